Background: an optimization exercise with open tools, aiming at small area, a short achievable clock period and few clock cycles. Do not read the settings as production practice. At most, simulation tests tie the RTL to the original design; equivalence was not proved. Runs are listed by start time; runs that overlapped did not see each other's results, and the first one shown may already differ from the original design. Not every run is shown, and edits may drop behaviour that the tests do not exercise. The RTL of runs 2 and 3 was laid out without a check of its function. Power figures rest on the tool's default switching activity, not on a simulated workload.

$ cat design/flow/design.v
module LASER (
input CLK,
input RST,
input [3:0] X,
input [3:0] Y,
output reg [3:0] C1X,
output reg [3:0] C1Y,
output reg [3:0] C2X,
output reg [3:0] C2Y,
output DONE);
parameter GETEDATA = 3'b000;
parameter LOOP = 3'b001;
parameter DECIDE_STEP = 3'b010;
parameter CALCULATE = 3'b011;
parameter CALCULATE2 = 3'b100;
parameter FINISH = 3'b101;
reg [1:0] count;
reg turn, changed, arr;  
reg [2:0] state, nextState;
reg [3:0] TX, TY, NX, NY, TX_t, TY_t; 
reg [5:0] num_count, C1Max, C2Max, AllMax, total_no_shadow, total, step, step_end;
reg array [0:15][0:15];
reg array_ [0:255];         
assign DONE = (state == FINISH);
wire arr_with_mask, inshadow, inshadow1, inshadow2,inshadow3, inshadow4, inshadow5, clear, writeable;
wire TX_B1, TX_B2, TX_B3, TX_B4, TX_S1, TX_S2, TX_S3, TX_S4;
wire [4:0] TX_m_NX, TY_m_NY, TX_NX, TY_NY;
assign TX_B4 = (TX >= 4); 
assign TX_B3 = (TX >= 3); 
assign TX_B2 = (TX >= 2); 
assign TX_B1 = (TX >= 1); 
assign TX_S4 = (TX <= 11); 
assign TX_S3 = (TX <= 12); 
assign TX_S2 = (TX <= 13); 
assign TX_S1 = (TX <= 14); 
assign clear = (state == FINISH);                  
assign writeable = (state == GETEDATA);
wire [3:0] TX_plus_4,TX_plus_3 ,TX_plus_2 ,TX_plus_1 ,TX_minus_1,TX_minus_2,TX_minus_3,TX_minus_4,
TY_plus_4 ,TY_plus_3 ,TY_plus_2 ,TY_plus_1 ,TY_minus_1,TY_minus_2,TY_minus_3,TY_minus_4; 
assign TX_plus_4 = TX + 4;
assign TX_plus_3 = TX + 3;
assign TX_plus_2 = TX + 2;
assign TX_plus_1 = TX + 1;
assign TX_minus_1 = TX - 1;
assign TX_minus_2 = TX - 2;
assign TX_minus_3 = TX - 3;
assign TX_minus_4 = TX - 4;
assign TY_plus_4 = TY + 4;
assign TY_plus_3 = TY + 3;
assign TY_plus_2 = TY + 2;
assign TY_plus_1 = TY + 1;
assign TY_minus_1 = TY - 1;
assign TY_minus_2 = TY - 2;
assign TY_minus_3 = TY - 3;
assign TY_minus_4 = TY - 4;
integer i, j;
assign TX_NX = (TX_t - NX);
assign TY_NY = (TY_t - NY);
assign TX_m_NX = (TX_NX[4] ? (~TX_NX + 1) : (TX_NX));
assign TY_m_NY = (TY_NY[4] ? (~TY_NY + 1) : (TY_NY));
assign inshadow1 = ((TX_m_NX) == 4) & (TY_m_NY == 0);
assign inshadow2 = ((TX_m_NX) == 3) & (TY_m_NY <= 2);
assign inshadow3 = ((TX_m_NX) == 2) & (TY_m_NY <= 3);
assign inshadow4 = ((TX_m_NX) == 1) & (TY_m_NY <= 3);
assign inshadow5 = (TX_m_NX == 0)   & ((TY_m_NY) <= 4);
assign inshadow = !(inshadow1 || inshadow2 || inshadow3 || inshadow4 || inshadow5);
assign arr_with_mask = (arr & inshadow);
always@(*)begin
		case(state)
			GETEDATA:begin
				if(num_count == 40 - 1)
					nextState = LOOP;
				else
					nextState = GETEDATA;
			end
			DECIDE_STEP:
				nextState = CALCULATE;
			CALCULATE:begin
				if(step == step_end)
					nextState = LOOP;
				else
					nextState = CALCULATE;
			end
			LOOP:begin
				if((TX == 15) && (TY == 15) && (changed == 0))
					nextState = FINISH;
				else
					nextState = DECIDE_STEP;
			end
			FINISH:
				nextState = GETEDATA;
			default:
				nextState = 0;
		endcase
end
always@(posedge CLK or posedge RST)begin
	if(RST)
		state <= 0;
	else
		state <= nextState;
end
always@(posedge CLK)begin
	if((RST) || (clear == 1))begin
		for(i = 0;i <= 15;i = i + 1)begin
			for(j = 0;j <= 15; j = j+ 1)begin
				array[i][j] <= 0;
			end
		end
	end
	else if(writeable == 1)begin
		for(i = 0;i <= 15;i = i + 1)begin
			for(j = 0;j <= 15; j = j+ 1)begin
				array[i][j] <= array[i][j];
			end
		end
		array[Y][X] <= 1;
	end
	else begin
		for(i = 0;i <= 15;i = i + 1)begin
			for(j = 0;j <= 15; j = j+ 1)begin
				array[i][j] <= array[i][j];
			end
		end
	end
end
always@(posedge CLK)begin
	step <= step + 1;
	if(RST || clear)begin
		NX <= 0;
		NY <= 0;
	end
	else begin
		NX <= NX;
		NY <= NY;
	end
	if(RST || clear)begin
		num_count <= 0;
		total_no_shadow <= 0;
		total <= 0;
		turn <= 0;
		step <= 6'b000000;
		step_end <= 6'b000000;
		changed <= 0;
		TX <= 0;
		TY <= 0;
		C1X <= 0;
		C1Y <= 0;
		C2X <= 0;
		C2Y <= 0;
		AllMax <= 0;
		C2Max <= 0;
		C1Max <= 0;
	end
	else
		case(state)
			GETEDATA:begin
				num_count <= num_count + 1;
				total_no_shadow <= 0;
				total <= 0;
			end
			LOOP:begin
				num_count <= num_count;
				if(((total + C2Max) > AllMax) && (turn == 0))begin
					changed <= 1;
					C1Max <= total_no_shadow;
					C1X <= TX;
					C1Y <= TY;
					AllMax <= (total + C2Max);
				end
				else if(((total + C1Max) >= AllMax) && (turn == 1))begin
					if(((total + C1Max) == AllMax)  && (C2Max < total_no_shadow))begin
						changed <= 1;
						C2Max <= total_no_shadow;
						C2X <= TX;
						C2Y <= TY;
					end
					else if((total + C1Max) == AllMax)begin
						changed <= changed;
						C2Max <= C2Max;
						C2X <= C2X;
						C2Y <= C2Y;
					end
					else begin
						changed <= 1;
						C2Max <= total_no_shadow;
						C2X <= TX;
						C2Y <= TY;
					end
					AllMax <= (total + C1Max);
				end
				else
					changed <= changed;
				if((TX == 15) && (TY == 15))begin
					changed <= 0;
					TX <= 0;
					TY <= 0;
					turn <= ~turn;
					NX <= turn ? C2X : C1X;
					NY <= turn ? C2Y : C1Y;
				end
				else if(TX == 15)begin
					turn <= turn;
					TX <= 0;
					TY <= TY_plus_1;
				end
				else 
					TX <= TX_plus_1;
				total_no_shadow <= 0;
				total <= 0;
			end
			DECIDE_STEP:begin
				num_count <= num_count;
				case(TY)
					3: begin
						case(TX)
							1:step <= 2;
							0:step <= 3;
							default:step <= 1;
						endcase
					end
					2: begin
						case(TX)
							2:step <= 7;
							1:step <= 8;
							0:step <= 9;
							default: step <= 6;
						endcase
					end
					1: begin
						case(TX)
							2:step <= 14;
							1:step <= 15;
							0:step <= 16;
							default:step <= 13;
						endcase
					end
					0: begin
						case(TX)
							3:step <= 21;
							2: step <= 22;
							1: step <= 23;
							0: step <= 24;
							default: step <= 20;
						endcase
					end
					default:
						step <= 0;
				endcase
				case(TY)
					15: step_end <= 28;
					14: step_end <= 35;
					13: step_end <= 42;
					12: step_end <= 47;
					default:
						step_end <= 48;
				endcase
				total_no_shadow <= 0;
				total <= 0;
			end
			CALCULATE:begin
				num_count <= num_count;
				if(arr == 1)
					total_no_shadow <= total_no_shadow + 1;
				else
					total_no_shadow <= total_no_shadow;
				if(arr_with_mask == 1) 
					total <= 1 + total;
				else
					total <= total;
			end
			FINISH:begin
				num_count <= num_count;
				total_no_shadow <= 0;
				total <= 0;
			end
			default:begin
				NX <= NX;
				NY <= NY;
				total_no_shadow <= 0;
				total <= 0;
				num_count <= 0;
			end
		endcase
end
always@(*)begin
		case(step)
			0:begin
				TY_t = TY_minus_4;
				TX_t = TX;
				arr = array[TY_minus_4][TX];
			end
			1:begin
				TY_t = TY_minus_3;
				if(TX_B2)begin
					arr = array[TY_minus_3][TX_minus_2];
					TX_t = TX_minus_2;
				end
				else begin
					arr = 0;
					TX_t = 0;
				end
			end
			2:begin
				TY_t = TY_minus_3;
				if(TX_B1)begin
					arr = array[TY_minus_3][TX_minus_1];
					TX_t = TX_minus_1;
				end
				else begin
					arr = 0;
					TX_t = 0;
				end
			end
			3:begin
				TY_t = TY_minus_3;
				TX_t = TX;
				arr = array[TY_minus_3][TX];
			end
			4:begin
				TY_t = TY_minus_3;
				if(TX_S1)begin
					arr = array[TY_minus_3][TX_plus_1];
					TX_t = TX_plus_1;
				end
				else begin
					arr = 0;
					TX_t = 0;
				end
			end
			5:begin
				TY_t = TY_minus_3;
				if(TX_S2)begin
					TX_t = TX_plus_2;
					arr = array[TY_minus_3][TX_plus_2];
				end
				else begin
					arr = 0;
					TX_t = 0;
				end
			end	
			6:begin
				TY_t = TY_minus_2;
				if(TX_B3) begin
					arr = array[TY_minus_2][TX_minus_3];
					TX_t = TX_minus_3;
				end
				else begin
					arr = 0;
					TX_t = 0;
				end
			end
			7:begin
				TY_t = TY_minus_2;
				if(TX_B2)begin
					arr = array[TY_minus_2][TX_minus_2];
					TX_t = TX_minus_2;
				end
				else begin
					arr = 0;
					TX_t = 0;
				end
			end
			8:begin
				TY_t = TY_minus_2;
				if(TX_B1)begin
					arr = array[TY_minus_2][TX_minus_1];
					TX_t = TX_minus_1;
				end
				else begin
					arr = 0;
					TX_t = 0;
				end
			end
			9:begin
				TY_t = TY_minus_2;
				TX_t = TX;
				arr = array[TY_minus_2][TX];
			end
			10:begin
				TY_t = TY_minus_2;
				if(TX_S1)begin
					arr = array[TY_minus_2][TX_plus_1];
					TX_t = TX_plus_1;
				end
				else begin
					arr = 0;
					TX_t = 0;
				end
			end
			11:begin
				TY_t = TY_minus_2;
				if(TX_S2)begin
					arr = array[TY_minus_2][TX_plus_2];
					TX_t = TX_plus_2;
				end
				else begin
					arr = 0;
					TX_t = 0;
				end
			end
			12:begin
				TY_t = TY_minus_2;
				if(TX_S3)begin
					arr = array[TY_minus_2][TX_plus_3];
					TX_t = TX_plus_3;
				end
				else begin
					arr = 0;
					TX_t = 0;
				end
			end
			13:begin
				TY_t = TY_minus_1;
				if(TX_B3)begin
					arr = array[TY_minus_1][TX_minus_3];
					TX_t = TX_minus_3;
				end
				else begin
					arr = 0;
					TX_t = 0;
				end
			end
			14:begin
				TY_t = TY_minus_1;
				if(TX_B2)begin
					arr = array[TY_minus_1][TX_minus_2];
					TX_t = TX_minus_2;
				end
				else begin
					arr = 0;
					TX_t = 0;
				end
			end
			15:begin
				TY_t = TY_minus_1;
				if(TX_B1)begin
					arr = array[TY_minus_1][TX_minus_1];
					TX_t = TX_minus_1;
				end
				else begin
					arr = 0;
					TX_t = 0;
				end
			end
			16:begin 
				TY_t = TY_minus_1;
				TX_t = TX;
				arr = array[TY_minus_1][TX];
			end
			17:begin
				TY_t = TY_minus_1;
				if(TX_S1)begin
					arr = array[TY_minus_1][TX_plus_1];
					TX_t = TX_plus_1;
				end
				else begin
					arr = 0;
					TX_t = 0;
				end
			end
			18:begin
				TY_t = TY_minus_1;
				if(TX_S2)begin
					arr = array[TY_minus_1][TX_plus_2];
					TX_t = TX_plus_2;
				end
				else begin
					arr = 0;
					TX_t = 0;
				end
			end
			19:begin
				TY_t = TY_minus_1;
				if(TX_S3)begin
					arr = array[TY_minus_1][TX_plus_3];
					TX_t = TX_plus_3;
				end
				else begin
					arr = 0;
					TX_t = 0;
				end
			end
			20:begin 
				TY_t = TY;
				if(TX_B4)begin
					arr = array[TY][TX_minus_4];
					TX_t = TX_minus_4;
				end
				else begin
					arr = 0;
					TX_t = 0;
				end
			end
			21:begin 
				TY_t = TY;
				if(TX_B3)begin
					arr = array[TY][TX_minus_3];
					TX_t = TX_minus_3;
				end
				else begin
					arr = 0;
					TX_t = 0;
				end
			end
			22:begin 
				TY_t = TY;
				if(TX_B2)begin
					arr = array[TY][TX_minus_2];
					TX_t = TX_minus_2;
				end
				else begin
					arr = 0;
					TX_t = 0;
				end
			end
			23:begin 
				TY_t = TY;
				if(TX_B1)begin
					arr = array[TY][TX_minus_1];
					TX_t = TX_minus_1;
				end
				else begin
					arr = 0;
					TX_t = 0;
				end
			end
			24:begin 
				TY_t = TY;
				TX_t = TX;
				arr = array[TY][TX]; 
			end
			25:begin 
				TY_t = TY;
				if(TX_S1)begin
					arr = array[TY][TX_plus_1];
					TX_t = TX_plus_1;
				end
				else begin
					arr = 0;
					TX_t = 0;
				end
			end
			26:begin 
				TY_t = TY;
				if(TX_S2)begin
					arr = array[TY][TX_plus_2];
					TX_t = TX_plus_2;
				end
				else begin
					arr = 0;
					TX_t = 0;
				end
			end
			27:begin 
				TY_t = TY;
				if(TX_S3)begin
					arr = array[TY][TX_plus_3];
					TX_t = TX_plus_3;
				end
				else begin
					arr = 0;
					TX_t = 0;
				end
			end
			28:begin 
				TY_t = TY;
				if(TX_S4)begin
					arr = array[TY][TX_plus_4];
					TX_t = TX_plus_4;
				end
				else begin
					arr = 0;
					TX_t = 0;
				end
			end
			29:begin 
				TY_t = TY_plus_1;
				if(TX_B3)begin
					arr = array[TY_plus_1][TX_minus_3];
					TX_t = TX_minus_3;
				end
				else begin
					arr = 0;
					TX_t = 0;
				end
			end
			30:begin
				TY_t = TY_plus_1;
				if(TX_B2)begin
					arr = array[TY_plus_1][TX_minus_2];
					TX_t = TX_minus_2;
				end
				else begin
					arr = 0;
					TX_t = 0;
				end
			end
			31:begin 
				TY_t = TY_plus_1;
				if(TX_B1)begin
					arr = array[TY_plus_1][TX_minus_1];
					TX_t = TX_minus_1;
				end
				else begin
					arr = 0;
					TX_t = 0;
				end
			end
			32:begin 
				TY_t = TY_plus_1;
				TX_t = TX;
				arr =	array[TY_plus_1][TX]            ;
			end
			33:begin 
				TY_t = TY_plus_1;
				if(TX_S1)begin
					arr = array[TY_plus_1][TX_plus_1];
					TX_t = TX_plus_1;
				end
				else begin
					arr = 0;
					TX_t = 0;
				end
			end
			34:begin 
				TY_t = TY_plus_1;
				if(TX_S2)begin
					arr = array[TY_plus_1][TX_plus_2];
					TX_t = TX_plus_2;
				end
				else begin
					arr = 0;
					TX_t = 0;
				end
			end
			35:begin 
				TY_t = TY_plus_1;
				if(TX_S3)begin
					arr = array[TY_plus_1][TX_plus_3];
					TX_t = TX_plus_3;
				end
				else begin
					arr = 0;
					TX_t = 0;
				end
			end
			36:begin 
				TY_t = TY_plus_2;
				if(TX_B3)begin
					arr = array[TY_plus_2][TX_minus_3];
					TX_t = TX_minus_3;
				end
				else begin
					arr = 0;
					TX_t = 0;
				end
			end
			37:begin 
				TY_t = TY_plus_2;
				if(TX_B2)begin
					arr = array[TY_plus_2][TX_minus_2];
					TX_t = TX_minus_2;
				end
				else begin
					arr = 0;
					TX_t = 0;
				end
			end
			38:begin 
				TY_t = TY_plus_2;
				if(TX_B1)begin
					arr = array[TY_plus_2][TX_minus_1];
					TX_t = TX_minus_1;
				end
				else begin
					arr = 0;
					TX_t = 0;
				end
			end
			39:begin 
				TY_t = TY_plus_2;
				TX_t = TX;
				arr = array[TY_plus_2][TX]; 
			end
			40:begin 
				TY_t = TY_plus_2;
				if(TX_S1)begin
					arr = array[TY_plus_2][TX_plus_1];
					TX_t = TX_plus_1;
				end
				else begin
					arr = 0;
					TX_t = 0;
				end
			end
			41:begin 
				TY_t = TY_plus_2;
				if(TX_S2)begin
					arr = array[TY_plus_2][TX_plus_2];
					TX_t = TX_plus_2;
				end
				else begin
					arr = 0;
					TX_t = 0;
				end
			end
			42:begin 
				TY_t = TY_plus_2;
				if(TX_S3)begin
					arr = array[TY_plus_2][TX_plus_3];
					TX_t = TX_plus_3;
				end
				else begin
					TX_t = 0;
					arr = 0;
				end
			end
			43:begin 
				TY_t = TY_plus_3;
				if(TX_B2)begin
					arr = array[TY_plus_3][TX_minus_2];
					TX_t = TX_minus_2;
				end
				else begin
					arr = 0;
					TX_t = 0;
				end
			end
			44:begin 
				TY_t = TY_plus_3;
				if(TX_B1)begin
					arr = array[TY_plus_3][TX_minus_1];
					TX_t = TX_minus_1;
				end
				else begin
					arr = 0;
					TX_t = 0;
				end
			end
			45:begin 
				TY_t = TY_plus_3;
				TX_t = TX;
				arr = array[TY_plus_3][TX]            ;
			end
			46:begin 
				TY_t = TY_plus_3;
				if(TX_S1)begin
					arr = array[TY_plus_3][TX_plus_1];
					TX_t = TX_plus_1;
				end
				else begin
					arr = 0;
					TX_t = 0;
				end
			end
			47:begin 
				TY_t = TY_plus_3;
				if(TX_S2)begin
					arr = array[TY_plus_3][TX_plus_2];
					TX_t = TX_plus_2;
				end
				else begin
					arr = 0;
					TX_t = 0;
				end
			end
			48:begin 
				TY_t = TY_plus_4;
				TX_t = TX;
				arr = array[TY_plus_4][TX];
			end
			default:begin
				arr = 0;
				TX_t = 0;
				TY_t = 0;
			end
		endcase
end
endmodule
$ cat design/flow/run.sh
#!/bin/bash
# synth_recipe.tcl (not shown) runs the flow's synth.tcl, then flattens the netlist and writes it again
# the make line also repeats each setting of config.mk as NAME=value (left out here)
make -C /OpenROAD-flow-scripts/flow DESIGN_CONFIG=/design/flow/config.mk WORK_HOME=/design/flow/orfs CLKGATE_MAP_FILE= SYNTH_SCRIPT=/design/flow/synth_recipe.tcl finish
$ cat design/flow/config.mk
export PLATFORM = sky130hd
export DESIGN_NAME = LASER
export DESIGN_NICKNAME = LASER
export VERILOG_FILES = /design/flow/design.v
export SDC_FILE = /design/flow/constraint.sdc
export NUM_CORES = 4
export LEC_CHECK = 0
export CAP_MARGIN = 20
export CORE_MARGIN = 2
export CORE_UTILIZATION = 40
export SLEW_MARGIN = 20
$ cat design/flow/constraint.sdc
create_clock -name core_clock -period 10.0 [get_ports {CLK}]
set_input_delay 2.0000 -clock core_clock [delete_from_list [all_inputs] [get_ports {CLK}]]
set_output_delay 2.0000 -clock core_clock [all_outputs]
set_load 0.01 [all_outputs]
==> impl_metrics.tcl, run 1 <==
set metrics [dict create \
    final_cells 4782 \
    synth_fp_nets 3844 \
    start_kind "register" \
    finalClockSkew_ns 0.0223 \
    layout-drive-gt1-share_pct 19.8 \
    rows 109 \
    ys_seq_area_share_pct 19.5 \
    clkTransAtPathRegs_ns 0.07 \
    cts_made_buffers 38 \
    wl_per_cell_um 34.9 \
    fmax_ghz 0.140 \
    worst_setup_path_end_kind "register" \
    ir_drop_v 0.000130 \
    route.vias.total 35100 \
    grt_pass1_wl_um 239000 \
    cts-resized-gates 0 \
    final-setup-viol-count 0 \
    clk_path_buf_depth 3 \
    ys_warn_count 1 \
    postCtsSetupBuffers 0 \
    insertion_delay_ns 0.60 \
    hold_buffers 0 \
    drc_errors 0 \
    ant_nets 0 \
    die_w_um 302 \
    total_power_mw 4.85 \
    synth_top_area_share_pct 23.6 \
    power_density_mw_per_mm2 127 \
    period_minus_slack_ns 7.17 \
    cts-root-buf "clkbuf_16" \
    min-delay-path-class "reg -> reg" \
    cp_max_fo 51 \
    rsz0062_at_grt "no" \
    drt_iter0_markers 5648 \
    yosysUniqueCellTypes 90 \
    p_leak_nw 12.7 \
    grtUsageTotal_pct 35.8 \
    placedCellCount 4709 \
    routabilityCongestion 1.16 \
    io_buffers 26 \
    multiInputGateArea_sq_mm 0.0271 \
    outcome "timing/DRC/antenna clean" \
    r2r_start "TX[0]" \
    dieArea_sq_mm 0.0913 \
    hold_viol_final 0 \
    design_area_sq_mm 0.0381 \
    antenna_found_initial 11 \
    ys_ff_latch 341 \
    placed_cell_area_sq_mm 0.0369 \
    maxCapViolations 0 \
    ios 27 \
    clock_sinks 341 \
    overflow 0 \
    fp.dieH_um 302 \
    cp.required_ns 10.50 \
    drv_slew 0 \
    seq_area_sq_mm 0.00694 \
    avgSynthCellArea_sq_um 9.45 \
    startpoint "TX[0]" \
    synthCells 3761 \
    synth_area_leaders "mux4_2 (24%), dfxtp_1 (19%), mux2i_1 (9.7%)" \
    yosysTopAreaCell "mux4_2" \
    routed_wl_um 167000 \
    crit_type "reg -> reg" \
    coreArea_sq_mm 0.0882 \
    netlist_area_sq_mm 0.0356 \
    final_nets 3668 \
    area_growth_pct 7.28 \
    grt_pass1_vias 32300 \
    hpwlAfterDp_um 126000 \
    fin_setup_tns_ns 0 \
    fillerInstances 8560 \
    viasPerCell 7.34 \
    drtPass1Iterations 8 \
    tritoncts "built" \
    ys.flop_type "dfxtp_1" \
    synthArstFlopShare_pct 0.880 \
    arrival_ns 7.67 \
    grt_max_degree 187 \
    relSlewSlack_pct 14.1 \
    synth_edf_count 8 \
    period_share_pct 71.7 \
    hp-start "step_end[0]" \
    h-tree-depth 2 \
    worst_pin_slew_ns 1.25 \
    initial_core_util_pct 40.3 \
]
[through the flow]
stage	hold slack, ns	setup slack, ns	util, %
finish	0.470	2.83	43.2
CTS	0.472	3.22	43.2
global route	0.493	2.65	43.2
global placement	0.455	3.28	41.7
detailed placement	0.463	3.21	41.8
floorplan	0.424	3.43	-
[placed cells by master, fill, tap and decap left out, types with 15 or more instances in the layout]
cell type          n
mux4_2           373
nand2_1          367
mux2i_1          345
dfxtp_1          323
nor2_1           275
a22o_1           211
a21oi_1          143
o21ai_0          127
nand3_1          120
buf_4            105
mux2_2            99
nor3_1            81
mux2_1            70
ha_1              66
inv_1             48
a211oi_1          47
a22oi_1           43
o22ai_1           40
clkbuf_16         40
nand4_1           38
o211ai_1          36
nand2b_1          29
xnor2_1           28
and2_1            26
o2111ai_1         26
clkdlybuf4s50_1   26
a31oi_1           23
nor4_1            22
or3_1             19
a21o_1            18
nor2b_1           18
a221oi_1          18
and3_1            17
o221ai_1          16
a2111oi_0         15
o21ai_1           15
[routing by layer]
metal | vias up | track usage, % | wire length [um]
met4 | 16 | 19.2 | 10700
met3 | 588 | 11.6 | 21700
li1 | 14500 | - | -
met2 | 2605 | 52.8 | 71100
met5 | - | 0 | 136
met1 | 17400 | 46.6 | 63400
[worst max-delay path, stage by stage (launching register included)]
cell	delay, ns
dfxtp_4	0.69
inv_2	0.04
buf_4	0.32
ha_4	0.95
buf_4	0.69
mux2i_1	0.32
mux2i_1	0.13
a221oi_1	0.97
nand3_1	0.23
a31oi_1	0.28
a2111oi_0	0.10
or4b_1	0.61
o31ai_1	0.61
and4_1	0.67
o21ai_0	0.19
a21oi_1	0.15
[cell usage after synthesis, types with 15 or more instances]
| library cell | n |
|---|---|
| nand4_1 | 38 |
| a2111oi_0 | 17 |
| a22o_1 | 211 |
| and3_1 | 17 |
| a221oi_1 | 18 |
| clkbuf_1 | 197 |
| a211oi_1 | 48 |
| a31oi_1 | 23 |
| a21oi_1 | 143 |
| buf_2 | 78 |
| o2111ai_1 | 26 |
| o21ai_0 | 127 |
| mux2_1 | 70 |
| nor3_1 | 85 |
| buf_6 | 15 |
| mux4_2 | 373 |
| o221ai_1 | 16 |
| nor2b_1 | 18 |
| ha_1 | 69 |
| a21o_1 | 18 |
| o21ai_1 | 15 |
| nor4_1 | 25 |
| nand2b_1 | 29 |
| dfxtp_1 | 330 |
| buf_4 | 27 |
| o211ai_1 | 36 |
| xnor2_1 | 41 |
| or3_1 | 19 |
| mux2i_1 | 345 |
| nand3_1 | 120 |
| o22ai_1 | 40 |
| a22oi_1 | 43 |
| nand2_1 | 367 |
| nor2_1 | 288 |
| and2_1 | 26 |
| mux2_2 | 99 |
| buf_1 | 34 |
| inv_1 | 49 |
[flip-flops by register name, summed over array words and instances (netlist names)]
| signal | count |
|---|---|
| num_count | 6 |
| state | 3 |
| NY | 4 |
| changed | 1 |
| C2Y | 4 |
| step | 6 |
| TX | 4 |
| AllMax | 6 |
| C1X | 4 |
| step_end | 6 |
| array | 256 |
| C2Max | 6 |
| NX | 4 |
| C1Y | 4 |
| turn | 1 |
| total | 6 |
| C1Max | 6 |
| C2X | 4 |
| total_no_shadow | 6 |
| TY | 4 |
[worst paths after layout]
| path | to | slack, ns | cells past startpoint |
|---|---|---|---|
| setup reg to reg | total_no_shadow[2] | 2.83 | 15 |
| min in group asynchronous | state[2] | 2.18 | 2 |
| hold / removal | step_end[0] | 0.47 | 2 |
| setup / recovery | total_no_shadow[2] | 2.83 | 15 |
| max in group asynchronous | state[0] | 7.59 | 2 |
| hold reg to reg | step_end[0] | 0.47 | 2 |
[cells by family (layout without fill, tap and decap cells)]
group	Yosys count	count (layout)	synth area share [%]
multiplexers	887	887	38.7
adder cells (fa/ha/maj)	73	73	2.65
buffers and inverters	410	260	5.20
XOR/XNOR	60	60	1.58
AO/OA/AOI/OAI	918	918	18.7
flip-flops	341	341	19.5
AND/OR/NAND/NOR	1072	1072	13.7
other	0	6	0
[final cells by class]
cell class / count / share of cell area [%]
clock buffers: 51 / 2.89
flip-flops and latches: 341 / 18.2
repair buffers: 135 / 2.93
clock inverters: 15 / 0.407
diodes: 6 / 0.0394
multi-input cells: 3010 / 71.1
well taps: 1165 / 3.82
inverters: 59 / 0.590
[power by group]
group          total, mW  internal, mW  switching (mW)  leakage, nW
clock               1.45         0.829           0.619        0.610
sequential          1.44          1.38          0.0633         2.80
combinational       1.95         0.713            1.24         9.32
Testbench counts, summed over its fixed seeds: cycles 4,090,998.
==> inputs of run 2 (changes only) <==
==> design/flow/design.v (replaced) <==
module LASER (
input CLK,
input RST,
input [3:0] X,
input [3:0] Y,
output reg [3:0] C1X,
output reg [3:0] C1Y,
output reg [3:0] C2X,
output reg [3:0] C2Y,
output DONE);
localparam NR = 17;      
localparam PC = 10;      
reg        inph;         
reg [5:0]  cnt;          
reg        wv;           
reg [3:0]  Xr, Yr;       
reg [4:0]  wo;           
reg        s1;           
reg [4:0]  y1;           
reg        v2;           
reg [3:0]  y2;           
reg        done_r;
reg        turn, changed, first;
reg [3:0]  NX, NY;
reg [5:0]  C1Max, C2Max, AllMax;
assign DONE = done_r;
wire st = inph & (cnt == 6'd0);      
reg [15:0] ring [0:NR-1];
wire [5:0] wsum = {2'b00, Yr} + {1'b0, wo};
wire [4:0] wrow = (wsum >= 6'd17) ? wsum - 6'd17 : wsum[4:0];
integer p;
always @(posedge CLK) begin
	for (p = 0; p < NR; p = p + 1)
		ring[p] <= (st ? 16'd0 : ring[(p + 1) % NR]) |
		           ((wv && wrow == p) ? (16'd1 << Xr) : 16'd0);
end
reg [15:0] cu0, cu2, cu3, cu4;
integer c;
reg [4:0] du;
always @(*) begin
	for (c = 0; c < 16; c = c + 1) begin
		du = (c >= NX) ? (c - NX) : (NX - c);
		cu0[c] = (du == 0);
		cu2[c] = (du <= 2);
		cu3[c] = (du <= 3);
		cu4[c] = (du <= 4);
	end
end
reg [8:0] rok, rv0, rv2, rv3, rv4;
integer d;
reg signed [6:0] ry, dv;
always @(*) begin
	for (d = 0; d < 9; d = d + 1) begin
		ry = $signed({2'b00, y1}) + d - 4;
		rok[d] = (ry >= 0) && (ry <= 15);
		dv = ry - $signed({3'b000, NY});
		if (dv < 0) dv = -dv;
		rv0[d] = (dv == 0);
		rv2[d] = (dv <= 2);
		rv3[d] = (dv <= 3);
		rv4[d] = (dv <= 4);
	end
end
reg [15:0] a [0:8];
reg [15:0] m [0:8];
integer e;
always @(*) begin
	for (e = 0; e < 9; e = e + 1) begin
		a[e] = ring[PC - 4 + e] & {16{rok[e]}};
		m[e] = a[e] & ~(({16{rv0[e]}} & cu4) | ({16{rv2[e]}} & cu3) |
		                ({16{rv3[e]}} & cu2) | ({16{rv4[e]}} & cu0));
	end
end
function [95:0] discsum;
	input [15:0] r0, r1, r2, r3, r4, r5, r6, r7, r8;
	reg [3:0] v1 [0:23];
	reg [3:0] v5 [0:23];
	reg [3:0] v7 [0:23];
	reg [3:0] v9 [0:23];
	integer k, x;
	begin
		for (k = 0; k < 24; k = k + 1) begin
			v1[k] = 0; v5[k] = 0; v7[k] = 0; v9[k] = 0;
		end
		for (k = 0; k < 16; k = k + 1) begin
			v1[k+4] = r4[k];
			v5[k+4] = r2[k] + r3[k] + r4[k] + r5[k] + r6[k];
			v7[k+4] = v5[k+4] + r1[k] + r7[k];
			v9[k+4] = v7[k+4] + r0[k] + r8[k];
		end
		for (x = 0; x < 16; x = x + 1)
			discsum[6*x +: 6] = v1[x] + v5[x+1] + v7[x+2] + v7[x+3] + v9[x+4] +
			                    v7[x+5] + v7[x+6] + v5[x+7] + v1[x+8];
	end
endfunction
wire [95:0] own1 = discsum(a[0], a[1], a[2], a[3], a[4], a[5], a[6], a[7], a[8]);
wire [95:0] tot1 = discsum(m[0], m[1], m[2], m[3], m[4], m[5], m[6], m[7], m[8]);
wire skip00 = first && (y1 == 5'd0);
reg [95:0] own2, tot2;
always @(posedge CLK) begin
	own2 <= own1;
	tot2 <= {tot1[95:6], skip00 ? 6'd0 : tot1[5:0]};
end
wire [5:0] kadd = turn ? C1Max : C2Max;
reg [11:0] key [0:15];
integer i;
always @(*) begin
	for (i = 0; i < 16; i = i + 1)
		key[i] = {tot2[6*i +: 6] + kadd, turn ? own2[6*i +: 6] : 6'd0};
end
reg [11:0] k1 [0:7];  reg [3:0] i1 [0:7];
reg [11:0] k2 [0:3];  reg [3:0] i2 [0:3];
reg [11:0] k3 [0:1];  reg [3:0] i3 [0:1];
reg [11:0] bk;        reg [3:0] bi;
integer j;
always @(*) begin
	for (j = 0; j < 7; j = j + 1) begin
		if (key[2*j+1] > key[2*j]) begin k1[j] = key[2*j+1]; i1[j] = 2*j+1; end
		else                       begin k1[j] = key[2*j];   i1[j] = 2*j;   end
	end
	k1[7] = key[14]; i1[7] = 14;
	for (j = 0; j < 4; j = j + 1) begin
		if (k1[2*j+1] > k1[2*j]) begin k2[j] = k1[2*j+1]; i2[j] = i1[2*j+1]; end
		else                     begin k2[j] = k1[2*j];   i2[j] = i1[2*j];   end
	end
	for (j = 0; j < 2; j = j + 1) begin
		if (k2[2*j+1] > k2[2*j]) begin k3[j] = k2[2*j+1]; i3[j] = i2[2*j+1]; end
		else                     begin k3[j] = k2[2*j];   i3[j] = i2[2*j];   end
	end
	if (k3[1] > k3[0]) begin bk = k3[1]; bi = i3[1]; end
	else               begin bk = k3[0]; bi = i3[0]; end
end
wire [11:0] skey = {AllMax, turn ? C2Max : 6'd0};
wire        uA   = bk > skey;                  
wire [11:0] kA   = uA ? bk : skey;
wire        uB   = key[15] > kA;               
wire [3:0]  xA   = uA ? bi : (turn ? C2X : C1X);
wire [3:0]  yA   = uA ? y2 : (turn ? C2Y : C1Y);
wire        chA  = changed | uA;
wire [3:0]  wx   = uB ? 4'd15 : bi;
wire [5:0]  wown = own2[6*wx +: 6];
wire [5:0]  ws   = uB ? key[15][11:6] : bk[11:6];
wire        upd  = uA | uB;
always @(posedge CLK) begin
	if (RST || done_r) begin
		inph <= 1'b1;
		cnt <= 6'd0;
		s1 <= 1'b0;
		v2 <= 1'b0;
		done_r <= 1'b0;
		turn <= 1'b0;
		changed <= 1'b0;
		first <= 1'b1;
		NX <= 4'd0; NY <= 4'd0;
		C1X <= 4'd0; C1Y <= 4'd0; C2X <= 4'd0; C2Y <= 4'd0;
		C1Max <= 6'd0; C2Max <= 6'd0; AllMax <= 6'd0;
	end else begin
		if (inph) begin
			cnt <= cnt + 6'd1;
			if (cnt == 6'd39) inph <= 1'b0;
		end
		if (wv && !inph) s1 <= 1'b1;
		v2 <= s1 && (y1 != 5'd16);
		y2 <= y1[3:0];
		if (v2) begin
			if (upd) begin
				changed <= 1'b1;
				AllMax <= ws;
				if (turn) begin
					C2X <= wx; C2Y <= y2; C2Max <= wown;
				end else begin
					C1X <= wx; C1Y <= y2; C1Max <= wown;
				end
			end
			if (y2 == 4'd15) begin
				if (!chA) begin
					done_r <= 1'b1;
					s1 <= 1'b0;
				end
				changed <= 1'b0;
				turn <= ~turn;
				first <= 1'b0;
				NX <= xA;
				NY <= yA;
			end
		end
	end
end
always @(posedge CLK) begin
	wv <= inph & ~RST;
	Xr <= X;
	Yr <= Y;
	wo <= st ? 5'd15 : ((wo == 5'd0) ? 5'd16 : wo - 5'd1);
	y1 <= (wv && !inph) ? 5'd0 : ((y1 == 5'd16) ? 5'd0 : y1 + 5'd1);
end
endmodule
==> impl_metrics.tcl, run 2 <==
set metrics [dict create \
    clk_path_buf_depth 3 \
    wl_per_cell_um 29.0 \
    dieArea_sq_mm 0.147 \
    drtPass1Iterations 6 \
    cpPeakStageDelay_ns 0.39 \
    h-tree-depth 2 \
    grt_max_degree 193 \
    largest_reg_flops 272 \
    rsz0062_at_grt "yes" \
    maxCapViolations 0 \
    worst_setup_path_end_kind "register" \
    synth_common_cells "inv_1 (1137), fa_1 (676), ha_1 (586)" \
    overflow 0 \
    initial_core_util_pct 40.2 \
    worst-r2r-setup-slack_ns -3.36 \
    mostFrequentLayoutCells "inv_1 (1119), buf_4 (1073), fa_1 (655)" \
    cts-root-buf "clkbuf_16" \
    clkTransAtPathRegs_ns 0.06 \
    synth_edf_count 4 \
    synth_top_area_share_pct 23.5 \
    drc_errors 0 \
    ys.flop_type "dfxtp_1" \
    fp.dieH_um 383 \
    largest-register "ring" \
    grt_pass1_vias 53700 \
    grtUsageTotal_pct 37.0 \
    netlist_area_sq_mm 0.0576 \
    insertion_delay_ns 0.74 \
    so_faults "negative setup slack" \
    viasPerCell 5.58 \
    ys_ff_latch 542 \
    routabilityCongestion 1.09 \
    period_minus_slack_ns 13.36 \
    yosysUniqueCellTypes 94 \
    cp_max_fo 8 \
    ant_nets 0 \
    r2r_start "turn" \
    worst_pin_slew_ns 1.12 \
    setup_ws_ns -3.36 \
    drv_slew 0 \
    clock_sinks 542 \
    relSlewSlack_pct 25.0 \
    route.vias.total 53100 \
    grt_pass1_wl_um 387000 \
    yosysTopAreaCell "fa_1" \
    routed_wl_um 276000 \
    die_w_um 383 \
    layout-drive-gt1-share_pct 23.6 \
    arrival_ns 13.95 \
    cp_slowest_cell "a2111o_1" \
    hpwlAfterDp_um 226000 \
    area_growth_pct 28.8 \
    synthArstFlopShare_pct 0 \
    hold_buffers 0 \
    final_nets 8825 \
    synth.most_common_cell "inv_1" \
    io_buffers 26 \
    finalClockSkew_ns 0.0629 \
    hold_depth 1 \
    hold_ws_ns 0.444 \
    r2r-end "C2Max[0]" \
    worstHoldEndpoint "ring[16][14]" \
    synth_area_leaders "fa_1 (24%), dfxtp_1 (19%), ha_1 (13%)" \
    crit_type "reg -> reg" \
    synthCells 6508 \
    start_kind "register" \
    synth_fp_nets 7780 \
    fmax_ghz 0.0749 \
    final-setup-viol-count 45 \
    hold_viol_final 0 \
    cp.required_ns 10.59 \
    avgSynthCellArea_sq_um 8.85 \
    ys_seq_area_share_pct 18.9 \
    coreArea_sq_mm 0.143 \
    tritoncts "built" \
    ios 27 \
    crit_path_frequent_cell "buf_4" \
    rr_worst_depth 88 \
    drt_iter0_markers 4900 \
    final_common_cell "inv_1" \
    antenna_found_initial 18 \
    cts_made_buffers 61 \
    min-delay-path-class "reg -> reg" \
    fillerInstances 13500 \
    period_share_pct 134 \
    ys_warn_count 19 \
    outcome "complete, but fails checks" \
    rows 139 \
    hp-start "ring[0][14]" \
]
## run 2: cell families (layout without fill, tap and decap cells)
kind of cell	count (synthesis)	in the layout	synth area share [%]
buf+inv	1369	2465	8.95
flops	542	542	18.9
compound gates	1561	1561	18.3
xor+xnor	326	326	4.97
fa+ha+maj	1264	1264	36.3
mux	103	103	1.84
simple gates	1343	1344	10.7
other cells	0	5	0
## run 2: per-layer routing
metal	wire length [um]	vias up	part of all wire [%]	global-route usage, %
met3	22000	708	8.0	7.63
li1	-	23800	-	-
met2	119000	2284	43	56.7
met1	113000	26300	41	47.0
met5	80	-	0.029	0
met4	22700	14	8.2	24.6
## run 2: worst max-delay path by stage
stage / to / start / slack [ns]
after floorplan: C1Max[4] / turn / -5.11
after global placement: C2Max[1] / turn / -3.97
after detailed placement: C2Max[1] / turn / -4.36
after CTS: C2Max[1] / turn / -3.22
after global routing: C2Max[0] / turn / -3.89
final: C2Max[0] / turn / -3.36
## run 2: metrics by stage
stage / cell area (sq um) / instances / worst slack, ns / util [%] / TNS [ns]
floorplan: 58000 / 6508 / -5.11 / - / -194.47
global placement: 67400 / 9203 / -3.97 / 47.0 / -148.06
detailed placement: 67400 / 9203 / -4.36 / 47.0 / -162.78
CTS: 72200 / 9443 / -3.22 / 50.4 / -117.29
global route: 74100 / 9508 / -3.89 / 51.7 / -146.79
finish: 74100 / 9513 / -3.36 / 51.7 / -122.50
## run 2: critical path, delay by kind of cell (launching register included)
kind,cells,cell delay [ns]
AOI/OAI and AO/OA,20,3.79
buffers and inverters,45,5.42
muxes,3,0.58
DFF,1,0.38
adders and majority gates,5,1.30
and+or+nand+nor,14,1.49
xor gates and xnor gates,1,0.25
## run 2: layout make-up
type	count	area [sq um]	share of cell area [%]
inverters	1140	4290	5.78
multi-input cells	4598	44200	59.7
clock buffers	80	1740	2.34
clock inverters	35	543	0.732
well taps	1903	2380	3.21
diodes	5	12.5	0.0169
repair buffers	1210	10000	13.5
flip-flops and latches	542	10900	14.7
## run 2: timing repair
item	in CTS	in global routing
endpoints found under the setup margin	55	84
pin swaps	122	165
gates resized for setup	335	303
setup buffers	122	64
gates cloned	7	4
Power of run 2 is not shown: default switching activity piles up to over one toggle a cycle in this logic, so the estimate is an artifact.
==> run 3: too many edits to list; what changed since run 2 <==
design/flow/design.v: 196 -> 1047 lines; modules unchanged: 0
  LASER: edited, 196 -> 1039 lines, shown in part
  LASER_fa: new, 4 lines
  LASER_ha: new, 4 lines
==> module LASER, changes in run 3, first 59 of 1129 lines <==
@@ -8,8 +8,8 @@
 output reg [3:0] C2X,
 output reg [3:0] C2Y,
 output DONE);
-localparam NR = 17;      
-localparam PC = 10;      
+localparam NR = 18;      
+localparam PC = 13;      
 reg        inph;         
 reg [5:0]  cnt;          
 reg        wv;           
@@ -17,8 +17,9 @@
 reg [4:0]  wo;           
 reg        s1;           
 reg [4:0]  y1;           
-reg        v2;           
-reg [3:0]  y2;           
+reg        v2, v3;       
+reg [3:0]  y2, y3;       
+reg        f2;           
 reg        done_r;
 reg        turn, changed, first;
 reg [3:0]  NX, NY;
@@ -27,126 +28,964 @@
 wire st = inph & (cnt == 6'd0);      
 reg [15:0] ring [0:NR-1];
 wire [5:0] wsum = {2'b00, Yr} + {1'b0, wo};
-wire [4:0] wrow = (wsum >= 6'd17) ? wsum - 6'd17 : wsum[4:0];
+wire [4:0] wrow = (wsum >= 6'd18) ? wsum - 6'd18 : wsum[4:0];
+wire [15:0] wcol = 16'd1 << Xr;
 integer p;
 always @(posedge CLK) begin
 	for (p = 0; p < NR; p = p + 1)
 		ring[p] <= (st ? 16'd0 : ring[(p + 1) % NR]) |
-		           ((wv && wrow == p) ? (16'd1 << Xr) : 16'd0);
+		           ((wv && wrow == p) ? wcol : 16'd0);
 end
 reg [15:0] cu0, cu2, cu3, cu4;
-integer c;
+reg [8:0]  rv0, rv2, rv3, rv4;
+reg [3:0]  rokr;             
+wire       pend = v3 && (y3 == 4'd15);       
+wire [3:0] nxn, nyn;                         
+wire [4:0] y1n = (wv && !inph) ? 5'd0 : ((y1 == 5'd17) ? 5'd0 : y1 + 5'd1);
+reg [15:0] cu0n, cu2n, cu3n, cu4n;
+reg [8:0]  rv0n, rv2n, rv3n, rv4n;
+integer c, d;
 reg [4:0] du;
+reg signed [6:0] dv;
 always @(*) begin
 	for (c = 0; c < 16; c = c + 1) begin
-		du = (c >= NX) ? (c - NX) : (NX - c);
-		cu0[c] = (du == 0);
-		cu2[c] = (du <= 2);
-		cu3[c] = (du <= 3);
-		cu4[c] = (du <= 4);
+		du = (c >= nxn) ? (c - nxn) : (nxn - c);
+		cu0n[c] = (du == 0);
+		cu2n[c] = (du <= 2);
==> module LASER_fa as of run 3 <==
module LASER_fa (input a, input b, input c, output s, output co);
assign s = a ^ b ^ c;
assign co = (a & b) | (a & c) | (b & c);
endmodule
==> module LASER_ha as of run 3 <==
module LASER_ha (input a, input b, output s, output co);
assign s = a ^ b;
assign co = a & b;
endmodule
--- a/design/flow/config.mk
+++ b/design/flow/config.mk
@@ -7,5 +7,6 @@
 export LEC_CHECK = 0
 export CAP_MARGIN = 20
 export CORE_MARGIN = 2
-export CORE_UTILIZATION = 40
+export CORE_UTILIZATION = 55
 export SLEW_MARGIN = 20
+export SYNTH_HIERARCHICAL = 1
==> impl_metrics.tcl, run 3 <==
set metrics [dict create \
    route.vias.total 41900 \
    synth.most_common_cell "dfxtp_1" \
    synthCells 5296 \
    min-delay-path-class "reg -> reg" \
    ant_nets 0 \
    drtPass1Iterations 14 \
    power_density_mw_per_mm2 176 \
    setup_ws_ns 3.08 \
    cts-resized-gates 0 \
    io_buffers 26 \
    internal_power_mw 6.30 \
    netSwitchingPower_mw 4.00 \
    h-tree-depth 3 \
    hold_depth 0 \
    ys_warn_count 13 \
    largest_reg_flops 288 \
    ys.flop_type "dfxtp_1" \
    worst-r2r-setup-slack_ns 3.08 \
    routed_wl_um 189000 \
    worstHoldEndpoint "y3[2]" \
    p_leak_nw 27.2 \
    grt_pass1_wl_um 278000 \
    outcome "timing/DRC/antenna clean" \
    hpwlAfterDp_um 150000 \
    synth_fp_nets 6439 \
    synth_common_cells "dfxtp_1 (731), fa_1 (679), nand2_1 (526)" \
    arrival_ns 7.52 \
    pwr-share-seq_pct 34.7 \
    yosysTopAreaCell "dfxtp_1" \
    netlist_area_sq_mm 0.0545 \
    avgSynthCellArea_sq_um 10.3 \
    antenna_found_initial 4 \
    final_common_cell "dfxtp_1" \
    hold_buffers 0 \
    worst_pin_slew_ns 1.30 \
    grtUsageTotal_pct 36.9 \
    fp.dieH_um 319 \
    initial_core_util_pct 55.5 \
    largest-register "ring" \
    relSlewSlack_pct 13.3 \
    switching_share_pct 38.8 \
    area_growth_pct 7.09 \
    cp_max_fo 32 \
    ios 27 \
    mostFrequentLayoutCells "dfxtp_1 (730), fa_1 (679), nand2_1 (525)" \
    synth_top_area_share_pct 26.8 \
    clkTransAtPathRegs_ns 0.07 \
    viasPerCell 6.43 \
    wl_per_cell_um 29.0 \
    period_share_pct 69.2 \
    crit_type "reg -> reg" \
    design_area_sq_mm 0.0584 \
    r2r-end "rv2[3]" \
    ys_ff_latch 731 \
    fin_setup_tns_ns 0 \
    cp.required_ns 10.60 \
    drc_errors 0 \
    r2r_start "turn" \
    ir_drop_v 0.000199 \
    clk_path_buf_depth 3 \
    dieArea_sq_mm 0.102 \
    rr_worst_depth 23 \
    overflow 0 \
    coreArea_sq_mm 0.0983 \
    fillerInstances 8504 \
    clockPowerShare_pct 30.1 \
    fmax_ghz 0.145 \
    final_cells 6511 \
    yosysUniqueCellTypes 99 \
    grt_pass1_vias 41800 \
    drt_iter0_markers 5569 \
    layout-drive-gt1-share_pct 5.99 \
    placedCellCount 6365 \
    tritoncts "built" \
    synth_edf_count 0 \
    finalClockSkew_ns 0.0519 \
    cts_made_buffers 80 \
    cts-root-buf "clkbuf_16" \
    final_nets 6304 \
    ys_seq_area_share_pct 26.8 \
    routabilityCongestion 0.998 \
    start_kind "register" \
    grt_max_degree 232 \
    pre_cts_ws_ns 3.13 \
    worst_setup_path_end_kind "register" \
    period_minus_slack_ns 6.92 \
    hp-start "y2[2]" \
    hold_viol_final 0 \
    clock_sinks 731 \
    synthArstFlopShare_pct 0 \
    drv_slew 0 \
    utilization_pct 59.4 \
    synth_area_leaders "dfxtp_1 (27%), fa_1 (25%), ha_1 (10%)" \
    postCtsSetupBuffers 0 \
    maxCapViolations 0 \
    rsz0062_at_grt "no" \
    final-setup-viol-count 0 \
    insertion_delay_ns 0.71 \
    placed_cell_area_sq_mm 0.0556 \
    die_w_um 319 \
    rows 115 \
    p_comb_share_pct 35.2 \
]
## run 3: cell count changes in the layout (fill, tap and decap cells not counted), sizes merged, moves of 129 or more
cell,delta
buf,-1144
inv,-883
a21oi,-223
dfxtp,+193
a222oi,+144
and3,+137
nor2,-133
ha,-132
a22o,-129
## run 3: logic make-up (layout without fill, tap and decap cells)
group | Yosys count | after routing | share of synthesized area (%)
adders and majority gates | 1170 | 1170 | 36.0
xor gates and xnor gates | 191 | 191 | 3.08
muxes | 138 | 138 | 2.65
AOI/OAI and AO/OA | 1247 | 1247 | 16.2
and+or+nand+nor | 1278 | 1278 | 11.2
buffers and inverters | 541 | 468 | 3.91
other | 0 | 1 | 0
DFF | 731 | 731 | 26.8
## run 3: layout make-up
type                    instances  area (sq um)  area share, %
clock buffers                  99          2180           3.74
inverters                     261           985           1.69
flip-flops and latches        731         14600           25.1
multi-input cells            4024         37800           64.8
diodes                          1          2.50        0.00428
clock inverters                45           592           1.01
well taps                    1287          1610           2.76
repair buffers                 63           548          0.938
## run 3: power groups by stage
stage / logic (mW) / registers (mW) / clock network [mW]
floorplan: 2.58 / 3.33 / 0
global placement: 3.52 / 3.60 / 0
detailed placement: 3.55 / 3.60 / 0
CTS: 3.57 / 3.54 / 3.15
global route: 3.98 / 3.56 / 3.27
finish: 3.62 / 3.57 / 3.10
## run 3: metal layers
| layer | up-vias | part of all wire, % | global-route usage (%) |
|---|---|---|---|
| li1 | 18500 | - | - |
| met1 | 20600 | 42 | 49.6 |
| met2 | 2139 | 43 | 54.7 |
| met3 | 571 | 9.4 | 9.66 |
| met4 | 4 | 6.3 | 19.7 |
| met5 | - | 0.053 | 0.615 |
## run 3: worst max path at each step
stage                     startpoint        end  slack, ns  cells past startpoint
after floorplan                 turn  qk3[0][6]       3.37                     26
after global placement           RST     rv2[6]       3.10                     20
after detailed placement         RST     rv2[6]       3.13                     20
after CTS                       turn     rv2[3]       3.15                     23
after global routing            turn     rv2[3]       2.64                     23
final                           turn     rv2[3]       3.08                     23
## run 3: modules after synthesis, one instance, submodules excluded
module,flops+latches,cells inside
LASER,731,4552
LASER_ha,0,1
LASER_fa,0,1
## run 3: worst max-delay path, stage by stage, from the launching register on
cell and delay, ns:
dfxtp_2 0.83, buf_4 0.49, nand4_1 0.14, nor3_1 0.31, o31ai_1 0.17, and2_1 0.21, and3_1 0.30, nor2_1 0.34
nand3_1 0.56, o221a_2 0.49, inv_1 0.07, ha_1 0.25, inv_1 0.10, fa_1 0.67, inv_1 0.14, nor2_1 0.19
nand2_1 0.09, nor3_1 0.14, a21oi_1 0.05, a2111oi_0 0.38, o21ai_0 0.14, o311ai_0 0.25, and2_1 0.25, a21boi_0 0.20
## run 3: per-stage QoR
step | power, mW | hold slack, ns
floorplan | 5.91 | 0.310
global placement | 7.12 | 0.311
detailed placement | 7.16 | 0.312
CTS | 10.3 | 0.326
global route | 10.8 | 0.329
finish | 10.3 | 0.326
## Run 4: large edit since run 3, in outline
design/flow/design.v: 1047 -> 980 lines; modules unchanged: 2
  LASER: edited, 1039 -> 972 lines, shown in part
==> module LASER, changes in run 4, first 58 of 1375 lines <==
@@ -24,6 +24,7 @@
 reg        turn, changed, first;
 reg [3:0]  NX, NY;
 reg [5:0]  C1Max, C2Max, AllMax;
+reg [5:0]  kadd;         
 assign DONE = done_r;
 wire st = inph & (cnt == 6'd0);      
 reg [15:0] ring [0:NR-1];
@@ -40,28 +41,31 @@
 reg [8:0]  rv0, rv2, rv3, rv4;
 reg [3:0]  rokr;             
 wire       pend = v3 && (y3 == 4'd15);       
-wire [3:0] nxn, nyn;                         
 wire [4:0] y1n = (wv && !inph) ? 5'd0 : ((y1 == 5'd17) ? 5'd0 : y1 + 5'd1);
+function [3:0] dcls;
+	input integer v;
+	integer av;
+	begin
+		av = (v < 0) ? -v : v;
+		dcls = {av <= 4, av <= 3, av <= 2, av == 0};
+	end
+endfunction
 reg [15:0] cu0n, cu2n, cu3n, cu4n;
 reg [8:0]  rv0n, rv2n, rv3n, rv4n;
-integer c, d;
-reg [4:0] du;
-reg signed [6:0] dv;
+reg [3:0]  cl;
+integer c, d, ix, iy, iy1, iny;
 always @(*) begin
+	ix = xA; iy = yA; iy1 = y1n; iny = NY;
 	for (c = 0; c < 16; c = c + 1) begin
-		du = (c >= nxn) ? (c - nxn) : (nxn - c);
-		cu0n[c] = (du == 0);
-		cu2n[c] = (du <= 2);
-		cu3n[c] = (du <= 3);
-		cu4n[c] = (du <= 4);
+		if (RST || done_r) cl = dcls(c);
+		else if (pend)     cl = dcls(c - ix);
+		else               cl = {cu4[c], cu3[c], cu2[c], cu0[c]};
+		{cu4n[c], cu3n[c], cu2n[c], cu0n[c]} = cl;
 	end
 	for (d = 0; d < 9; d = d + 1) begin
-		dv = $signed({2'b00, y1n}) + d - 4 - $signed({3'b000, nyn});
-		if (dv < 0) dv = -dv;
-		rv0n[d] = (dv == 0);
-		rv2n[d] = (dv <= 2);
-		rv3n[d] = (dv <= 3);
-		rv4n[d] = (dv <= 4);
+		if (pend) cl = dcls(d - 4 - iy);
+		else      cl = dcls(iy1 + d - 4 - iny);
+		{rv4n[d], rv3n[d], rv2n[d], rv0n[d]} = cl;
 	end
 end
 always @(posedge CLK) begin
@@ -99,8 +103,8 @@
 	assign ta8 = ring[PC - 4 + 8] & {16{rok[8]}}; 
 	assign tm8 = ta8 & ~(({16{rv0[8]}} & cu4) | ({16{rv2[8]}} & cu3) | 
==> impl_metrics.tcl, run 4 <==
set metrics [dict create \
    avgSynthCellArea_sq_um 10.3 \
    cts-root-buf "clkbuf_16" \
    drc_errors 0 \
    largest-register "ring" \
    design_area_sq_mm 0.0592 \
    ys_ff_latch 735 \
    period_share_pct 66.2 \
    coreArea_sq_mm 0.0986 \
    area_growth_pct 7.83 \
    gr-usage-met2_pct 58.6 \
    dieArea_sq_mm 0.102 \
    ir_drop_v 0.000432 \
    cts-resized-gates 0 \
    arrival_ns 7.21 \
    hpwlAfterDp_um 161000 \
    h-tree-depth 3 \
    mostFrequentLayoutCells "dfxtp_1 (733), fa_1 (691), nand2_1 (444)" \
    min-delay-path-class "reg -> reg" \
    hold_ws_ns 0.315 \
    grt_pass1_vias 42500 \
    grt_use_met3_pct 11.2 \
    worst_setup_path_end_kind "register" \
    postCtsSetupBuffers 0 \
    fmax_ghz 0.151 \
    crit_family "adder cells" \
    tritoncts "built" \
    yosysTopAreaCell "dfxtp_1" \
    fp.dieH_um 320 \
    synth.most_common_cell "dfxtp_1" \
    rows 115 \
    placed_cell_area_sq_mm 0.0562 \
    largest_reg_flops 288 \
    relSlewSlack_pct 24.8 \
    synth_top_area_share_pct 26.8 \
    hold_buffers 0 \
    outcome "timing/DRC/antenna clean" \
    cpPeakStageDelay_ns 0.91 \
    drv_slew 0 \
    worst_pin_slew_ns 1.12 \
    die_w_um 320 \
    crit_type "reg -> reg" \
    ys_warn_count 15 \
    netlist_area_sq_mm 0.0549 \
    synth_area_leaders "dfxtp_1 (27%), fa_1 (25%), ha_1 (7.6%)" \
    cp_max_fo 16 \
    wl_per_cell_um 31.1 \
    cts_made_buffers 81 \
    clk_path_buf_depth 3 \
    ys.flop_type "dfxtp_1" \
    cp_slowest_cell "dfxtp_1" \
    cp.required_ns 10.59 \
    yosysUniqueCellTypes 90 \
    rsz0062_at_grt "no" \
    synth_edf_count 0 \
    p_leak_nw 27.3 \
    period_minus_slack_ns 6.62 \
    routabilityCongestion 1.07 \
    drtPass1Iterations 12 \
    final_nets 6226 \
    io_buffers 26 \
    overflow 0 \
    maxCapViolations 0 \
    use_met1_pct 52.7 \
    power_density_mw_per_mm2 247 \
    synth_fp_nets 6356 \
    clock_sinks 735 \
    layout-drive-gt1-share_pct 6.60 \
    synthArstFlopShare_pct 0 \
    crit_path_frequent_cell "fa_1" \
    final-setup-viol-count 0 \
    clkTransAtPathRegs_ns 0.07 \
    grt_max_degree 262 \
    utilization_pct 60.0 \
    viasPerCell 6.61 \
    final_common_cell "dfxtp_1" \
    hold_viol_final 0 \
    antenna_found_initial 5 \
    synth_common_cells "dfxtp_1 (735), fa_1 (691), nand2_1 (444)" \
    routed_wl_um 204000 \
    route.vias.total 43300 \
    crit_buf_inv 0 \
    grt_most_used_layer "met2" \
    ys_seq_area_share_pct 26.8 \
    fin_setup_tns_ns 0 \
    crit_chain "a222oi_1 -> and3_1 -> fa_1 -> fa_1 -> fa_1 -> fa_1 -> fa_1 -> fa_1 -> fa_1 -> fa_1 -> fa_1 -> ha_1 -> xnor2_1 -> xnor2_1" \
    start_kind "register" \
    ios 27 \
    initial_core_util_pct 55.7 \
    drt_iter0_markers 5806 \
    finalClockSkew_ns 0.0533 \
    ant_nets 0 \
    grt_pass1_wl_um 295000 \
    grtUsageTotal_pct 39.7 \
    synthCells 5321 \
    insertion_delay_ns 0.71 \
]
-- run 4: changes by cell type after synthesis, moves of 38 or more --
cell      before  now
ha_1         454  334
nand2_1      526  444
o21ai_0      300  207
a22o_1       145  249
nand3_1       63  101
clkbuf_1     216  255
mux2i_1       86  129
a21oi_1      232  173
-- run 4: power breakdown --
group          internal [mW]  switching (mW)  leakage, nW
Clock                   1.90            1.34         1.40
Combinational           2.84            5.02         20.0
Sequential              3.19           0.344         5.94
Total                   7.93            6.70         27.3
-- run 4: per-layer routing --
metal | up-vias | share of wire, %
li1 | 18800 | -
met1 | 21400 | 40
met2 | 2477 | 42
met3 | 556 | 11
met4 | 4 | 6.7
met5 | - | 0.040
-- run 4: per-module statistics from Yosys, one instance, submodules excluded --
module    copies in the design  area, sq um  flip-flops and latches
LASER                        1        41300                     735
LASER_fa                   680         20.0                       0
-- run 4: final timing paths --
check / end / startpoint / slack, ns / depth (start not counted)
hold reg to reg: k15[9] / tot2[93] / 0.31 / 0
setup / recovery: tot2[77] / rv2[5] / 3.38 / 14
hold / removal: k15[9] / tot2[93] / 0.31 / 0
setup reg to reg: tot2[77] / rv2[5] / 3.38 / 14
-- run 4: kinds of logic (layout without fill, tap and decap cells) --
family | Yosys count | after routing | share of synthesized area [%]
buffers and inverters | 578 | 512 | 4.02
XOR/XNOR | 218 | 218 | 3.49
flip-flops | 735 | 735 | 26.8
other | 0 | 4 | 0
adder cells (fa/ha/maj) | 1044 | 1044 | 33.2
AND/OR/NAND/NOR | 1297 | 1297 | 11.8
multiplexers | 168 | 168 | 3.16
AO/OA/AOI/OAI | 1281 | 1281 | 17.6
-- run 4: area by class of cell --
class | count | area [sq um]
Fill cell | 8259 | 39400
Multi-Input combinational cell | 4008 | 38100
Sequential cell | 735 | 14700
Clock buffer | 107 | 2280
Tap cell | 1287 | 1610
Inverter | 264 | 991
Timing Repair Buffer | 101 | 856
Clock inverter | 40 | 644
Antenna cell | 4 | 10.0
-- run 4: stage by stage --
stage	setup slack (ns)	power, mW	cells
finish	3.38	14.6	6546
global route	3.27	15.4	6542
CTS	3.49	14.4	6540
detailed placement	3.54	11.2	6393
global placement	3.65	11.1	6392
floorplan	4.12	8.81	5321
Testbench counts for the RTL of run 4, summed over its fixed seeds: cycles 11,250.
==> run 5: too many edits to list; what changed since run 4 <==
design/flow/design.v: 980 -> 1025 lines; modules unchanged: 1
  LASER: edited, 972 -> 1021 lines, shown in part
  removed: LASER_ha
==> module LASER, changes in run 5, first 59 of 1732 lines <==
@@ -8,18 +8,20 @@
 output reg [3:0] C2X,
 output reg [3:0] C2Y,
 output DONE);
-localparam NR = 18;      
-localparam PC = 13;      
+localparam NR = 19;      
+localparam PC = 16;      
 reg        inph;         
 reg [5:0]  cnt;          
 reg        wv;           
 reg [3:0]  Xr, Yr;       
 reg [4:0]  wo;           
 reg        s1;           
+reg        sb;           
 reg [4:0]  y1;           
+reg [4:0]  yb;           
 reg        v2, v3;       
 reg [3:0]  y2, y3;       
-reg        f2;           
+reg        fb, f2;       
 reg        done_r;
 reg        turn, changed, first;
 reg [3:0]  NX, NY;
@@ -29,7 +31,7 @@
 wire st = inph & (cnt == 6'd0);      
 reg [15:0] ring [0:NR-1];
 wire [5:0] wsum = {2'b00, Yr} + {1'b0, wo};
-wire [4:0] wrow = (wsum >= 6'd18) ? wsum - 6'd18 : wsum[4:0];
+wire [4:0] wrow = (wsum >= 6'd19) ? wsum - 6'd19 : wsum[4:0];
 wire [15:0] wcol = 16'd1 << Xr;
 integer p;
 always @(posedge CLK) begin
@@ -37,11 +39,6 @@
 		ring[p] <= (st ? 16'd0 : ring[(p + 1) % NR]) |
 		           ((wv && wrow == p) ? wcol : 16'd0);
 end
-reg [15:0] cu0, cu2, cu3, cu4;
-reg [8:0]  rv0, rv2, rv3, rv4;
-reg [3:0]  rokr;             
-wire       pend = v3 && (y3 == 4'd15);       
-wire [4:0] y1n = (wv && !inph) ? 5'd0 : ((y1 == 5'd17) ? 5'd0 : y1 + 5'd1);
 function [3:0] dcls;
 	input integer v;
 	integer av;
@@ -50,774 +47,804 @@
 		dcls = {av <= 4, av <= 3, av <= 2, av == 0};
 	end
 endfunction
-reg [15:0] cu0n, cu2n, cu3n, cu4n;
-reg [8:0]  rv0n, rv2n, rv3n, rv4n;
-reg [3:0]  cl;
-integer c, d, ix, iy, iy1, iny;
-always @(*) begin
-	ix = xA; iy = yA; iy1 = y1n; iny = NY;
-	for (c = 0; c < 16; c = c + 1) begin
-		if (RST || done_r) cl = dcls(c);
-		else if (pend)     cl = dcls(c - ix);
-		else               cl = {cu4[c], cu3[c], cu2[c], cu0[c]};
==> impl_metrics.tcl, run 5 <==
set metrics [dict create \
    outcome "timing/DRC/antenna clean" \
    hpwlAfterDp_um 156000 \
    final-setup-viol-count 0 \
    finalClockSkew_ns 0.0411 \
    io_buffers 26 \
    largest_reg_flops 304 \
    fmax_ghz 0.221 \
    ios 27 \
    worst-r2r-setup-slack_ns 5.47 \
    ys_warn_count 13 \
    postCtsSetupBuffers 0 \
    grt_max_degree 106 \
    final_nets 6117 \
    cts_made_buffers 100 \
    clk_path_buf_depth 3 \
    drc_errors 0 \
    cts-root-buf "clkbuf_16" \
    overflow 0 \
    period_minus_slack_ns 4.53 \
    route.vias.total 41900 \
    cp_max_fo 12 \
    seq_area_sq_mm 0.0190 \
    fin_setup_tns_ns 0 \
    hold_viol_final 0 \
    start_kind "register" \
    ir_drop_v 0.000269 \
    relSlewSlack_pct 27.7 \
    cpPeakStageDelay_ns 0.76 \
    fp.dieH_um 326 \
    ant_nets 0 \
    h-tree-depth 3 \
    yosysTopAreaCell "dfxtp_1" \
    dieArea_sq_mm 0.106 \
    layout-drive-gt1-share_pct 7.37 \
    crit_type "reg -> reg" \
    worst_setup_path_end_kind "register" \
    cts-resized-gates 0 \
    synth.most_common_cell "dfxtp_1" \
    rows 117 \
    mostFrequentLayoutCells "dfxtp_1 (946), fa_1 (688), nand2_1 (452)" \
    clock_sinks 948 \
    initial_core_util_pct 55.7 \
    placed_cell_area_sq_mm 0.0581 \
    ys_ff_latch 948 \
    drtPass1Iterations 12 \
    min-delay-path-class "reg -> reg" \
    grt_pass1_wl_um 282000 \
    netlist_area_sq_mm 0.0569 \
    maxCapViolations 0 \
    design_area_sq_mm 0.0617 \
    clkTransAtPathRegs_ns 0.06 \
    grtUsageTotal_pct 36.3 \
    synth_top_area_share_pct 33.4 \
    synthArstFlopShare_pct 0 \
    synth_common_cells "dfxtp_1 (948), fa_1 (688), nand2_1 (453)" \
    crit_buf_inv 1 \
    p_leak_nw 27.6 \
    routabilityCongestion 1.03 \
    synth_edf_count 0 \
    power_density_mw_per_mm2 194 \
    worst_pin_slew_ns 1.08 \
    avgSynthCellArea_sq_um 10.9 \
    area_growth_pct 8.46 \
    crit_chain "inv_1 -> ha_1 -> and3b_1 -> o31ai_1 -> a211oi_1 -> o41ai_1 -> nor2b_1 -> o22ai_2 -> o41ai_2 -> a221o_1 -> o21ai_1 -> o22ai_1" \
    cp_slowest_cell "nor2b_1" \
    multiInputGateArea_sq_mm 0.0358 \
    die_w_um 326 \
    rsz0062_at_grt "no" \
    final_common_cell "dfxtp_1" \
    synth_area_leaders "dfxtp_1 (33%), fa_1 (24%), ha_1 (7.1%)" \
    ys.flop_type "dfxtp_1" \
    pre_cts_ws_ns 5.60 \
    synth_fp_nets 6248 \
    ys_seq_area_share_pct 33.4 \
    wl_per_cell_um 29.5 \
    grt_pass1_vias 41000 \
    synthCells 5228 \
    arrival_ns 5.16 \
    setup_ws_ns 5.47 \
    crit_family "compound AO/OA/AOI/OAI gates" \
    drt_iter0_markers 5454 \
    fillerInstances 8673 \
    coreArea_sq_mm 0.102 \
    drv_slew 0 \
    insertion_delay_ns 0.72 \
    tritoncts "built" \
    routed_wl_um 193000 \
    antenna_found_initial 10 \
    largest-register "ring" \
    period_share_pct 45.3 \
    yosysUniqueCellTypes 101 \
    hold_buffers 0 \
    viasPerCell 6.39 \
    cp.required_ns 10.63 \
]
run 5: Yosys stat by module (local to each module, per instance):
module,cells inside,area (sq um),flip-flops and latches,times used
LASER,4548,43300,948,1
LASER_fa,1,20.0,0,680
run 5: final cells by class:
cell class | count | share of cell area, %
Tap cell | 1368 | 2.77
Antenna cell | 7 | 0.0284
Sequential cell | 948 | 30.8
Clock inverter | 48 | 1.16
Multi-Input combinational cell | 3718 | 58.0
Timing Repair Buffer | 83 | 1.11
Clock buffer | 137 | 4.69
Inverter | 246 | 1.50
run 5: layer usage:
layer  part of all wire, %  track usage (%)
met5                 0.011                0
met1                    42             50.3
met4                   4.3             13.1
met3                   9.3             8.99
met2                    44             55.3
run 5: final timing paths:
check,startpoint,cells after the start,end
setup reg to reg,qk3[0][1],12,cu4[10]
hold reg to reg,own2[90],0,k15[0]
hold / removal,own2[90],0,k15[0]
setup / recovery,qk3[0][1],12,cu4[10]
run 5: report_power, final:
group	switching (mW)	internal [mW]
Clock	1.63	2.40
Combinational	1.83	1.24
Sequential	0.786	4.11
run 5: kinds of logic after synthesis:
family                     synth area share (%)
buffers and inverters                      3.91
muxes                                      2.84
AOI/OAI and AO/OA                          15.6
adders and majority gates                  31.9
DFF                                        33.4
and+or+nand+nor                            9.98
xor gates and xnor gates                   2.40
run 5: stage by stage:
| stage | total power, mW | instances | utilization (%) | hold slack (ns) |
|---|---|---|---|---|
| CTS | 12.0 | 6548 | 60.4 | 0.320 |
| finish | 12.0 | 6555 | 60.4 | 0.321 |
| detailed placement | 7.94 | 6363 | 56.8 | 0.312 |
| global route | 12.5 | 6550 | 60.4 | 0.323 |
| floorplan | 6.65 | 5228 | - | 0.310 |
| global placement | 7.91 | 6362 | 56.8 | 0.311 |
Testbench counts for the RTL of run 5, summed over its fixed seeds: cycles 11,430.
==> inputs of run 6 (changes only) <==
--- a/design/flow/config.mk
+++ b/design/flow/config.mk
@@ -5,8 +5,8 @@
 export SDC_FILE = /design/flow/constraint.sdc
 export NUM_CORES = 4
 export LEC_CHECK = 0
-export CAP_MARGIN = 20
+export CAP_MARGIN = 50
 export CORE_MARGIN = 2
 export CORE_UTILIZATION = 55
-export SLEW_MARGIN = 20
+export SLEW_MARGIN = 70
 export SYNTH_HIERARCHICAL = 1
==> impl_metrics.tcl, run 6 <==
set metrics [dict create \
    synthArstFlopShare_pct 0 \
    viasPerCell 6.35 \
    route.vias.total 41900 \
    area_growth_pct 10.5 \
    rows 117 \
    maxCapViolations 0 \
    synth_common_cells "dfxtp_1 (948), fa_1 (688), nand2_1 (453)" \
    cts_made_buffers 101 \
    clk_path_buf_depth 3 \
    synthCells 5228 \
    cts-root-buf "clkbuf_16" \
    yosysUniqueCellTypes 101 \
    netlist_area_sq_mm 0.0569 \
    fmax_ghz 0.231 \
    total_power_mw 12.2 \
    drtPass1Iterations 20 \
    cp_slowest_cell "fa_1" \
    largest_reg_flops 304 \
    avgSynthCellArea_sq_um 10.9 \
    worst_setup_path_end_kind "register" \
    relSlewSlack_pct 66.8 \
    rsz0062_at_grt "no" \
    synth_edf_count 0 \
    dieArea_sq_mm 0.106 \
    final_common_cell "dfxtp_1" \
    ys_seq_area_share_pct 33.4 \
    ys_warn_count 13 \
    crit_path_frequent_cell "fa_1" \
    grt_pass1_wl_um 283000 \
    synth_area_leaders "dfxtp_1 (33%), fa_1 (24%), ha_1 (7.1%)" \
    grt_max_degree 68 \
    synth_fp_nets 6248 \
    fin_setup_tns_ns 0 \
    drv_slew 0 \
    h-tree-depth 3 \
    antenna_found_initial 11 \
    ys.flop_type "dfxtp_1" \
    routed_wl_um 194000 \
    period_minus_slack_ns 4.32 \
    hpwlAfterDp_um 157000 \
    crit_type "reg -> reg" \
    wl_per_cell_um 29.4 \
    worst_pin_slew_ns 0.497 \
    initial_core_util_pct 55.7 \
    arrival_ns 4.92 \
    final-setup-viol-count 0 \
    crit_chain "fa_1 -> fa_1 -> fa_1 -> fa_1 -> fa_1 -> fa_1 -> fa_1 -> ha_1 -> xnor2_1 -> xnor2_1" \
    ant_nets 0 \
    layout-drive-gt1-share_pct 12.3 \
    cp_max_fo 5 \
    final_nets 6150 \
    period_share_pct 43.2 \
    drt_iter0_markers 5094 \
    route.top_layer_used "met5" \
    fp.dieH_um 326 \
    mostFrequentLayoutCells "dfxtp_1 (789), fa_1 (688), nand2_1 (444)" \
    power_density_mw_per_mm2 193 \
    cts-resized-gates 0 \
    drt-met1-wl_um 81400 \
    die_w_um 326 \
    wl_met2_um 85900 \
    p_leak_nw 27.9 \
    synth_top_area_share_pct 33.4 \
    hold_buffers 0 \
    largest-register "ring" \
    ios 27 \
    synth.most_common_cell "dfxtp_1" \
    yosysTopAreaCell "dfxtp_1" \
    cp.required_ns 10.59 \
    finalClockSkew_ns 0.0300 \
    clock_sinks 948 \
    grtUsageTotal_pct 36.3 \
    hold_viol_final 0 \
    start_kind "register" \
    grt_pass1_vias 41300 \
    overflow 0 \
    coreArea_sq_mm 0.102 \
    clkTransAtPathRegs_ns 0.07 \
    outcome "timing/DRC/antenna clean" \
    drc_errors 0 \
    ys_ff_latch 948 \
    routabilityCongestion 1.03 \
    route.met3.wl_um 18400 \
    insertion_delay_ns 0.69 \
    postCtsSetupBuffers 0 \
    io_buffers 26 \
    ir_drop_v 0.000220 \
    min-delay-path-class "reg -> reg" \
    tritoncts "built" \
    cpPeakStageDelay_ns 0.59 \
]
[run 6: cell count changes in the layout (fill, tap and decap cells not counted), sizes merged]
cell / delta
buf: +28
inv: +3
clkinv: -6
clkinvlp: +7
diode: +5
clkbuf: +2
[run 6: layout make-up]
| class | instances | area [sq um] |
|---|---|---|
| fillers | 8527 | 39300 |
| multi-input cells | 3718 | 36500 |
| flip-flops and latches | 948 | 19200 |
| clock buffers | 135 | 2810 |
| well taps | 1368 | 1710 |
| repair buffers | 115 | 995 |
| inverters | 246 | 925 |
| clock inverters | 52 | 718 |
| diodes | 12 | 30.0 |
[run 6: worst paths after layout]
path	start	endpoint	slack, ns	cells past startpoint
max	pt_qsc[10]	tot2[77]	5.68	10
min	tot2[92]	k15[8]	0.31	0
max reg2reg	pt_qsc[10]	tot2[77]	5.68	10
min reg2reg	tot2[92]	k15[8]	0.31	0
[run 6: power breakdown]
group | switching, mW | total (mW) | internal [mW]
Clock | 1.64 | 3.99 | 2.35
Sequential | 0.788 | 4.93 | 4.14
Combinational | 1.92 | 3.24 | 1.32
Total | 4.34 | 12.2 | 7.81
[run 6: critical path: cells and delay by family, from the launching register on]
| family | cells | cell delay [ns] |
|---|---|---|
| adder cells (fa/ha/maj) | 8 | 3.36 |
| XOR/XNOR | 2 | 0.33 |
| flip-flops | 1 | 0.55 |
[run 6: cells by family after synthesis]
kind of cell	after synthesis	share of synthesized area [%]
AO/OA/AOI/OAI	1206	15.6
XOR/XNOR	156	2.40
adder cells (fa/ha/maj)	1043	31.9
buffers and inverters	562	3.91
flip-flops	948	33.4
multiplexers	154	2.84
AND/OR/NAND/NOR	1159	9.98
[run 6: routing by layer]
metal / vias up / global-route usage [%]
met5: - / 0
met1: 21000 / 50.1
met3: 397 / 9.26
li1: 18400 / -
met2: 2027 / 55.2
met4: 6 / 13.9
[run 6: stage by stage]
step                      std cells  utilization, %  worst slack (ns)  hold slack [ns]  instance area, sq um
after floorplan                5228               -              6.00            0.310                 56900
after global placement         6362            56.8              5.66            0.311                 58100
after detailed placement       6391            57.9              5.70            0.312                 59100
after CTS                      6578            61.3              5.69            0.314                 62600
after global routing           6587            61.5              5.54            0.324                 62900
final                          6594            61.5              5.68            0.310                 62900
[run 6: per-module statistics from Yosys, one instance, submodules excluded]
| module | cell area [sq um] | copies in the design | flip-flops and latches | cells |
|---|---|---|---|---|
| LASER | 43300 | 1 | 948 | 4548 |
| LASER_fa | 20.0 | 680 | 0 | 1 |
==> inputs of run 7 (changes only) <==
--- a/design/flow/config.mk
+++ b/design/flow/config.mk
@@ -5,8 +5,8 @@
 export SDC_FILE = /design/flow/constraint.sdc
 export NUM_CORES = 4
 export LEC_CHECK = 0
-export CAP_MARGIN = 50
+export CAP_MARGIN = 80
 export CORE_MARGIN = 2
 export CORE_UTILIZATION = 55
-export SLEW_MARGIN = 70
+export SLEW_MARGIN = 90
 export SYNTH_HIERARCHICAL = 1
==> impl_metrics.tcl, run 7 <==
set metrics [dict create \
    outcome "did not finish" \
    stop_stage "global routing" \
    stop_error "[ERROR GRT-0116] Global routing finished with congestion. Check the congestion regions in the DRC Viewer." \
    rows 117 \
    synth_area_leaders "dfxtp_1 (33%), fa_1 (24%), ha_1 (7.1%)" \
    hold_buffers 0 \
    synth_compound_area_share_pct 15.6 \
    synthArstFlopShare_pct 0 \
    cts_made_buffers 99 \
    synth.mux.area_fraction_pct 2.84 \
    synth_top_area_share_pct 33.4 \
    yosysTopAreaCell "dfxtp_1" \
    ys_warn_count 13 \
    die_w_um 326 \
    routabilityCongestion 1.03 \
    synthAdderAreaFrac_pct 31.9 \
    placed_cell_area_sq_mm 0.0863 \
    grt_pass1_vias 70300 \
    synth_common_cells "dfxtp_1 (948), fa_1 (688), nand2_1 (453)" \
    clk_path_buf_depth 3 \
    synthCells 5228 \
    placedCellCount 8466 \
    synth_fp_nets 6248 \
    synth_edf_count 0 \
    ios 27 \
    grt_pass1_wl_um 550000 \
    synth.most_common_cell "dfxtp_1" \
    cts-root-buf "clkbuf_16" \
    hpwlAfterDp_um 237000 \
    grt_max_degree 22 \
    io_buffers 26 \
    initial_core_util_pct 55.7 \
    grtUsageTotal_pct 73.4 \
    synth_simple_gate_area_share_pct 9.98 \
    ys_seq_area_share_pct 33.4 \
    synth_top_family_by_area "adder cells" \
    h-tree-depth 3 \
    netlist_area_sq_mm 0.0569 \
    overflow 1020 \
    synth_xor_area_share_pct 2.40 \
    clock_sinks 948 \
    avgSynthCellArea_sq_um 10.9 \
    ys.flop_type "dfxtp_1" \
    ys_ff_latch 948 \
    fp.dieH_um 326 \
    yosysUniqueCellTypes 101 \
]
-- run 7: cell counts after synthesis --
Identical to the previous run, type by type.
-- run 7: cells by family after synthesis --
family / count (synthesis)
and+or+nand+nor: 1159
AOI/OAI and AO/OA: 1206
muxes: 154
xor gates and xnor gates: 156
buffers and inverters: 562
DFF: 948
adders and majority gates: 1043
-- run 7: worst min-delay path by stage --
stage,end,slack [ns]
4_1_cts,rvb0[2],0.33
3_5_place_dp,k15[11],0.31
3_3_place_gp,rvb0[1],0.31
2_1_floorplan,f2,0.31
-- run 7: per-stage QoR --
stage | utilization [%] | worst slack [ns] | setup TNS, ns
3_3_place_gp | 56.8 | 5.66 | 0
3_5_place_dp | 84.4 | -22.59 | -1037.66
2_1_floorplan | - | 6.00 | 0
4_1_cts | 85.7 | 0.0182 | 0
-- run 7: timing repair --
| action | in CTS |
|---|---|
| pin swaps | 46 |
| setup buffers | 33 |
| cloned | 0 |
| endpoints found under the setup margin | 151 |
| resized for setup | 207 |
-- run 7: per-module statistics from Yosys, one instance, submodules excluded --
module	cell area (sq um)	times used	flip-flops and latches
LASER	43300	1	948
LASER_fa	20.0	680	0
-- run 7: metal layers --
metal / GRT overflow / GRT usage (%)
met5: 5 / 36.2
met4: 298 / 67.4
met3: 27 / 59.5
met2: 644 / 90.4
met1: 46 / 73.7
==> inputs of run 8 (changes only) <==
--- a/design/flow/config.mk
+++ b/design/flow/config.mk
@@ -5,8 +5,8 @@
 export SDC_FILE = /design/flow/constraint.sdc
 export NUM_CORES = 4
 export LEC_CHECK = 0
-export CAP_MARGIN = 80
+export CAP_MARGIN = 40
 export CORE_MARGIN = 2
 export CORE_UTILIZATION = 55
-export SLEW_MARGIN = 90
+export SLEW_MARGIN = 60
 export SYNTH_HIERARCHICAL = 1
==> impl_metrics.tcl, run 8 <==
set metrics [dict create \
    clk_path_buf_depth 3 \
    io_buffers 26 \
    yosysTopAreaCell "dfxtp_1" \
    cts-root-buf "clkbuf_16" \
    dieArea_sq_mm 0.106 \
    clockPowerShare_pct 33.6 \
    initial_core_util_pct 55.7 \
    layout-drive-gt1-share_pct 9.98 \
    synthAdderAreaFrac_pct 31.9 \
    synth_compound_area_share_pct 15.6 \
    worst_setup_path_end_kind "register" \
    ios 27 \
    period_minus_slack_ns 4.28 \
    worst-r2r-setup-slack_ns 5.72 \
    fmax_ghz 0.234 \
    routabilityCongestion 1.03 \
    ys.flop_type "dfxtp_1" \
    maxCapViolations 0 \
    ys_ff_latch 948 \
    rsz0062_at_grt "no" \
    insertion_delay_ns 0.76 \
    worst_pin_slew_ns 0.625 \
    pwr-share-seq_pct 40.5 \
    start_kind "register" \
    crit_chain "fa_1 -> fa_1 -> fa_1 -> fa_1 -> fa_1 -> fa_1 -> fa_1 -> ha_1 -> xnor2_1 -> xnor2_1" \
    synth_xor_area_share_pct 2.40 \
    period_share_pct 42.8 \
    switching_share_pct 35.9 \
    final_common_cell "dfxtp_1" \
    synth.most_common_cell "dfxtp_1" \
    drc_errors 0 \
    final-setup-viol-count 0 \
    relSlewSlack_pct 58.2 \
    cp_slowest_cell "dfxtp_1" \
    cts_made_buffers 102 \
    fillerInstances 8578 \
    ys_warn_count 13 \
    synthArstFlopShare_pct 0 \
    r2r_start "pt_qsc[4]" \
    ir_drop_v 0.000200 \
    synth_common_cells "dfxtp_1 (948), fa_1 (688), nand2_1 (453)" \
    finalClockSkew_ns 0.0841 \
    synth_simple_gate_area_share_pct 9.98 \
    grt_pass1_wl_um 284000 \
    hold_viol_final 0 \
    route.vias.total 41900 \
    outcome "timing/DRC/antenna clean" \
    postCtsSetupBuffers 0 \
    cp.required_ns 10.55 \
    startpoint "pt_qsc[4]" \
    r2r-end "tot2[23]" \
    hold_depth 0 \
    synth_top_family_by_area "adder cells" \
    area_growth_pct 9.53 \
    placedCellCount 6368 \
    clock_sinks 948 \
    ys_seq_area_share_pct 33.4 \
    viasPerCell 6.38 \
    arrival_ns 4.83 \
    grt_pass1_vias 41500 \
    fp.dieH_um 326 \
    crit_type "reg -> reg" \
    grtUsageTotal_pct 36.4 \
    overflow 0 \
    yosysUniqueCellTypes 101 \
    cts-resized-gates 0 \
    p_comb_share_pct 26.0 \
    rr_worst_depth 10 \
    crit_path_frequent_cell "fa_1" \
    hold_buffers 0 \
    netlist_area_sq_mm 0.0569 \
    rows 117 \
    final_nets 6131 \
    min-delay-path-class "reg -> reg" \
    coreArea_sq_mm 0.102 \
    cpPeakStageDelay_ns 0.53 \
    synth_area_leaders "dfxtp_1 (33%), fa_1 (24%), ha_1 (7.1%)" \
    antenna_found_initial 9 \
    synth.mux.area_fraction_pct 2.84 \
    synth_fp_nets 6248 \
    placed_cell_area_sq_mm 0.0584 \
    largest_reg_flops 304 \
    ant_nets 0 \
    internal_power_mw 7.79 \
    drt_iter0_markers 5233 \
    wl_per_cell_um 29.5 \
    netSwitchingPower_mw 4.36 \
    routed_wl_um 194000 \
    h-tree-depth 3 \
    clkTransAtPathRegs_ns 0.06 \
    p_leak_nw 27.7 \
    final_cells 6571 \
    design_area_sq_mm 0.0623 \
    cp_max_fo 5 \
    grt_max_degree 106 \
    hpwlAfterDp_um 156000 \
    die_w_um 326 \
    critical_path.endpoint "tot2[23]" \
    drtPass1Iterations 13 \
    avgSynthCellArea_sq_um 10.9 \
    power_density_mw_per_mm2 195 \
    synth_top_area_share_pct 33.4 \
    mostFrequentLayoutCells "dfxtp_1 (869), fa_1 (688), nand2_1 (444)" \
    tritoncts "built" \
    largest-register "ring" \
    synth_edf_count 0 \
    fin_setup_tns_ns 0 \
    drv_slew 0 \
    synthCells 5228 \
]
## run 8: per-stage QoR
stage          utilization (%)  worst slack [ns]  hold WS (ns)  power (mW)
2_1_floorplan                -              6.00         0.310        6.65
3_3_place_gp              56.8              5.66         0.311        7.91
3_5_place_dp              57.2              5.75         0.312        8.03
4_1_cts                   60.8              5.74         0.319        12.1
5_1_grt                   61.0              5.55         0.323        12.7
6_report                  61.0              5.72         0.318        12.1
## run 8: worst max-delay path: cells and delay by family (launching register included)
kind | cells | cell delay [ns]
xor gates and xnor gates | 2 | 0.27
DFF | 1 | 0.53
adders and majority gates | 8 | 3.33
## run 8: cell families after synthesis
kind of cell    count (synthesis)
simple gates                 1159
fa+ha+maj                    1043
compound gates               1206
xor+xnor                      156
mux                           154
buf+inv                       562
flops                         948
## run 8: Yosys stat by module, one instance, submodules excluded
module | flip-flops and latches | area [sq um]
LASER | 948 | 43300
LASER_fa | 0 | 20.0
## run 8: how the worst min path moves through the flow
stage	from	slack (ns)	end
6_report	tot2[91]	0.32	k15[7]
5_1_grt	tot2[91]	0.32	k15[7]
4_1_cts	tot2[91]	0.32	k15[7]
3_5_place_dp	rv0[1]	0.31	rvb0[0]
3_3_place_gp	rv2[1]	0.31	rvb0[1]
2_1_floorplan	fb	0.31	f2
## run 8: power groups by stage
stage               sequential, mW  clock (mW)  combinational [mW]
finish                        4.92        4.08                3.15
global route                  4.92        4.28                3.45
CTS                           4.87        4.13                3.09
detailed placement            4.95           0                3.07
global placement              4.93           0                2.98
floorplan                     4.40           0                2.25
## run 8: per-layer routing
metal,vias up,GRT usage (%),part of all wire (%)
met3,461,8.70,9.5
met2,2108,55.4,44
li1,18400,-,-
met4,6,13.7,4.4
met1,21000,50.5,42
met5,-,0,0.029
## run 8: cell type report
cell class,count,area (sq um),share of cell area (%)
Multi-Input combinational cell,3718,36100,57.9
Sequential cell,948,19100,30.6
Clock buffer,141,2940,4.72
Tap cell,1368,1710,2.75
Inverter,246,925,1.48
Timing Repair Buffer,95,821,1.32
Clock inverter,50,763,1.22
Antenna cell,5,12.5,0.0201
==> inputs of run 9 (changes only) <==
==> design/flow/config.mk (replaced) <==
export PLATFORM = sky130hd
export DESIGN_NAME = LASER
export DESIGN_NICKNAME = LASER
export VERILOG_FILES = /design/flow/design.v
export SDC_FILE = /design/flow/constraint.sdc
export NUM_CORES = 4
export LEC_CHECK = 0
export CAP_MARGIN = 50
export CORE_MARGIN = 2
export CORE_UTILIZATION = 62
export SLEW_MARGIN = 70
export SYNTH_HIERARCHICAL = 1
==> impl_metrics.tcl, run 9 <==
set metrics [dict create \
    crit_type "reg -> reg" \
    yosysUniqueCellTypes 101 \
    cp_max_fo 5 \
    grt_pass1_vias 41700 \
    clk_path_buf_depth 3 \
    h-tree-depth 3 \
    drtPass1Iterations 17 \
    clkTransAtPathRegs_ns 0.07 \
    rr_worst_depth 10 \
    setup_ws_ns 5.76 \
    grtUsageTotal_pct 39.8 \
    initial_core_util_pct 62.4 \
    antenna_found_initial 11 \
    insertion_delay_ns 0.68 \
    power_density_mw_per_mm2 189 \
    final-setup-viol-count 0 \
    synth_area_leaders "dfxtp_1 (33%), fa_1 (24%), ha_1 (7.1%)" \
    r2r_start "pt_qsc[10]" \
    hpwlAfterDp_um 152000 \
    total_power_mw 11.8 \
    hold_viol_final 0 \
    ys_seq_area_share_pct 33.4 \
    synth_common_cells "dfxtp_1 (948), fa_1 (688), nand2_1 (453)" \
    placed_cell_area_sq_mm 0.0588 \
    ant_nets 0 \
    coreArea_sq_mm 0.0912 \
    routed_wl_um 188000 \
    io_buffers 26 \
    ys_ff_latch 948 \
    clock_sinks 948 \
    cts-resized-gates 0 \
    avgSynthCellArea_sq_um 10.9 \
    synth_edf_count 0 \
    route.vias.total 42300 \
    hp-start "tot2[92]" \
    pre_cts_ws_ns 5.80 \
    min-delay-path-class "reg -> reg" \
    ir_drop_v 0.000260 \
    cp.required_ns 10.55 \
    grt_pass1_wl_um 274000 \
    period_minus_slack_ns 4.24 \
    cts_made_buffers 97 \
    synth_top_area_share_pct 33.4 \
    fin_setup_tns_ns 0 \
    tritoncts "built" \
    hold_depth 0 \
    layout-drive-gt1-share_pct 11.9 \
    rsz0062_at_grt "no" \
    largest-register "ring" \
    ios 27 \
    cp_slowest_cell "fa_1" \
    overflow 0 \
    r2r-end "tot2[77]" \
    synth_fp_nets 6248 \
    maxCapViolations 0 \
    wl_per_cell_um 29.5 \
    cpPeakStageDelay_ns 0.57 \
    relSlewSlack_pct 64.5 \
    drv_slew 0 \
    ys.flop_type "dfxtp_1" \
    largest_reg_flops 304 \
    viasPerCell 6.63 \
    drc_errors 0 \
    worst_setup_path_end_kind "register" \
    area_growth_pct 9.52 \
    worst-r2r-setup-slack_ns 5.76 \
    start_kind "register" \
    p_leak_nw 27.8 \
    worst_pin_slew_ns 0.518 \
    yosysTopAreaCell "dfxtp_1" \
    dieArea_sq_mm 0.0942 \
    netlist_area_sq_mm 0.0569 \
    ys_warn_count 13 \
    final_common_cell "dfxtp_1" \
    postCtsSetupBuffers 0 \
    synthArstFlopShare_pct 0 \
    final_nets 6146 \
    fp.dieH_um 307 \
    hold_ws_ns 0.322 \
    crit_chain "fa_1 -> fa_1 -> fa_1 -> fa_1 -> fa_1 -> fa_1 -> fa_1 -> ha_1 -> xnor2_1 -> xnor2_1" \
    synthCells 5228 \
    crit_path_frequent_cell "fa_1" \
    fmax_ghz 0.236 \
    arrival_ns 4.79 \
    worstHoldEndpoint "k15[8]" \
    grt_max_degree 77 \
    design_area_sq_mm 0.0623 \
    period_share_pct 42.4 \
    synth.most_common_cell "dfxtp_1" \
    die_w_um 307 \
    rows 111 \
    cts-root-buf "clkbuf_16" \
    routabilityCongestion 1.08 \
    hold_buffers 0 \
    outcome "timing/DRC/antenna clean" \
    mostFrequentLayoutCells "dfxtp_1 (794), fa_1 (688), nand2_1 (443)" \
    finalClockSkew_ns 0.0196 \
    drt_iter0_markers 6150 \
]
run 9: cell count changes in the layout (fill, tap and decap cells not counted), moves of 7 or more:
cell / previous run / this run
dfxtp_2: 78 / 139
clkbuf_1: 15 / 23
buf_2: 2 / 12
bufinv_16: 12 / 5
dfxtp_4: 1 / 15
dfxtp_1: 869 / 794
nor2_4: 10 / 20
clkbuf_8: 26 / 18
run 9: metrics by stage:
stage,cells,util (%)
2_1_floorplan,5228,-
3_3_place_gp,6173,63.4
3_5_place_dp,6208,64.5
4_1_cts,6378,67.9
5_1_grt,6383,68.3
6_report,6384,68.3
run 9: logic make-up after synthesis:
logic type                 share of synthesized area [%]
AOI/OAI and AO/OA                                   15.6
and+or+nand+nor                                     9.98
adders and majority gates                           31.9
DFF                                                 33.4
buffers and inverters                               3.91
xor gates and xnor gates                            2.40
muxes                                               2.84
run 9: power breakdown:
part / internal (mW) / total [mW] / switching [mW]
registers: 4.14 / 4.89 / 0.753
logic: 1.31 / 3.23 / 1.92
clock network: 2.09 / 3.63 / 1.54
total: 7.54 / 11.8 / 4.21
run 9: layer usage:
layer  up-vias  GRT usage, %  routed length (um)
li1      18400             -                   -
met5         -             0                  41
met2      2422          60.1               81300
met4         6          19.1               11400
met1     20900          53.3               75400
met3       573          10.7               19900
run 9: how the worst max path moves through the flow:
| stage | from | to | slack, ns |
|---|---|---|---|
| after CTS | pt_qsc[11] | tot2[77] | 5.79 |
| final | pt_qsc[10] | tot2[77] | 5.76 |
| after global placement | qk3[1][5] | C2Max[3] | 5.74 |
| after global routing | pt_qsc[10] | tot2[77] | 5.65 |
| after detailed placement | pt_qsc[11] | tot2[77] | 5.80 |
| after floorplan | pt_qsc[11] | tot2[77] | 6.00 |
run 9: worst max-delay path, delay by kind of cell (launching register included):
family,cells,cell delay [ns]
DFF,1,0.52
xor gates and xnor gates,2,0.26
adders and majority gates,8,3.34
run 9: Yosys stat by module, one instance, submodules excluded:
module    flops+latches  area, sq um  cells inside
LASER               948        43300          4548
LASER_fa              0         20.0             1
run 9: cell type report:
class                           count  area [sq um]
Antenna cell                        1          2.50
Clock buffer                      140          2820
Clock inverter                     30           328
Fill cell                        7022         28900
Inverter                          246           925
Multi-Input combinational cell   3718         36500
Sequential cell                   948         19200
Tap cell                         1186          1480
Timing Repair Buffer              115          1070
==> inputs of run 10 (changes only) <==
--- a/design/flow/config.mk
+++ b/design/flow/config.mk
@@ -5,8 +5,8 @@
 export SDC_FILE = /design/flow/constraint.sdc
 export NUM_CORES = 4
 export LEC_CHECK = 0
-export CAP_MARGIN = 50
+export CAP_MARGIN = 40
 export CORE_MARGIN = 2
 export CORE_UTILIZATION = 62
-export SLEW_MARGIN = 70
+export SLEW_MARGIN = 60
 export SYNTH_HIERARCHICAL = 1
==> impl_metrics.tcl, run 10 <==
set metrics [dict create \
    cts_made_buffers 98 \
    synth_common_cells "dfxtp_1 (948), fa_1 (688), nand2_1 (453)" \
    clk_path_buf_depth 3 \
    worst_setup_path_end_kind "register" \
    min-delay-path-class "reg -> reg" \
    synth_area_leaders "dfxtp_1 (33%), fa_1 (24%), ha_1 (7.1%)" \
    wl_met2_um 81700 \
    outcome "timing/DRC/antenna clean" \
    setup_ws_ns 5.78 \
    postCtsSetupBuffers 0 \
    power_density_mw_per_mm2 193 \
    hpwlAfterDp_um 151000 \
    overflow 0 \
    insertion_delay_ns 0.69 \
    largest-register "ring" \
    hold_buffers 0 \
    viasPerCell 6.62 \
    wl_per_cell_um 29.4 \
    relSlewSlack_pct 57.3 \
    netSwitchingPower_mw 4.24 \
    layout-drive-gt1-share_pct 9.63 \
    switching_share_pct 35.5 \
    initial_core_util_pct 62.4 \
    crit_type "reg -> reg" \
    worst_pin_slew_ns 0.640 \
    drv_slew 0 \
    drt_iter0_markers 6051 \
    route.top_layer_used "met5" \
    grt_pass1_vias 41300 \
    route.met3.wl_um 19800 \
    maxCapViolations 0 \
    grt_pass1_wl_um 273000 \
    mostFrequentLayoutCells "dfxtp_1 (876), fa_1 (688), nand2_1 (443)" \
    utilization_pct 67.8 \
    ant_nets 0 \
    largest_reg_flops 304 \
    cp.required_ns 10.55 \
    cp_max_fo 5 \
    antenna_found_initial 6 \
    p_comb_share_pct 26.2 \
    coreArea_sq_mm 0.0912 \
    final-setup-viol-count 0 \
    p_leak_nw 27.7 \
    yosysUniqueCellTypes 101 \
    period_share_pct 42.2 \
    ys_seq_area_share_pct 33.4 \
    routabilityCongestion 1.08 \
    ir_drop_v 0.000261 \
    avgSynthCellArea_sq_um 10.9 \
    dieArea_sq_mm 0.0942 \
    fp.dieH_um 307 \
    cts-resized-gates 0 \
    drt-met1-wl_um 75100 \
    synth.most_common_cell "dfxtp_1" \
    ys.flop_type "dfxtp_1" \
    seq_area_sq_mm 0.0191 \
    start_kind "register" \
    drtPass1Iterations 17 \
    rsz0062_at_grt "no" \
    drc_errors 0 \
    yosysTopAreaCell "dfxtp_1" \
    synth_top_area_share_pct 33.4 \
    grt_max_degree 84 \
    multiInputGateArea_sq_mm 0.0361 \
    pwr-share-seq_pct 41.0 \
    rows 111 \
    period_minus_slack_ns 4.22 \
    synth_fp_nets 6248 \
    cts-root-buf "clkbuf_16" \
    synthArstFlopShare_pct 0 \
    ys_warn_count 13 \
    ys_ff_latch 948 \
    grtUsageTotal_pct 39.7 \
    routed_wl_um 187000 \
    netlist_area_sq_mm 0.0569 \
    internal_power_mw 7.69 \
    clockPowerShare_pct 32.8 \
    ios 27 \
    synthCells 5228 \
    final_common_cell "dfxtp_1" \
    total_power_mw 11.9 \
    fillerInstances 6969 \
    final_cells 6374 \
    die_w_um 307 \
    pre_cts_ws_ns 5.79 \
    route.vias.total 42200 \
    fin_setup_tns_ns 0 \
    synth_edf_count 0 \
    io_buffers 26 \
    area_growth_pct 8.70 \
    clock_sinks 948 \
    finalClockSkew_ns 0.0319 \
    tritoncts "built" \
    fmax_ghz 0.237 \
    arrival_ns 4.77 \
    hold_viol_final 0 \
    clkTransAtPathRegs_ns 0.07 \
    final_nets 6122 \
    h-tree-depth 3 \
    placedCellCount 6183 \
]
[run 10: final cells by class]
cell class	instances	share of cell area, %
Clock inverter	44	0.941
Sequential cell	948	30.8
Tap cell	1186	2.40
Inverter	246	1.49
Timing Repair Buffer	90	1.32
Clock buffer	138	4.67
Multi-Input combinational cell	3718	58.3
Antenna cell	4	0.0162
[run 10: final timing paths]
path | depth (start not counted) | slack (ns) | start | endpoint
worst max register to register | 10 | 5.78 | pt_qsc[11] | tot2[77]
worst max-delay path | 10 | 5.78 | pt_qsc[11] | tot2[77]
worst min register to register | 0 | 0.30 | rv3[1] | rvb0[2]
worst min-delay path | 0 | 0.30 | rv3[1] | rvb0[2]
[run 10: power by group through the flow]
stage               Combinational, mW  Clock, mW  Sequential, mW
floorplan                        2.25          0            4.40
global placement                 2.90          0            4.91
detailed placement               3.03          0            4.93
CTS                              3.07       3.94            4.84
global route                     3.38       4.08            4.90
finish                           3.12       3.91            4.89
[run 10: through the flow]
stage,area [sq um],hold WS (ns)
3_3_place_gp,57800,0.310
4_1_cts,61700,0.305
6_report,61800,0.304
3_5_place_dp,58200,0.312
2_1_floorplan,56900,0.310
5_1_grt,61800,0.318
[run 10: modules after synthesis, one instance, submodules excluded]
module | area (sq um) | cells inside | times used | flops+latches
LASER | 43300 | 4548 | 1 | 948
LASER_fa | 20.0 | 1 | 680 | 0
[run 10: cell families after synthesis]
| kind of cell | Yosys count | share of synthesized area (%) |
|---|---|---|
| AOI/OAI and AO/OA | 1206 | 15.6 |
| and+or+nand+nor | 1159 | 9.98 |
| adders and majority gates | 1043 | 31.9 |
| DFF | 948 | 33.4 |
| buffers and inverters | 562 | 3.91 |
| xor gates and xnor gates | 156 | 2.40 |
| muxes | 154 | 2.84 |
[run 10: routing by layer]
| layer | track usage [%] | vias up |
|---|---|---|
| met3 | 10.0 | 547 |
| met5 | 0.879 | - |
| li1 | - | 18400 |
| met2 | 59.9 | 2386 |
| met1 | 53.6 | 20900 |
| met4 | 19.1 | 4 |
[run 10: critical path, cell delays in order, from the launching register on]
cell	delay, ns
dfxtp_1	0.51
fa_1	0.51
fa_1	0.57
fa_1	0.44
fa_1	0.39
fa_1	0.40
fa_1	0.40
fa_1	0.39
ha_1	0.22
xnor2_1	0.13
xnor2_1	0.12

==> static timing again, ports no longer ideal <==
The results above use ideal ports. As a check the final layouts listed here were re-extracted and re-timed, cells and wires unchanged.
Step 1: set_driving_cell puts a clkbuf_16 on CLK and a buf_2 on each other input, an assumption about the parent block.
Step 2 times the ports against the registers' clock, not the clock port: input delays grow and output delays shrink by t, the midpoint of the rising clock arrivals with the driver on.
Slacks: no drivers / after step 1 / after step 2; pairs: no drivers / after step 1.
run	shift t [ns]	setup slack, ns	hold slack, ns	clock arrival spread, ns	slew at the worst register clock pin (ns)
run 1	0.651	2.832 / 2.832 / 2.832	0.470 / 0.470 / 0.470	0.023 / 0.023	0.07 / 0.07
run 2	0.785	-3.358 / -3.358 / -3.358	0.444 / 0.444 / 0.444	0.063 / 0.063	0.09 / 0.09
run 3	0.752	3.081 / 3.081 / 3.081	0.326 / 0.326 / 0.326	0.052 / 0.052	0.07 / 0.07
run 4	0.760	3.382 / 3.382 / 3.382	0.315 / 0.315 / 0.315	0.057 / 0.057	0.07 / 0.07
run 5	0.777	5.466 / 5.466 / 5.466	0.321 / 0.321 / 0.321	0.042 / 0.042	0.07 / 0.07
run 6	0.747	5.676 / 5.676 / 5.676	0.310 / 0.310 / 0.310	0.030 / 0.030	0.07 / 0.07
run 8	0.789	5.720 / 5.720 / 5.720	0.318 / 0.318 / 0.318	0.086 / 0.086	0.07 / 0.07
run 9	0.746	5.758 / 5.758 / 5.758	0.322 / 0.322 / 0.322	0.023 / 0.023	0.07 / 0.07
run 10	0.743	5.777 / 5.777 / 5.777	0.304 / 0.304 / 0.304	0.033 / 0.034	0.07 / 0.07
